This is an optimization exercise on Yosys and OpenROAD, whose aim is small area and a short achievable clock period, not a production implementation. In this exercise RTL edits were held to simulation tests only and were not proved equivalent to the original. Runs are listed by start time; runs that overlapped did not see each other's results, and the first one shown may already differ from the original design. Not every run is shown, and edits may drop behaviour that the tests do not exercise. Power is estimated from default activity; no workload was simulated. The clock port is modelled as an ideal driver; clocking choices that lean on that would not hold on a real chip.

$ cat flow/run.sh
#!/bin/bash
# synth_recipe.tcl (not shown) runs the flow's synth.tcl, then flattens the netlist and writes it again
# the make line also repeats each setting of config.mk as NAME=value (left out here)
make -C /OpenROAD-flow-scripts/flow DESIGN_CONFIG=/design/flow/config.mk WORK_HOME=/design/flow/orfs CLKGATE_MAP_FILE= SYNTH_SCRIPT=/design/flow/synth_recipe.tcl finish
$ cat flow/config.mk
export PLATFORM = sky130hd
export DESIGN_NAME = SPIwrap
export DESIGN_NICKNAME = SPIwrap
export VERILOG_FILES = /design/flow/design.v
export SDC_FILE = /design/flow/constraint.sdc
export NUM_CORES = 4
export LEC_CHECK = 0
export CAP_MARGIN = 20
export CORE_MARGIN = 2
export CORE_UTILIZATION = 30
export SLEW_MARGIN = 20
export SYNTH_MEMORY_MAX_BITS = 4096
$ cat flow/constraint.sdc
create_clock -name core_clock -period 6.0 [get_ports {SCK}]
set_input_delay 1.2000 -clock core_clock [delete_from_list [all_inputs] [get_ports {SCK}]]
set_output_delay 1.2000 -clock core_clock [all_outputs]
set_load 0.01 [all_outputs]
$ cat flow/design.v
module SPImem(din, rx_valid, clk, rst_n, dout, tx_valid);
	input rx_valid, clk, rst_n;
	parameter MEM_DEPTH=256, ADDR_SIZE=8;
	input [ADDR_SIZE+1:0] din;
	output reg [ADDR_SIZE-1:0]dout;
	output reg tx_valid;
	reg [ADDR_SIZE-1:0] addr;
	reg sent;
	reg [ADDR_SIZE-1:0] mem [MEM_DEPTH-1:0];
	always @(posedge clk or negedge rst_n) begin
		if (~rst_n) begin
			dout<='b0;
			tx_valid<=0;
			sent<=0;
		end
		else if (rx_valid && din[9:8]!=2'b11) begin
			if (din[9:8]==2'b01) begin
				mem[addr]<=din[7:0];
				tx_valid<=0;
			end
			else begin
				addr<=din[7:0];
				tx_valid<=0;
				if (din[9:8]==2'b10) begin
					sent<=0;
				end
				else begin
					sent<=1;
				end
			end
		end
		else if (din[9:8]==2'b11 && sent==0) begin
			dout<=mem[addr];
			tx_valid<=1;
			sent<=1;
		end
		else begin
			tx_valid<=0;
		end
	end
endmodule
module SPIslav(MOSI, MISO, SS_n, clk, rst_n, rx_data, rx_valid, tx_data, tx_valid);
	parameter IDLE=3'b000, CHK_CMD=3'b001, WRITE=3'b010, READ_ADD=3'b011, READ_DATA=3'b100;
	input MOSI, SS_n, tx_valid, clk, rst_n;
	output reg MISO, rx_valid;
	input [7:0] tx_data;
	output reg [9:0] rx_data;
	reg [2:0] cs,ns;
	reg readflag;
	reg [3:0] counter;
	reg [9:0] addr_data;
	always @(posedge clk or negedge rst_n) begin
		if (~rst_n) begin
			MISO<=0;
			counter<=0;
			readflag<=0;
			addr_data<=0;
			rx_valid<=0;
			rx_data<=0;
			cs<=IDLE;
		end
		else begin
			cs<=ns;
			if (~SS_n) begin
				if (cs==IDLE) begin
					rx_valid<=0;
					MISO<=0;
				end
				else if (cs==CHK_CMD) begin
					rx_valid<=0;
					MISO<=0;				
				end
				else if (counter!=9 && cs!=READ_DATA) begin
					addr_data<={addr_data,MOSI};
					counter<=counter+1;
					rx_valid<=0;
					MISO<=0;
				end
				else if (cs==WRITE) begin
					rx_valid<=1;
					rx_data<={addr_data,MOSI};
					counter<=0;
				end
				else if (cs==READ_ADD) begin
					rx_valid<=1;
					rx_data<={addr_data,MOSI};
					counter<=0;
					readflag<=1;
				end
				else if (cs==READ_DATA) begin
					if (counter!=9 && readflag) begin
						addr_data<={addr_data,MOSI};
						counter<=counter+1;
						rx_valid<=0;
						MISO<=0;
					end
					else if (readflag) begin
						rx_valid<=1;
						rx_data<={addr_data,MOSI};
						readflag<=0;
					end
					else begin
						rx_valid<=0;
						rx_data<=0;
						if (~readflag && counter==9) begin
							counter<=0;
						end
						else if (tx_valid==1) begin
							addr_data[7:0]<=tx_data;
							MISO<=tx_data[7];
						end
						else begin
							{MISO, addr_data[6:1]}<=addr_data[6:0];
						end
					end
				end
				else begin
					rx_valid<=0;
					MISO<=0;
					counter<=0;
				end
			end
			else begin
				rx_valid<=0;
				MISO<=0;
				counter<=0;
			end
		end
	end
	always @(*) begin
		case (cs)
			IDLE:
				if (~SS_n) begin
					ns=CHK_CMD;
				end
				else begin
					ns=IDLE;
				end
			CHK_CMD:
				if (~SS_n) begin
					if (~MOSI) begin
						ns=WRITE;
					end
					else if (~readflag) begin
						ns=READ_ADD;
					end
					else begin
						ns=READ_DATA;
					end
				end
				else begin
					ns=IDLE;
				end
			WRITE:
				if (~SS_n) begin
					ns=WRITE;
				end
				else begin
					ns=IDLE;
				end
			READ_ADD:
				if (~SS_n) begin
					ns=READ_ADD;
				end
				else begin
					ns=IDLE;
				end
			READ_DATA:
				if (~SS_n) begin
					ns=READ_DATA;
				end
				else begin
					ns=IDLE;
				end
			default: ns=IDLE;
		endcase
	end
endmodule
module SPIwrap(MOSI, SCK, SS_n, rst_n, MISO);
	input MOSI, SCK, SS_n, rst_n;
	output MISO;
	wire rx_valid, tx_valid;
	wire [7:0] tx_data;
	wire [9:0] rx_data;
	SPImem SPImem1(rx_data, rx_valid, SCK, rst_n, tx_data, tx_valid);
	SPIslav SPIslav1(MOSI, MISO, SS_n, SCK, rst_n, rx_data, rx_valid, tx_data, tx_valid);
endmodule
==> key figures, run 1 <==
Route
  – Drt drc: 0
  – DR vias/cell: 7.194
  – Routed Antenna Nets: 0
  – WL/cell: 59.88 microns
  – Final WL: 552800 microns
  – 1st-pass router iterations: 9
  – Starting DRT DRC Count: 16.39k
  – Vias: 66.41k

Logic synthesis
  – Synth top cells by count: edfxtp_1, nand3_1, a22oi_1
  – Top-count cell post-synth: edfxtp_1
  – Synthesis-stage register bit count: 2095
  – Sequential share of the synthesized area: 78.24%
  – Post-synth EDFFs: 2056
  – Mapped Area: 80150 sq um
  – Top cells by area, synth: edfxtp_1, a22oi_1, nand3_1, nor2_1, nand4_1
  – Number of cells produced by synthesis: 5077
  – Fraction of registers with async set/reset: 1.862%
  – Share of the synthesized area in the top cell type: 77.03%
  – Syn nets: 5083
  – Cell taking the most area after synthesis: edfxtp_1
  – Ys Warns: 3
  – Distinct cell type count after synthesis: 64
  – Synth Area per Inst: 15.79 sq um
  – Dominant synthesized flop cell: edfxtp_1

Outcome
  – Status: finished clean

STA
  – Setup TNS: 0 ns
  – Final setup viols: 0
  – Shortest period the worst path allows: 5.761 ns
  – Final Max Tran Viols: 0
  – Unrepaired setup endpoints after global routing: no
  – Slew of the pin with the lowest slew margin: 1.398 ns
  – Final hold viol count: 0
  – Hold_ws: 0.3386 ns
  – F_max: 173.6 MHz
  – Clk_skew: 0.1034 ns
  – Slew headroom: 6.477%
  – Final worst path period share: 96.02%

CTS
  – CTS Hold Bufs: 0
  – Clk sinks: 2095
  – Resized Gates After CTS: 0
  – Post-CTS Repair Setup Buffers: 0
  – H-tree levels: 4
  – Longest Clk Path Bufs: 3
  – Worst-path clk slew: 0.06 ns
  – Inserted Clock Buffers: 223
  – CTS tree: yes
  – Clock latency (worst-skew pair): 0.98 ns
  – Clk Tree Root Cell: clkbuf_16

Final layout
  – Final design utilization: 36.49%
  – Footprint of the multi-input gates: 16990 sq um
  – Sequential cell area: 62750 sq um
  – Syn-to-layout area delta: 20.91%
  – Layout cells sized above 1: 20.07%
  – Post-route cell area: 96910 sq um
  – Filler cells: 24.76k
  – Nets@finish: 5449

Placement
  – Placed Area: 89110 sq um
  – DP Wirelength: 371400 microns
  – Number of port buffers: 4
  – Final RePlAce weighted congestion: 1.096

Floorplan
  – Initial core utilization: 30.18%
  – Cell row count: 189
  – Total core area: 265600 sq um
  – Die span in y: 520.9 microns
  – Die width: 520.9 microns
  – Die area: 271300 sq um
  – IO Pins: 5

Min path
  – HP Class: input port to asynchronous set/reset pin

Power
  – Max IR drop VDD: 259.8 uV
  – Total design power: 32.76 mW
  – Pleak: 29.98 nW
  – Pwr/cell area: 338.1 nW/um^2

Setup path
  – CP Capture Type: register
  – Crit Path Class: register to register
  – Critical Path Start Type: register
  – Req. time, crit path: 6.84 ns
  – CP Max Fanout: 38
  – Data arrival, critical path: 6.60 ns

Global route
  – Initial antenna violation count: 95
  – Largest net degree at the start of global routing: 154
  – Global-route wire length before repair: 680100 microns
  – Gr usage total: 39.70%
  – Gr ovfl total: 0
  – Vias in the first global route: 56.65k

Run
  – Max-cap viol count: 0
==> cell families (layout without fill, tap and decap cells) <==
logic type / count (synthesis) / count (layout) / synth area share [%]
and+or+nand+nor: 1536 / 1536 / 9.993
buffers and inverters: 425 / 977 / 2.390
xor gates and xnor gates: 1 / 1 / 0.01093
muxes: 15 / 15 / 0.1904
other: 0 / 70 / 0
adders and majority gates: 2 / 2 / 0.03121
DFF: 2095 / 2095 / 78.24
AOI/OAI and AO/OA: 1003 / 1003 / 9.141
==> through the flow <==
| stage | cells | setup slack, ns |
|---|---|---|
| global placement | 8729 | 0.3907 |
| global route | 9167 | 0.6543 |
| finish | 9232 | 0.2385 |
| detailed placement | 8742 | 0.7267 |
| floorplan | 5077 | 2.000 |
| CTS | 9153 | 0.7436 |
==> final cells by class <==
type                            count  share of cell area (%)
Antenna cell                       70                  0.1807
Clock buffer                      264                   5.917
Clock inverter                    147                   1.765
Inverter                            5                 0.01937
Multi-Input combinational cell   2557                   17.53
Sequential cell                  2095                   64.74
Tap cell                         3533                   4.561
Timing Repair Buffer              561                   5.287
==> state kept, by name, indices dropped and copies added (netlist names) <==
| name | cells |
|---|---|
| SPIslav1.rx_data | 10 |
| SPIslav1.counter | 4 |
| SPIslav1.cs | 3 |
| SPIslav1.rx_valid | 1 |
| SPImem1.dout | 8 |
| SPIslav1.readflag | 1 |
| SPImem1.addr | 8 |
| SPImem1.tx_valid | 1 |
| SPIslav1.addr_data | 9 |
| SPImem1.sent | 1 |
| SPImem1.mem | 2048 |
| SPIslav1.MISO | 1 |
==> final timing paths <==
| kind | startpoint | to | slack (ns) | cells after the start |
|---|---|---|---|---|
| worst max register to register | SPImem1.addr[7] | SPImem1.dout[5] | 0.24 | 10 |
| worst max-delay path | SPImem1.addr[7] | SPImem1.dout[5] | 0.24 | 10 |
| worst min register to register | SPIslav1.addr_data[8] | SPIslav1.addr_data[8] | 0.51 | 1 |
| min in group core_clock | SPIslav1.addr_data[8] | SPIslav1.addr_data[8] | 0.51 | 1 |
| max in group asynchronous | rst_n | SPIslav1.rx_data[1] | 5.15 | 2 |
| worst min-delay path | rst_n | SPIslav1.counter[2] | 0.34 | 2 |
==> power breakdown <==
part / internal, mW / switching [mW] / total (mW)
logic: 0.135 / 1.10 / 1.24
registers: 16.8 / 0.313 / 17.1
clock network: 7.99 / 6.44 / 14.4
==> per-layer routing <==
metal	GRT usage, %	part of all wire [%]	vias up
met3	22.36	18	2247
met4	32.69	11	50
met1	46.58	33	34020
met5	0.4388	0.11	-
li1	-	-	21620
met2	52.14	38	8473
==> cell usage in the layout, fill, tap and decap left out, types with 11 or more instances in the layout <==
master      netlist  layout
a22o_1           42      42
nor2_4            0      28
nor4_1           83      67
a22oi_1         450     449
mux2i_1          13      13
o211ai_1         11      11
nor3_1           76      24
diode_2           0      70
o21ai_0          36      36
clkinv_1          0      45
nand4_1         186     186
clkinv_2          0      47
buf_12            0      60
nor2_1          314     205
a222oi_1         16      16
a21oi_1         105     105
nand3_1         610     610
dfrtp_1          39      31
edfxtp_1       2056    2056
clkinvlp_4        0      11
a221oi_1         26      26
clkinv_16         0      12
a32oi_1         119     118
buf_4            11     479
nor3_4            0      44
nor2_2            0      81
clkbuf_1        143      41
or4_1            31      31
nor4_2            2      16
o22ai_1         148     147
bufinv_16         0      26
nand2_1         129     128
nand4b_1         11      11
clkbuf_16         0     223
==> worst max-delay path, stage by stage (launching register included) <==
cell and delay [ns]:
edfxtp_1 1.05, buf_4 0.30, nand4bb_4 0.21, buf_12 0.40, nor2_1 0.45, a32oi_1 0.94, nand4_1 0.44, or4_1 0.70
nor4_4 0.81, buf_4 0.23, a21oi_1 0.06
==> run 2, diff against run 1 <==
--- a/flow/design.v
+++ b/flow/design.v
@@ -1,41 +1,58 @@
 module SPImem(din, rx_valid, clk, rst_n, dout, tx_valid);
 	input rx_valid, clk, rst_n;
-	parameter MEM_DEPTH=256, ADDR_SIZE=8;
-	input [ADDR_SIZE+1:0] din;
-	output reg [ADDR_SIZE-1:0]dout;
+	input [9:0] din;
+	output [7:0] dout;
 	output reg tx_valid;
-	reg [ADDR_SIZE-1:0] addr;
+	reg [7:0] addr;
 	reg sent;
-	reg [ADDR_SIZE-1:0] mem [MEM_DEPTH-1:0];
+	reg [7:0] data;       
+	reg wpend;            
+	reg [2:0] ph;
+	reg [2047:0] ring;    
+	wire [255:0] tap = ring[2047:1792];
+	wire hit = (ph == addr[2:0]);
+	wire [7:0] tapbyte = tap[addr[7:3]*8 +: 8];
+	wire wr = rx_valid && din[9:8] == 2'b01;
+	wire ld = rx_valid && !din[8];
+	assign dout = data;
+	reg [255:0] first;
+	integer r;
+	always @(*) begin
+		for (r = 0; r < 32; r = r + 1)
+			first[r*8 +: 8] = (hit && wpend && addr[7:3] == r) ? data : tap[r*8 +: 8];
+	end
+	always @(posedge clk) begin
+		ring <= {ring[1791:0], first};
+		ph <= ph + 3'd1;
+		if (ld)
+			addr <= din[7:0];
+		if (wr) begin
+			data <= din[7:0];
+			wpend <= 1'b1;
+		end
+		else if (hit) begin
+			if (wpend)
+				wpend <= 1'b0;
+			else
+				data <= tapbyte;
+		end
+	end
 	always @(posedge clk or negedge rst_n) begin
 		if (~rst_n) begin
-			dout<='b0;
-			tx_valid<=0;
-			sent<=0;
-		end
-		else if (rx_valid && din[9:8]!=2'b11) begin
-			if (din[9:8]==2'b01) begin
-				mem[addr]<=din[7:0];
-				tx_valid<=0;
-			end
-			else begin
-				addr<=din[7:0];
-				tx_valid<=0;
-				if (din[9:8]==2'b10) begin
-					sent<=0;
-				end
-				else begin
-					sent<=1;
-				end
-			end
-		end
-		else if (din[9:8]==2'b11 && sent==0) begin
-			dout<=mem[addr];
-			tx_valid<=1;
-			sent<=1;
+			tx_valid <= 0;
+			sent <= 0;
+		end
+		else if (rx_valid && din[9:8] != 2'b11) begin
+			tx_valid <= 0;
+			if (din[9:8] != 2'b01)
+				sent <= ~din[9];
+		end
+		else if (din[9:8] == 2'b11 && sent == 0) begin
+			tx_valid <= 1;
+			sent <= 1;
 		end
 		else begin
-			tx_valid<=0;
+			tx_valid <= 0;
 		end
 	end
 endmodule
==> key figures, run 2 <==
Logic synthesis
  – Dominant synthesized flop cell: dfxtp_1
  – Sequential share of the synthesized area: 86.71% (+8.5 points)
  – Post-synth EDFFs: 16 (-99%)
  – Distinct cell type count after synthesis: 59 (-7.8%)
  – Ys Warns: 2 (-1)
  – Cell taking the most area after synthesis: dfxtp_1
  – Syn nets: 2789 (-45%)
  – Mapped Area: 48820 sq um (-39%)
  – Synth Area per Inst: 17.55 sq um (+11%)
  – Synth top cells by count: dfxtp_1, mux2_2, mux2i_1
  – Number of cells produced by synthesis: 2782 (-45%)
  – Fraction of registers with async set/reset: 1.477% (-0.38 points)
  – Top-count cell post-synth: dfxtp_1
  – Synthesis-stage register bit count: 2099 (+0.19%)
  – Share of the synthesized area in the top cell type: 84.14% (+7.1 points)
  – Top cells by area, synth: dfxtp_1, mux2_2, mux4_2, dfrtp_1, mux2i_1

Final layout
  – Syn-to-layout area delta: 18.26%
  – Most frequent cells in the layout: dfxtp_1, mux2_2, clkbuf_16
  – Top flop regs: SPImem1.ring (2048), SPIslav1.rx_data (10), SPIslav1.addr_data (9)
  – Filler cells: 15.23k (-38%)
  – Largest Register: SPImem1.ring
  – Most common cell after layout, fill and taps aside: dfxtp_1
  – Nets@finish: 2929 (-46%)
  – Final design utilization: 35.60% (-0.90 points)
  – Layout cells sized above 1: 20.46% (+0.38 points)
  – Post-route cell area: 57740 sq um (-40%)
  – Max reg flops: 2048 (unchanged)

Power
  – Net load switching power: 5.072 mW (-35%)
  – Max IR drop VDD: 277.2 uV (+6.7%)
  – Seq pwr share: 54.0% (+1.8 points)
  – Clock network power share: 45.7% (+1.7 points)
  – Sw Share: 19.48% (-4.5 points)
  – Pwr/cell area: 451.0 nW/um^2 (+33%)
  – Pleak: 22.99 nW (-23%)
  – Internal: 20.97 mW (-16%)
  – Gate power share: 0.4% (-3.4 points)

STA
  – Setup TNS: 0 ns (unchanged)
  – Final Max Tran Viols: 0 (unchanged)
  – Clk_skew: 0.02933 ns (-0.07409 ns)
  – Slew of the pin with the lowest slew margin: 1.027 ns (-0.3704 ns)
  – Final setup viols: 0 (unchanged)
  – Final hold viol count: 0 (unchanged)
  – Final worst path period share: 49.16% (-47 points)
  – Slew headroom: 31.37% (+25 points)
  – F_max: 339.0 MHz (+95%)
  – Unrepaired setup endpoints after global routing: no
  – Shortest period the worst path allows: 2.950 ns (-2.812 ns)

Setup path
  – Bufs and invs on worst path: 2 (-1)
  – CP Capture Type: register
  – Crit Path Class: register to register
  – Critical Path Start Type: register
  – Critical Path Most Common Cell: buf_4
  – Slowest CP cell: buf_4
  – Crit-path cells: buf_4 -> buf_4 -> mux2i_1 -> o22ai_1 -> nor4_1 -> o21ai_0 -> o211a_1
  – Cell class contributing the biggest share of worst-path delay: buffers and inverters
  – Data arrival, critical path: 3.47 ns (-3.13 ns)
  – Critical Path Max Stage Delay: 0.60 ns (-0.45 ns)
  – CP Max Fanout: 30 (-21%)
  – Req. time, crit path: 6.52 ns (-0.32 ns)

Run
  – Max-cap viol count: 0 (unchanged)

Floorplan
  – IO Pins: 5 (unchanged)
  – Die span in y: 407.4 microns (-22%)
  – Total core area: 162200 sq um (-39%)
  – Cell row count: 148 (-22%)
  – Initial core utilization: 30.10% (-0.084 points)
  – Die width: 407.4 microns (-22%)
  – Die area: 166000 sq um (-39%)

Global route
  – Vias in the first global route: 19.54k (-65%)
  – Gr ovfl total: 0 (unchanged)
  – Largest net degree at the start of global routing: 40 (-74%)
  – Gr usage total: 9.101% (-31 points)
  – Initial antenna violation count: 0 (-100%)
  – Global-route wire length before repair: 115800 microns (-83%)

Route
  – 1st-pass router iterations: 4 (-5)
  – Drt drc: 0 (unchanged)
  – DR vias/cell: 3.659 (-49%)
  – Starting DRT DRC Count: 833 (-95%)
  – WL/cell: 14.38 microns (-76%)
  – Final WL: 75500 microns (-86%)
  – Vias: 19.21k (-71%)
  – Routed Antenna Nets: 0 (unchanged)

Outcome
  – Status: finished clean

CTS
  – Clk Tree Root Cell: clkbuf_16
  – Resized Gates After CTS: 0 (unchanged)
  – H-tree levels: 4 (unchanged)
  – Inserted Clock Buffers: 185 (-17%)
  – Clock latency (worst-skew pair): 0.77 ns (-0.21 ns)
  – Longest Clk Path Bufs: 3 (unchanged)
  – CTS tree: yes
  – CTS Hold Bufs: 0 (unchanged)
  – Clk sinks: 2099 (+0.19%)
  – Post-CTS Repair Setup Buffers: 0 (unchanged)
  – Worst-path clk slew: 0.06 ns (about the same)

Min path
  – HP Class: register to register

Placement
  – Number of port buffers: 4 (unchanged)
  – Placed Area: 51380 sq um (-42%)
  – Final RePlAce weighted congestion: 0.7412 (-32%)
  – DP Wirelength: 45170 microns (-88%)
run 2: cell types whose count changed in the layout (fill, tap and decap cells not counted), moves of 118 or more:
cell / previous run / this run
a32oi_1: 118 / 0
nor2_1: 205 / 23
edfxtp_1: 2056 / 16
mux2_2: 2 / 234
buf_4: 479 / 15
dfxtp_1: 0 / 2052
o22ai_1: 147 / 22
a22oi_1: 449 / 0
nand4_1: 186 / 1
nand3_1: 610 / 2
run 2: power by group through the flow:
stage / sequential [mW] / combinational, mW / clock, mW
floorplan: 14.3 / 0.0837 / 0
global placement: 14.4 / 0.0953 / 0
detailed placement: 14.4 / 0.0973 / 0
CTS: 14.0 / 0.0975 / 12.2
global route: 14.0 / 0.113 / 12.8
finish: 14.1 / 0.0965 / 11.9
run 2: metal layers:
layer / track usage (%) / routed length [microns] / up-vias
li1: - / - / 9469
met1: 12.32 / 37110 / 9303
met2: 13.75 / 32720 / 293
met3: 2.021 / 2990 / 149
met4: 4.400 / 2682 / 0
met5: 0 / 0 / -
run 2: final timing paths:
| path | from | endpoint | slack, ns | cells after the start |
|---|---|---|---|---|
| worst max-delay path | SPImem1.addr[4] | SPImem1.data[6] | 3.05 | 7 |
| worst min-delay path | SPImem1.ring[1071] | SPImem1.ring[1327] | 0.31 | 0 |
| worst max register to register | SPImem1.addr[4] | SPImem1.data[6] | 3.05 | 7 |
| worst min register to register | SPImem1.ring[1071] | SPImem1.ring[1327] | 0.31 | 0 |
| max in group asynchronous | rst_n | SPIslav1.addr_data[1] | 4.86 | 2 |
| min in group asynchronous | rst_n | SPIslav1.cs[2] | 0.82 | 2 |
run 2: layout make-up:
| type | instances | area, sq um | area share [%] |
|---|---|---|---|
| multi-input combinational | 609 | 6142 | 10.64 |
| timing repair buffer | 19 | 152.6 | 0.2644 |
| tap | 2175 | 2721 | 4.713 |
| sequential | 2099 | 42340 | 73.32 |
| antenna | 1 | 2.502 | 0.004334 |
| inverter | 8 | 30.03 | 0.05201 |
| clock buffer | 264 | 5358 | 9.279 |
| clock inverter | 76 | 999.7 | 1.731 |
run 2: kinds of logic (layout without fill, tap and decap cells):
| group | after synthesis | after routing | synth area share [%] |
|---|---|---|---|
| AO/OA/AOI/OAI | 84 | 84 | 1.115 |
| adder cells (fa/ha/maj) | 3 | 3 | 0.07689 |
| AND/OR/NAND/NOR | 147 | 147 | 1.989 |
| other | 0 | 1 | 0 |
| XOR/XNOR | 5 | 5 | 0.1051 |
| flip-flops | 2099 | 2099 | 86.71 |
| buffers and inverters | 74 | 367 | 0.7099 |
| multiplexers | 370 | 370 | 9.295 |
run 2: per-stage QoR:
step,power (mW),instances,hold slack [ns],worst slack [ns]
final,26.04,5251,0.3059,3.050
after global routing,26.92,5250,0.3086,2.762
after CTS,26.33,5250,0.3004,2.926
after detailed placement,14.46,4910,0.3121,2.965
after global placement,14.46,4910,0.3096,3.007
after floorplan,14.42,2782,0.3096,3.921
run 2: worst register-to-register path, delay by kind of cell (launching register included):
| family | cells | cell delay (ns) |
|---|---|---|
| buf+inv | 2 | 1.13 |
| compound gates | 3 | 0.50 |
| simple gates | 1 | 0.46 |
| flops | 1 | 0.36 |
| mux | 1 | 0.26 |
==> run 3, diff against run 2 <==
==> flow/design.v (replaced) <==
module SPImem(din, rx_valid, clk, rst_n, dout, tx_valid);
	input rx_valid, clk, rst_n;
	input [9:0] din;
	output [7:0] dout;
	output reg tx_valid;
	reg [7:0] addr;
	reg sent;
	reg [7:0] data;       
	reg wpend;            
	reg [2:0] ph;
	reg hit;              
	reg [2047:0] ring;    
	wire [255:0] tap = ring[2047:1792];
	wire wr = rx_valid && din[9:8] == 2'b01;
	wire ld = rx_valid && !din[8];
	assign dout = data;
	reg [31:0] rsel;
	reg [255:0] first;
	reg [7:0] tapbyte;
	integer r;
	always @(*) begin
		tapbyte = 8'd0;
		for (r = 0; r < 32; r = r + 1) begin
			rsel[r] = addr[7:3] == r;
			tapbyte = tapbyte | (tap[r*8 +: 8] & {8{rsel[r]}});
			first[r*8 +: 8] = (hit && wpend && rsel[r]) ? data : tap[r*8 +: 8];
		end
	end
	always @(posedge clk) begin
		ring <= {ring[1791:0], first};
		ph <= ph + 3'd1;
		hit <= ph + 3'd1 == addr[2:0];
		if (ld)
			addr <= din[7:0];
		if (wr) begin
			data <= din[7:0];
			wpend <= 1'b1;
		end
		else if (hit) begin
			if (wpend)
				wpend <= 1'b0;
			else
				data <= tapbyte;
		end
	end
	always @(posedge clk or negedge rst_n) begin
		if (~rst_n) begin
			tx_valid <= 0;
			sent <= 0;
		end
		else if (rx_valid && din[9:8] != 2'b11) begin
			tx_valid <= 0;
			if (din[9:8] != 2'b01)
				sent <= ~din[9];
		end
		else if (rx_valid && din[9:8] == 2'b11 && sent == 0) begin
			tx_valid <= 1;
			sent <= 1;
		end
		else begin
			tx_valid <= 0;
		end
	end
endmodule
module SPIslav(MOSI, MISO, SS_n, clk, rst_n, rx_data, rx_valid, tx_data, tx_valid);
	parameter IDLE=3'b000, CHK_CMD=3'b001, WRITE=3'b010, READ_ADD=3'b011, READ_DATA=3'b100;
	input MOSI, SS_n, tx_valid, clk, rst_n;
	output reg MISO, rx_valid;
	input [7:0] tx_data;
	output [9:0] rx_data;    
	reg [2:0] cs;
	reg readflag;
	reg [3:0] counter;
	reg [9:0] sr;            
	wire last = counter == 4'd9;
	assign rx_data = sr;
	always @(posedge clk) begin
		if (~SS_n) begin
			if ((cs == WRITE || cs == READ_ADD || (cs == READ_DATA && readflag)))
				sr <= {sr[8:0], MOSI};
			else if (cs == READ_DATA && !readflag && !last) begin
				if (tx_valid)
					sr[8:1] <= tx_data;
				else
					sr[7:2] <= sr[6:1];
			end
		end
	end
	always @(posedge clk or negedge rst_n) begin
		if (~rst_n) begin
			MISO <= 0;
			counter <= 0;
			readflag <= 0;
			rx_valid <= 0;
			cs <= IDLE;
		end
		else if (SS_n) begin
			cs <= IDLE;
			rx_valid <= 0;
			MISO <= 0;
			counter <= 0;
		end
		else begin
			case (cs)
				IDLE: begin
					cs <= CHK_CMD;
					rx_valid <= 0;
					MISO <= 0;
				end
				CHK_CMD: begin
					cs <= !MOSI ? WRITE : !readflag ? READ_ADD : READ_DATA;
					rx_valid <= 0;
					MISO <= 0;
				end
				WRITE, READ_ADD: begin
					counter <= last ? 4'd0 : counter + 4'd1;
					rx_valid <= last;
					MISO <= 0;
					if (last && cs == READ_ADD)
						readflag <= 1;
				end
				READ_DATA: begin
					if (readflag) begin
						if (!last)
							counter <= counter + 4'd1;
						else
							readflag <= 0;
						rx_valid <= last;
						MISO <= 0;
					end
					else begin
						rx_valid <= 0;
						if (last)
							counter <= 0;
						else if (tx_valid)
							MISO <= tx_data[7];
						else
							MISO <= sr[7];
					end
				end
				default: begin
					cs <= IDLE;
					rx_valid <= 0;
					MISO <= 0;
					counter <= 0;
				end
			endcase
		end
	end
endmodule
module SPIwrap(MOSI, SCK, SS_n, rst_n, MISO);
	input MOSI, SCK, SS_n, rst_n;
	output MISO;
	wire rx_valid, tx_valid;
	wire [7:0] tx_data;
	wire [9:0] rx_data;
	SPImem SPImem1(rx_data, rx_valid, SCK, rst_n, tx_data, tx_valid);
	SPIslav SPIslav1(MOSI, MISO, SS_n, SCK, rst_n, rx_data, rx_valid, tx_data, tx_valid);
endmodule
--- a/flow/config.mk
+++ b/flow/config.mk
@@ -7,6 +7,10 @@
 export LEC_CHECK = 0
 export CAP_MARGIN = 20
 export CORE_MARGIN = 2
-export CORE_UTILIZATION = 30
+export CORE_UTILIZATION = 60
+export CTS_BUF_LIST = sky130_fd_sc_hd__clkbuf_16
+export CTS_CLUSTER_DIAMETER = 80
+export CTS_CLUSTER_SIZE = 24
+export SETUP_SLACK_MARGIN = 3.6
 export SLEW_MARGIN = 20
 export SYNTH_MEMORY_MAX_BITS = 4096
==> key figures, run 3 <==
STA
  – Final setup viols: 0 (unchanged)
  – Shortest period the worst path allows: 2.424 ns (-0.5261 ns)
  – Slew headroom: 17.10% (-14 points)
  – Final hold viol count: 0 (unchanged)
  – Unrepaired setup endpoints after global routing: yes
  – Final Max Tran Viols: 0 (unchanged)
  – Slew of the pin with the lowest slew margin: 1.244 ns (+0.2162 ns)
  – F_max: 412.6 MHz (+22%)
  – Final worst path period share: 40.40% (-8.8 points)
  – Clk_skew: 0.02460 ns (-0.004735 ns)
  – Hold_ws: 0.3107 ns (+0.004808 ns)
  – Setup TNS: 0 ns (unchanged)

Route
  – 1st-pass router iterations: 6 (+2)
  – Starting DRT DRC Count: 1408 (+69%)
  – WL/cell: 23.89 microns (+66%)
  – Drt drc: 0 (unchanged)
  – Vias: 20.86k (+8.6%)
  – Routed Antenna Nets: 0 (unchanged)
  – DR vias/cell: 5.127 (+40%)
  – Final WL: 97200 microns (+29%)

Placement
  – Number of port buffers: 4 (unchanged)
  – DP Wirelength: 62560 microns (+39%)
  – Final RePlAce weighted congestion: 0.8867 (+20%)

Logic synthesis
  – Sequential share of the synthesized area: 87.08% (+0.37 points)
  – Syn nets: 2916 (+4.6%)
  – Mux cell area share after synthesis: 6.396% (-2.9 points)
  – Distinct cell type count after synthesis: 62 (+5.1%)
  – Top cells by area, synth: dfxtp_1, mux2_2, nand3_1, edfxtp_1, dfrtp_1
  – Share of the synthesized area in the top cell type: 84.85% (+0.72 points)
  – Post-synth EDFFs: 26 (+10)
  – Compound-Gate Fraction of Synth Area: 1.369% (+0.25 points)
  – Ys Warns: 2 (unchanged)
  – Mapped Area: 48440 sq um (-0.79%)
  – Fraction of registers with async set/reset: 0.5739% (-0.90 points)
  – Synthesis-stage register bit count: 2091 (-0.38%)
  – Dominant synthesized flop cell: dfxtp_1
  – Largest family of logic cells by synthesized area: multiplexers
  – Top-count cell post-synth: dfxtp_1
  – Synth Area per Inst: 16.65 sq um (-5.1%)
  – Cell taking the most area after synthesis: dfxtp_1
  – Post-synthesis xor/xnor area fraction: 0.07233% (-0.033 points)
  – Number of cells produced by synthesis: 2909 (+4.6%)
  – Synth top cells by count: dfxtp_1, mux2_2, nand3_1
  – Synth Area in Adders: 0.07750% (+0.00062 points)
  – Post-Synth Simple-Gate Area: 3.893% (+1.9 points)

Final layout
  – Filler cells: 5557 (-64%)
  – Layout cells sized above 1: 17.19% (-3.3 points)
  – Sequential cell area: 42180 sq um (-0.37%)
  – Largest Register: SPImem1.ring
  – Footprint of the multi-input gates: 5979 sq um (-2.6%)
  – Max reg flops: 2048 (unchanged)
  – Top flop regs: SPImem1.ring (2048), SPIslav1.sr (10)
  – Most common cell after layout, fill and taps aside: dfxtp_1
  – Most frequent cells in the layout: dfxtp_1, mux2_2, nand3_1
  – Nets@finish: 3000 (+2.4%)
  – Syn-to-layout area delta: 9.354%

Setup path
  – Crit Path Class: register to register
  – CP Max Fanout: 11 (-63%)
  – Data arrival, critical path: 2.85 ns (-0.62 ns)
  – Flop2flop setup slack: 3.58 ns (+0.53 ns)
  – Critical Path Start Type: register
  – Req. time, crit path: 6.43 ns (-0.09 ns)
  – CP Capture Type: register

CTS
  – Worst-path clk slew: 0.10 ns (+0.04 ns)
  – Inserted Clock Buffers: 98 (-47%)
  – CTS tree: yes
  – Clock latency (worst-skew pair): 0.68 ns (-0.09 ns)
  – Clk Tree Root Cell: clkbuf_16
  – Longest Clk Path Bufs: 3 (unchanged)
  – Clk sinks: 2091 (-0.38%)
  – H-tree levels: 3 (-1)
  – CTS Hold Bufs: 0 (unchanged)

Global route
  – Gr ovfl total: 0 (unchanged)
  – Global-route wire length before repair: 139000 microns (+20%)
  – Gr usage total: 23.51% (+14 points)
  – Initial antenna violation count: 4 (+4)
  – Largest net degree at the start of global routing: 40 (unchanged)
  – Vias in the first global route: 20.43k (+4.5%)

Floorplan
  – Die area: 83020 sq um (-50%)
  – Initial core utilization: 60.33% (+30 points)
  – IO Pins: 5 (unchanged)
  – Cell row count: 104 (-30%)
  – Total core area: 80290 sq um (-51%)
  – Die width: 288.1 microns (-29%)
  – Die span in y: 288.1 microns (-29%)

Min path
  – HP Class: register to register

Outcome
  – Status: finished clean

Run
  – Max-cap viol count: 0 (unchanged)
[run 3: kinds of logic (layout without fill, tap and decap cells)]
family	count (synthesis)	count (layout)
xor gates and xnor gates	4	4
other	0	2
and+or+nand+nor	338	342
muxes	276	276
DFF	2091	2091
adders and majority gates	3	3
buffers and inverters	111	205
AOI/OAI and AO/OA	86	86
[run 3: worst paths after layout]
| check | from | to | depth (start not counted) |
|---|---|---|---|
| max in group asynchronous | rst_n | SPIslav1.counter[3] | 1 |
| worst max-delay path | SPImem1.addr[5] | SPImem1.data[2] | 7 |
| worst max register to register | SPImem1.addr[5] | SPImem1.data[2] | 7 |
| worst min register to register | SPImem1.ring[1181] | SPImem1.ring[1437] | 0 |
| min in group asynchronous | rst_n | SPIslav1.MISO | 1 |
| worst min-delay path | SPImem1.ring[1181] | SPImem1.ring[1437] | 0 |
[run 3: layout make-up]
class                      count  area share (%)
sequential                  2091           79.64
tap                         1060           2.504
inverter                       7         0.04961
timing repair buffer          84           1.512
multi-input combinational    711           11.29
clock buffer                 100           4.724
clock inverter                14          0.2764
antenna                        2        0.009449
[run 3: per-layer routing]
layer / wire (microns) / track usage [%] / share of wire, %
met2: 42320 / 35.59 / 44
met1: 45590 / 33.51 / 47
met3: 5328 / 4.659 / 5.5
met4: 3964 / 9.301 / 4.1
met5: 0 / 0 / 0
[run 3: per-stage QoR]
stage / setup WS (ns) / instance area (sq um) / std cells / util (%)
floorplan: 3.647 / 48440 / 2909 / -
global placement: 2.891 / 49510 / 3892 / 61.66
detailed placement: 2.782 / 49510 / 3892 / 61.66
CTS: 3.539 / 52770 / 4056 / 65.73
global route: 3.542 / 52960 / 4067 / 65.97
finish: 3.576 / 52970 / 4069 / 65.97
[run 3: worst max-delay path, cell delays in order (launching register included)]
cell and delay (ns):
edfxtp_1 0.49, buf_6 0.17, and3b_2 0.23, buf_12 0.16, nand3_1 0.10, nand4_1 0.12
or4_4 0.59, o32a_1 0.31
[run 3: timing repair]
action,4_1_cts,5_1_grt
resized for setup,48,26
buffers inserted,45,11
endpoints found under the setup margin,265,46
gates cloned,5,0
pin swaps,9,10
Power of run 3 is not shown: the default activity estimate is doubtful for this run.
==> run 4, diff against run 3 <==
--- a/flow/design.v
+++ b/flow/design.v
@@ -7,41 +7,44 @@
 	reg sent;
 	reg [7:0] data;       
 	reg wpend;            
-	reg [2:0] ph;
+	reg [3:0] cnt;        
 	reg hit;              
+	reg ins, keep_n;      
 	reg [2047:0] ring;    
+	wire lap = cnt[3];
 	wire [255:0] tap = ring[2047:1792];
 	wire wr = rx_valid && din[9:8] == 2'b01;
 	wire ld = rx_valid && !din[8];
+	wire hit_next = cnt[2:0] + 3'd1 == addr[2:0];
+	wire wpend_next = wr || (wpend && !ins);
+	wire [7:0] wdata = data ^ {8{lap}};
 	assign dout = data;
-	reg [31:0] rsel;
 	reg [255:0] first;
 	reg [7:0] tapbyte;
+	reg sel, keep;
 	integer r;
 	always @(*) begin
 		tapbyte = 8'd0;
 		for (r = 0; r < 32; r = r + 1) begin
-			rsel[r] = addr[7:3] == r;
-			tapbyte = tapbyte | (tap[r*8 +: 8] & {8{rsel[r]}});
-			first[r*8 +: 8] = (hit && wpend && rsel[r]) ? data : tap[r*8 +: 8];
+			sel = ins && addr[7:3] == r;
+			keep = keep_n || addr[7:3] != r;
+			tapbyte = tapbyte | (tap[r*8 +: 8] & {8{addr[7:3] == r}});
+			first[r*8 +: 8] = ~((tap[r*8 +: 8] | {8{sel}}) & (wdata | {8{keep}}));
 		end
 	end
 	always @(posedge clk) begin
 		ring <= {ring[1791:0], first};
-		ph <= ph + 3'd1;
-		hit <= ph + 3'd1 == addr[2:0];
+		cnt <= cnt + 4'd1;
+		hit <= hit_next;
+		ins <= hit_next && wpend_next;
+		keep_n <= !(hit_next && wpend_next);
+		wpend <= wpend_next;
 		if (ld)
 			addr <= din[7:0];
-		if (wr) begin
+		if (wr)
 			data <= din[7:0];
-			wpend <= 1'b1;
-		end
-		else if (hit) begin
-			if (wpend)
-				wpend <= 1'b0;
-			else
-				data <= tapbyte;
-		end
+		else if (hit && !wpend)
+			data <= tapbyte ^ {8{lap}};
 	end
 	always @(posedge clk or negedge rst_n) begin
 		if (~rst_n) begin
--- a/flow/config.mk
+++ b/flow/config.mk
@@ -9,8 +9,8 @@
 export CORE_MARGIN = 2
 export CORE_UTILIZATION = 60
 export CTS_BUF_LIST = sky130_fd_sc_hd__clkbuf_16
-export CTS_CLUSTER_DIAMETER = 80
-export CTS_CLUSTER_SIZE = 24
+export CTS_CLUSTER_DIAMETER = 100
+export CTS_CLUSTER_SIZE = 32
 export SETUP_SLACK_MARGIN = 3.6
 export SLEW_MARGIN = 20
 export SYNTH_MEMORY_MAX_BITS = 4096
==> key figures, run 4 <==
Logic synthesis
  – Distinct cell type count after synthesis: 57 (-8.1%)
  – Share of the synthesized area in the top cell type: 86.80% (+1.9 points)
  – Mapped Area: 47420 sq um (-2.1%)
  – Dominant synthesized flop cell: dfxtp_1
  – Post-synth EDFFs: 26 (unchanged)
  – Top cells by area, synth: dfxtp_1, o22ai_1, edfxtp_1, mux2i_1, and3_1
  – Fraction of registers with async set/reset: 0.5731% (-0.00082 points)
  – Number of cells produced by synthesis: 2889 (-0.69%)
  – Synth top cells by count: dfxtp_1, o22ai_1, nor2_1
  – Cell taking the most area after synthesis: dfxtp_1
  – Top-count cell post-synth: dfxtp_1
  – Synth Area per Inst: 16.41 sq um (-1.4%)
  – Ys Warns: 2 (unchanged)
  – Synthesis-stage register bit count: 2094 (+0.14%)
  – Sequential share of the synthesized area: 89.08% (+2.0 points)
  – Syn nets: 2896 (-0.69%)

Final layout
  – Nets@finish: 2940 (-2.0%)
  – Filler cells: 5585 (+0.50%)
  – Most frequent cells in the layout: dfxtp_1, o22ai_1, clkbuf_16
  – Post-Layout Cell Count: 3993 (-1.9%)
  – Top flop regs: SPImem1.ring (2048), SPIslav1.sr (10)
  – Layout cells sized above 1: 7.985% (-9.2 points)
  – Max reg flops: 2048 (unchanged)
  – Diodes inserted: 0 (-2)
  – Largest Register: SPImem1.ring
  – Most common cell after layout, fill and taps aside: dfxtp_1
  – Syn-to-layout area delta: 8.351%

Run
  – Max-cap viol count: 0 (unchanged)

Route
  – DR vias/cell: 5.121 (-0.12%)
  – Drt drc: 0 (unchanged)
  – Final WL: 84780 microns (-13%)
  – Routed Antenna Nets: 0 (unchanged)
  – Vias: 20.45k (-2.0%)
  – WL/cell: 21.23 microns (-11%)
  – 1st-pass router iterations: 7 (+1)
  – Starting DRT DRC Count: 1540 (+9.4%)

CTS
  – CTS Hold Bufs: 0 (unchanged)
  – Clk Tree Root Cell: clkbuf_16
  – CTS tree: yes
  – H-tree levels: 3 (unchanged)
  – Clk sinks: 2094 (+0.14%)
  – Clock latency (worst-skew pair): 0.65 ns (-0.03 ns)
  – Longest Clk Path Bufs: 3 (unchanged)
  – Worst-path clk slew: 0.12 ns (+0.02 ns)
  – Inserted Clock Buffers: 75 (-23%)

Setup path
  – Crit Path Class: register to register
  – CP Max Fanout: 10 (-1)
  – Critical Path Max Stage Delay: 0.41 ns (-0.18 ns)
  – Critical Path Most Common Cell: buf_6
  – Crit-path cells: buf_6 -> buf_12 -> nor3b_4 -> buf_6 -> and3_4 -> a2111oi_4 -> nand4_1 -> o311a_1 -> nor3_2
  – Critical Path Start Type: register
  – Slowest CP cell: edfxtp_1
  – CP Capture Type: register
  – Data arrival, critical path: 2.96 ns (+0.11 ns)
  – Req. time, crit path: 6.50 ns (+0.07 ns)

Global route
  – Gr usage total: 20.86% (-2.6 points)
  – Initial antenna violation count: 1 (-3)
  – Largest net degree at the start of global routing: 35 (-13%)
  – Gr ovfl total: 0 (unchanged)
  – Global-route wire length before repair: 125800 microns (-9.5%)
  – Vias in the first global route: 19.78k (-3.1%)

Placement
  – Number of port buffers: 4 (unchanged)
  – DP Worst Slack: 2.911 ns (+0.1289 ns)
  – DP Wirelength: 53240 microns (-15%)
  – Final RePlAce weighted congestion: 0.8875 (about the same)
  – Placed insts: 3880 (-0.31%)

STA
  – Final setup viols: 0 (unchanged)
  – Shortest period the worst path allows: 2.459 ns (+0.03535 ns)
  – Fin worst setup slack: 3.541 ns (-0.03535 ns)
  – F_max: 406.6 MHz (-1.4%)
  – Final Max Tran Viols: 0 (unchanged)
  – Final hold viol count: 0 (unchanged)
  – Clk_skew: 0.02130 ns (-0.003298 ns)
  – Slew of the pin with the lowest slew margin: 1.079 ns (-0.1647 ns)
  – Setup TNS: 0 ns (unchanged)
  – Unrepaired setup endpoints after global routing: yes
  – Hold_ws: 0.3226 ns (+0.01183 ns)
  – Final worst path period share: 40.99% (+0.59 points)
  – Slew headroom: 27.93% (+11 points)

Floorplan
  – IO Pins: 5 (unchanged)
  – Die area: 81290 sq um (-2.1%)
  – Total core area: 78610 sq um (-2.1%)
  – Die span in y: 285.1 microns (-1.0%)
  – Cell row count: 103 (-0.96%)
  – Initial core utilization: 60.32% (about the same)
  – Die width: 285.1 microns (-1.0%)

Outcome
  – Status: finished clean

Min path
  – HP Class: register to register
-- run 4: changes by cell type in the layout (fill, tap and decap cells not counted), moves of 35 or more --
cell,change
nand4_1,-37
mux2_2,-251
o22ai_1,+267
nand3_1,-148
buf_4,-35
-- run 4: path summary, 6_finish.rpt --
| path | from | endpoint | slack [ns] | depth (start not counted) |
|---|---|---|---|---|
| worst min register to register | SPImem1.ring[1187] | SPImem1.ring[1443] | 0.32 | 0 |
| min in group asynchronous | rst_n | SPImem1.tx_valid | 0.91 | 1 |
| worst min-delay path | SPImem1.ring[1187] | SPImem1.ring[1443] | 0.32 | 0 |
| worst max register to register | SPImem1.addr[7] | SPImem1.data[0] | 3.54 | 9 |
| max in group asynchronous | rst_n | SPIslav1.counter[1] | 4.72 | 1 |
| worst max-delay path | SPImem1.addr[7] | SPImem1.data[0] | 3.54 | 9 |
-- run 4: metrics by stage --
| stage | area, sq um | util, % |
|---|---|---|
| 6_report | 51380 | 65.36 |
| 5_1_grt | 51380 | 65.36 |
| 4_1_cts | 51000 | 64.87 |
| 3_5_place_dp | 48570 | 61.78 |
| 3_3_place_gp | 48570 | 61.78 |
| 2_1_floorplan | 47420 | - |
-- run 4: critical path, delay by kind of cell (launching register included) --
| family | cells | cell delay [ns] |
|---|---|---|
| AO/OA/AOI/OAI | 2 | 0.73 |
| flip-flops | 1 | 0.41 |
| buffers and inverters | 3 | 0.46 |
| AND/OR/NAND/NOR | 4 | 0.70 |
-- run 4: timing repair --
action                                  in CTS  in global routing
buffers inserted                            14                  7
cloned                                       3                  2
pin swaps                                    7                 24
endpoints found under the setup margin     208                120
gates resized for setup                     66                 65
-- run 4: cell families after synthesis --
| family | Yosys count | synth area share (%) |
|---|---|---|
| AO/OA/AOI/OAI | 365 | 5.027 |
| XOR/XNOR | 13 | 0.2401 |
| adder cells (fa/ha/maj) | 3 | 0.07917 |
| buffers and inverters | 85 | 0.8127 |
| flip-flops | 2094 | 89.08 |
| multiplexers | 63 | 1.612 |
| AND/OR/NAND/NOR | 266 | 3.148 |
-- run 4: per-layer routing --
| layer | vias up | GRT usage [%] | wire, microns |
|---|---|---|---|
| li1 | 9747 | - | - |
| met1 | 10080 | 32.24 | 42800 |
| met2 | 466 | 30.21 | 35520 |
| met3 | 155 | 3.112 | 3874 |
| met4 | 0 | 7.042 | 2582 |
| met5 | - | 0 | 0 |
-- run 4: cell type report --
cell class                      count  area (sq um)  area share (%)
Multi-Input combinational cell    711          5279           10.27
Inverter                            8         30.03         0.05845
Tap cell                         1050          1314           2.557
Sequential cell                  2094         42240           82.22
Clock inverter                      9         62.56          0.1218
Timing Repair Buffer               43         499.2          0.9717
Clock buffer                       78          1952           3.799
Power of run 4 is not shown: the default activity estimate is doubtful for this run.
==> run 5, diff against run 4 <==
--- a/flow/design.v
+++ b/flow/design.v
@@ -6,10 +6,14 @@
 	reg [7:0] addr;
 	reg sent;
 	reg [7:0] data;       
+	reg dpol;             
 	reg wpend;            
 	reg [3:0] cnt;        
 	reg hit;              
 	reg ins, keep_n;      
+	reg [7:0] tcap;       
+	reg tpol;             
+	reg capn;             
 	reg [2047:0] ring;    
 	wire lap = cnt[3];
 	wire [255:0] tap = ring[2047:1792];
@@ -17,8 +21,8 @@
 	wire ld = rx_valid && !din[8];
 	wire hit_next = cnt[2:0] + 3'd1 == addr[2:0];
 	wire wpend_next = wr || (wpend && !ins);
-	wire [7:0] wdata = data ^ {8{lap}};
-	assign dout = data;
+	wire [7:0] wdata = data ^ {8{lap}};    
+	assign dout = data ^ {8{dpol}};
 	reg [255:0] first;
 	reg [7:0] tapbyte;
 	reg sel, keep;
@@ -41,10 +45,17 @@
 		wpend <= wpend_next;
 		if (ld)
 			addr <= din[7:0];
-		if (wr)
+		tcap <= tapbyte;
+		tpol <= lap;
+		capn <= hit && !wpend && !wr;
+		if (wr) begin
 			data <= din[7:0];
-		else if (hit && !wpend)
-			data <= tapbyte ^ {8{lap}};
+			dpol <= 1'b0;
+		end
+		else if (capn) begin
+			data <= tcap;
+			dpol <= tpol;
+		end
 	end
 	always @(posedge clk or negedge rst_n) begin
 		if (~rst_n) begin
==> key figures, run 5 <==
Setup path
  – CP endpoint: SPImem1.tcap[3]
  – Data arrival, critical path: 3.00 ns (+0.04 ns)
  – Reg-to-reg startpoint: SPImem1.addr[6]
  – Stages on the worst setup path: 6 (-3)
  – CP Capture Type: register
  – CP Max Fanout: 24 (+14)
  – CP startpoint: SPImem1.addr[6]
  – Cell class contributing the biggest share of worst-path delay: simple AND/OR/NAND/NOR gates
  – Crit Path Class: register to register
  – Critical Path Max Stage Delay: 0.79 ns (+0.38 ns)
  – Req. time, crit path: 6.59 ns (+0.09 ns)
  – Critical Path Start Type: register
  – Flop2flop setup slack: 3.59 ns (+0.05 ns)
  – Crit-path cells: buf_6 -> buf_12 -> or4b_2 -> o21ai_1 -> a2111oi_4 -> nand4b_1
  – Reg2Reg Capture Point: SPImem1.tcap[3]
  – Reg2Reg Depth: 6 (-3)
  – Bufs and invs on worst path: 2 (-1)
  – Slowest CP cell: or4b_2

Placement
  – Final RePlAce weighted congestion: 0.9363 (+5.5%)
  – DP Wirelength: 53660 microns (+0.79%)
  – Number of port buffers: 4 (unchanged)

Logic synthesis
  – Mapped Area: 47820 sq um (+0.85%)
  – Share of the synthesized area in the top cell type: 86.53% (-0.27 points)
  – Syn nets: 2963 (+2.3%)
  – Distinct cell type count after synthesis: 58 (+1.8%)
  – Synth Area per Inst: 16.18 sq um (-1.4%)
  – Cell taking the most area after synthesis: dfxtp_1
  – Post-synth EDFFs: 26 (unchanged)
  – Synth top cells by count: dfxtp_1, o22ai_1, clkbuf_1
  – Top cells by area, synth: dfxtp_1, o22ai_1, edfxtp_1, mux2i_1, mux2_2
  – Sequential share of the synthesized area: 88.79% (-0.29 points)
  – Number of cells produced by synthesis: 2956 (+2.3%)
  – Dominant synthesized flop cell: dfxtp_1
  – Fraction of registers with async set/reset: 0.5701% (-0.0030 points)
  – Ys Warns: 2 (unchanged)
  – Top-count cell post-synth: dfxtp_1
  – Synthesis-stage register bit count: 2105 (+0.53%)

Floorplan
  – IO Pins: 5 (unchanged)
  – Die width: 286.3 microns (+0.42%)
  – Die area: 81980 sq um (+0.84%)
  – Initial core utilization: 60.53% (+0.22 points)
  – Die span in y: 286.3 microns (+0.42%)
  – Total core area: 79000 sq um (+0.49%)
  – Cell row count: 103 (unchanged)

Final layout
  – Most common cell after layout, fill and taps aside: dfxtp_1
  – Most frequent cells in the layout: dfxtp_1, o22ai_1, clkbuf_16
  – Largest Register: SPImem1.ring
  – Final design utilization: 65.00% (-0.35 points)
  – Syn-to-layout area delta: 7.381%
  – Filler cells: 5632 (+0.84%)
  – Layout cells sized above 1: 6.582% (-1.4 points)
  – Nets@finish: 2973 (+1.1%)
  – Sequential cell area: 42460 sq um (+0.52%)
  – Footprint of the multi-input gates: 5110 sq um (-3.2%)
  – Max reg flops: 2048 (unchanged)
  – Top flop regs: SPImem1.ring (2048), SPIslav1.sr (10)

STA
  – Clk_skew: 0.02470 ns (+0.003405 ns)
  – Final worst path period share: 40.16% (-0.82 points)
  – Setup TNS: 0 ns (unchanged)
  – Final Max Tran Viols: 0 (unchanged)
  – Slew headroom: 35.41% (+7.5 points)
  – Unrepaired setup endpoints after global routing: yes
  – F_max: 415.0 MHz (+2.1%)
  – Final hold viol count: 0 (unchanged)
  – Shortest period the worst path allows: 2.410 ns (-0.04943 ns)
  – Slew of the pin with the lowest slew margin: 0.9614 ns (-0.1174 ns)
  – Final setup viols: 0 (unchanged)

CTS
  – Worst-path clk slew: 0.12 ns (about the same)
  – H-tree levels: 3 (unchanged)
  – Inserted Clock Buffers: 75 (unchanged)
  – Longest Clk Path Bufs: 3 (unchanged)
  – Clk Tree Root Cell: clkbuf_16
  – CTS tree: yes
  – Clock latency (worst-skew pair): 0.65 ns (about the same)
  – Clk sinks: 2105 (+0.53%)

Route
  – Routed Antenna Nets: 0 (unchanged)
  – Drt drc: 0 (unchanged)
  – DR vias/cell: 5.112 (-0.18%)
  – Vias: 20.60k (+0.72%)
  – Final WL: 85800 microns (+1.2%)
  – 1st-pass router iterations: 7 (unchanged)
  – Starting DRT DRC Count: 1387 (-9.9%)
  – WL/cell: 21.30 microns (+0.29%)

Min path
  – HP Class: register to register

Global route
  – Largest net degree at the start of global routing: 63 (+80%)
  – Vias in the first global route: 20.05k (+1.3%)
  – Global-route wire length before repair: 125900 microns (about the same)
  – Gr usage total: 20.78% (-0.085 points)
  – Initial antenna violation count: 1 (unchanged)
  – Gr ovfl total: 0 (unchanged)

Outcome
  – Status: finished clean

Run
  – Max-cap viol count: 0 (unchanged)
==> run 5: cell types whose count changed after synthesis, sizes merged, moves of 11 or more <==
cell    before   now
nand2       41    78
o21ai        8    21
dfxtp     2056  2067
nor2        71    32
mux2        17    32
clkbuf      53    79
and4        15     0
==> run 5: per-layer routing <==
metal	global-route usage, %	wire length, microns	up-vias	part of all wire [%]
met2	31.99	37700	421	44
met3	2.703	3068	167	3.6
met4	8.194	3401	0	4.0
li1	-	-	9887	-
met5	0	0	-	0
met1	30.18	41630	10120	49
==> run 5: timing repair <==
item,CTS,global route
endpoints found under the setup margin,246,53
hold buffers,0,0
buffers inserted,3,8
pin swaps,0,1
resized for setup,35,25
cloned,1,4
==> run 5: worst min path at each step <==
stage | slack, ns | depth (start not counted) | end | start
2_1_floorplan | 0.31 | 0 | SPImem1.ring[1000] | SPImem1.ring[744]
3_3_place_gp | 0.31 | 0 | SPImem1.ring[1139] | SPImem1.ring[883]
3_5_place_dp | 0.31 | 0 | SPImem1.ring[1863] | SPImem1.ring[1607]
4_1_cts | 0.32 | 0 | SPImem1.ring[843] | SPImem1.ring[587]
5_1_grt | 0.33 | 0 | SPImem1.ring[596] | SPImem1.ring[340]
6_report | 0.32 | 0 | SPImem1.ring[843] | SPImem1.ring[587]
==> run 5: final cells by class <==
cell class | count | area share, %
Clock inverter | 10 | 0.09259
Tap cell | 1050 | 2.558
Multi-Input combinational cell | 735 | 9.951
Timing Repair Buffer | 40 | 0.7894
Clock buffer | 79 | 3.850
Inverter | 9 | 0.06579
Antenna cell | 1 | 0.004873
Sequential cell | 2105 | 82.69
==> run 5: worst reg2reg max path: cells and delay by family, from the launching register on <==
| kind | cells | cell delay, ns |
|---|---|---|
| compound gates | 2 | 0.57 |
| flops | 1 | 0.48 |
| simple gates | 2 | 0.96 |
| buf+inv | 2 | 0.35 |
==> run 5: cell families after synthesis <==
group                    count (synthesis)  share of synthesized area [%]
AO/OA/AOI/OAI                          384                          5.230
XOR/XNOR                                21                         0.3846
adder cells (fa/ha/maj)                  3                        0.07850
buffers and inverters                  117                          1.047
flip-flops                            2105                          88.79
multiplexers                            72                          1.591
AND/OR/NAND/NOR                        254                          2.881
==> run 5: stage by stage <==
stage	cells	instance area [sq um]	setup slack (ns)	hold WS, ns
2_1_floorplan	2956	47830	3.734	0.3096
3_3_place_gp	3922	48900	2.304	0.3096
3_5_place_dp	3923	48930	2.569	0.3121
4_1_cts	4016	51120	3.525	0.3178
5_1_grt	4028	51350	3.530	0.3292
6_report	4029	51350	3.590	0.3215
Power of run 5 is not shown: the default activity estimate is doubtful for this run.
==> run 6, diff against run 5 <==
==> flow/flow/run.sh (new file) <==
#!/bin/bash
# The standard layout, with clock tree synthesis told to cluster up to 32
# flip-flops within 100 um under each clkbuf_16 and to add no dummy loads.
set -euo pipefail
CTS="-sink_clustering_enable -repair_clock_nets -sink_clustering_size 32 -sink_clustering_max_diameter 100 -buf_list sky130_fd_sc_hd__clkbuf_16 -dont_use_dummy_load"
bash standard.sh "CTS_ARGS=$CTS" finish > flow_make.log 2>&1
==> flow/standard.sh (new file) <==
#!/bin/bash
# synth_recipe.tcl (not shown) runs the flow's synth.tcl, then flattens the netlist and writes it again
# the make line also repeats each setting of config.mk as NAME=value (left out here)
make -C /OpenROAD-flow-scripts/flow DESIGN_CONFIG=/design/flow/config.mk WORK_HOME=/design/flow/orfs CLKGATE_MAP_FILE= SYNTH_SCRIPT=/design/flow/synth_recipe.tcl "${@:-finish}"
--- a/flow/config.mk
+++ b/flow/config.mk
@@ -8,9 +8,6 @@
 export CAP_MARGIN = 20
 export CORE_MARGIN = 2
 export CORE_UTILIZATION = 60
-export CTS_BUF_LIST = sky130_fd_sc_hd__clkbuf_16
-export CTS_CLUSTER_DIAMETER = 100
-export CTS_CLUSTER_SIZE = 32
 export SETUP_SLACK_MARGIN = 3.6
 export SLEW_MARGIN = 20
 export SYNTH_MEMORY_MAX_BITS = 4096
removed: flow/run.sh
==> key figures, run 6 <==
Global route
  – Gr ovfl total: 0 (unchanged)
  – Met1 usage: 30.33% (+0.15 points)
  – Vias in the first global route: 20.12k (+0.35%)
  – Initial antenna violation count: 1 (unchanged)
  – Global-route wire length before repair: 126600 microns (+0.55%)
  – GRT met3 Usage: 2.647% (-0.056 points)
  – Routing usage on met2: 32.35% (+0.36 points)
  – Busiest grt layer: met2
  – Largest net degree at the start of global routing: 34 (-46%)
  – Gr usage total: 20.93% (+0.16 points)

CTS
  – Inserted Clock Buffers: 75 (unchanged)
  – Clk sinks: 2105 (unchanged)
  – Clock latency (worst-skew pair): 0.65 ns (about the same)
  – H-tree levels: 3 (unchanged)
  – Longest Clk Path Bufs: 3 (unchanged)
  – Clk Tree Root Cell: clkbuf_16
  – CTS Hold Bufs: 0 (unchanged)
  – CTS tree: yes
  – Worst-path clk slew: 0.12 ns (about the same)

STA
  – F_max: 418.4 MHz (+0.82%)
  – Final hold viol count: 0 (unchanged)
  – Final Max Tran Viols: 0 (unchanged)
  – Final setup viols: 0 (unchanged)
  – Clk_skew: 0.03165 ns (+0.006948 ns)
  – Slew of the pin with the lowest slew margin: 0.9236 ns (-0.03783 ns)
  – Final worst path period share: 39.84% (-0.33 points)
  – Unrepaired setup endpoints after global routing: yes
  – Shortest period the worst path allows: 2.390 ns (-0.01951 ns)
  – Setup TNS: 0 ns (unchanged)
  – Slew headroom: 38.43% (+3.0 points)

Logic synthesis
  – Distinct cell type count after synthesis: 58 (unchanged)
  – Syn nets: 2963 (unchanged)
  – Dominant synthesized flop cell: dfxtp_1
  – Post-synth EDFFs: 26 (unchanged)
  – Cell taking the most area after synthesis: dfxtp_1
  – Mapped Area: 47820 sq um (unchanged)
  – Top-count cell post-synth: dfxtp_1
  – Synth Area per Inst: 16.18 sq um (unchanged)
  – Number of cells produced by synthesis: 2956 (unchanged)
  – Fraction of registers with async set/reset: 0.5701% (unchanged)
  – Top cells by area, synth: dfxtp_1, o22ai_1, edfxtp_1, mux2i_1, mux2_2
  – Synthesis-stage register bit count: 2105 (unchanged)
  – Synth top cells by count: dfxtp_1, o22ai_1, clkbuf_1
  – Sequential share of the synthesized area: 88.79% (unchanged)
  – Share of the synthesized area in the top cell type: 86.53% (unchanged)
  – Ys Warns: 2 (unchanged)

Min path
  – Startpoint of the worst hold path: SPImem1.ring[1632]
  – HP Class: register to register
  – Worst Hold Path Cells: 0 (unchanged)

Route
  – Final WL: 85150 microns (-0.76%)
  – 1st-pass router iterations: 7 (unchanged)
  – Drt drc: 0 (unchanged)
  – Starting DRT DRC Count: 1298 (-6.4%)
  – WL/cell: 21.23 microns (-0.31%)
  – Routed Antenna Nets: 0 (unchanged)
  – Vias: 20.53k (-0.34%)
  – DR vias/cell: 5.118 (+0.11%)

Final layout
  – Filler cells: 5623 (-0.16%)
  – Most common cell after layout, fill and taps aside: dfxtp_1
  – Diodes inserted: 0 (-1)
  – Most frequent cells in the layout: dfxtp_1, o22ai_1, nand2_1
  – Syn-to-layout area delta: 7.130%
  – Largest Register: SPImem1.ring
  – Top flop regs: SPImem1.ring (2048), SPIslav1.sr (10)
  – Max reg flops: 2048 (unchanged)
  – Nets@finish: 2970 (-0.10%)
  – Post-route cell area: 51230 sq um (-0.23%)
  – Layout cells sized above 1: 6.518% (-0.064 points)

Placement
  – Final RePlAce weighted congestion: 0.9363 (unchanged)
  – Placed Area: 48930 sq um (unchanged)
  – Number of port buffers: 4 (unchanged)
  – DP Wirelength: 53660 microns (unchanged)

Setup path
  – CP Capture Type: register
  – Req. time, crit path: 6.58 ns (about the same)
  – Flop2flop setup slack: 3.61 ns (+0.02 ns)
  – Critical Path Start Type: register
  – CP startpoint: SPImem1.addr[6]
  – Reg-to-reg startpoint: SPImem1.addr[6]
  – Reg2Reg Depth: 6 (unchanged)
  – Reg2Reg Capture Point: SPImem1.tcap[2]
  – CP Max Fanout: 24 (unchanged)
  – CP endpoint: SPImem1.tcap[2]
  – Crit Path Class: register to register
  – Data arrival, critical path: 2.97 ns (-0.03 ns)

Outcome
  – Status: finished clean

Run
  – Max-cap viol count: 0 (unchanged)

Floorplan
  – Initial core utilization: 60.53% (unchanged)
  – Total core area: 79000 sq um (unchanged)
  – Cell row count: 103 (unchanged)
  – Die span in y: 286.3 microns (unchanged)
  – Die area: 81980 sq um (unchanged)
  – IO Pins: 5 (unchanged)
  – Die width: 286.3 microns (unchanged)
[run 6: per-layer routing]
| layer | part of all wire (%) | routed length [microns] |
|---|---|---|
| met1 | 48 | 41110 |
| met2 | 44 | 37060 |
| met3 | 3.9 | 3321 |
| met4 | 4.3 | 3646 |
| met5 | 0.015 | 13 |
[run 6: timing repair]
item	4_1_cts	5_1_grt
pin swaps	0	1
setup buffers	4	5
setup endpoints to repair	245	46
resized for setup	40	23
gates cloned	2	2
[run 6: critical path: stages, from the launching register on]
cell and delay [ns]:
edfxtp_1 0.46, buf_4 0.21, buf_12 0.17, or4b_2 0.81, o21ai_1 0.43, a2111oi_4 0.10, nand4b_1 0.15
[run 6: stage by stage]
step | hold slack (ns) | utilization (%) | worst slack, ns | std cells
after floorplan | 0.3096 | - | 3.734 | 2956
after global placement | 0.3096 | 61.90 | 2.304 | 3922
after detailed placement | 0.3121 | 61.94 | 2.569 | 3923
after CTS | 0.3093 | 64.62 | 3.475 | 4004
after global routing | 0.3178 | 64.85 | 3.576 | 4011
final | 0.3083 | 64.85 | 3.610 | 4011
[run 6: worst min path at each step]
stage	slack, ns	endpoint
2_1_floorplan	0.31	SPImem1.ring[1000]
3_3_place_gp	0.31	SPImem1.ring[1139]
3_5_place_dp	0.31	SPImem1.ring[1863]
4_1_cts	0.31	SPImem1.ring[1888]
5_1_grt	0.32	SPImem1.ring[1122]
6_report	0.31	SPImem1.ring[1888]
[run 6: cell families (layout without fill, tap and decap cells)]
logic type / count (synthesis) / in the layout / share of synthesized area [%]
flip-flops: 2105 / 2105 / 88.79
buffers and inverters: 117 / 121 / 1.047
adder cells (fa/ha/maj): 3 / 3 / 0.07850
AND/OR/NAND/NOR: 254 / 255 / 2.881
AO/OA/AOI/OAI: 384 / 384 / 5.230
multiplexers: 72 / 72 / 1.591
XOR/XNOR: 21 / 21 / 0.3846
[run 6: area by class of cell]
type                            count  area, sq um  share of cell area [%]
Clock buffer                       75         1877                   3.663
Inverter                            9        33.78                 0.06594
Multi-Input combinational cell    735         5134                   10.02
Sequential cell                  2105        42460                   82.88
Tap cell                         1050         1314                   2.564
Timing Repair Buffer               37        411.6                  0.8035
Power of run 6 is not shown: the default activity estimate is doubtful for this run.
==> run 7, diff against run 6 <==
--- a/flow/design.v
+++ b/flow/design.v
@@ -26,13 +26,19 @@
 	reg [255:0] first;
 	reg [7:0] tapbyte;
 	reg sel, keep;
-	integer r;
+	integer r, g, k;
+	reg [7:0] grp;
 	always @(*) begin
 		tapbyte = 8'd0;
+		for (g = 0; g < 8; g = g + 1) begin
+			grp = 8'd0;
+			for (k = 0; k < 4; k = k + 1)
+				grp = grp | (tap[(g*4+k)*8 +: 8] & {8{addr[4:3] == k}});
+			tapbyte = tapbyte | (grp & {8{addr[7:5] == g}});
+		end
 		for (r = 0; r < 32; r = r + 1) begin
 			sel = ins && addr[7:3] == r;
 			keep = keep_n || addr[7:3] != r;
-			tapbyte = tapbyte | (tap[r*8 +: 8] & {8{addr[7:3] == r}});
 			first[r*8 +: 8] = ~((tap[r*8 +: 8] | {8{sel}}) & (wdata | {8{keep}}));
 		end
 	end
==> key figures, run 7 <==
Outcome
  – Status: finished clean

Route
  – DR vias/cell: 5.059 (-1.2%)
  – Drt drc: 0 (unchanged)
  – Routed Antenna Nets: 0 (unchanged)
  – Starting DRT DRC Count: 1100 (-15%)
  – 1st-pass router iterations: 5 (-2)
  – WL/cell: 21.41 microns (+0.88%)
  – Vias: 19.45k (-5.3%)
  – Final WL: 82320 microns (-3.3%)

Logic synthesis
  – Distinct cell type count after synthesis: 55 (-5.2%)
  – Mapped Area: 47740 sq um (-0.18%)
  – Share of the synthesized area in the top cell type: 86.68% (+0.15 points)
  – Syn nets: 2755 (-7.0%)
  – Ys Warns: 2 (unchanged)
  – Synth top cells by count: dfxtp_1, o22ai_1, nand2_1
  – Fraction of registers with async set/reset: 0.5701% (unchanged)
  – Top cells by area, synth: dfxtp_1, o22ai_1, mux4_2, edfxtp_1, mux4_1
  – Synth Area per Inst: 17.37 sq um (+7.4%)
  – Sequential share of the synthesized area: 88.94% (+0.16 points)
  – Synthesis-stage register bit count: 2105 (unchanged)
  – Top-count cell post-synth: dfxtp_1
  – Number of cells produced by synthesis: 2748 (-7.0%)
  – Post-synth EDFFs: 26 (unchanged)
  – Dominant synthesized flop cell: dfxtp_1
  – Cell taking the most area after synthesis: dfxtp_1

CTS
  – Worst-path clk slew: 0.12 ns (about the same)
  – Inserted Clock Buffers: 75 (unchanged)
  – Clock latency (worst-skew pair): 0.66 ns (about the same)
  – H-tree levels: 3 (unchanged)
  – Clk sinks: 2105 (unchanged)
  – CTS tree: yes
  – CTS Hold Bufs: 0 (unchanged)
  – Longest Clk Path Bufs: 3 (unchanged)
  – Clk Tree Root Cell: clkbuf_16

Setup path
  – Reg2Reg Depth: 4 (-2)
  – Cell class contributing the biggest share of worst-path delay: simple AND/OR/NAND/NOR gates
  – Critical Path Start Type: register
  – Data arrival, critical path: 2.93 ns (-0.04 ns)
  – Slowest CP cell: edfxtp_1
  – Stages on the worst setup path: 4 (-2)
  – Crit-path cells: nand2_1 -> nor2_2 -> nand2_1 -> o22ai_1
  – Critical Path Max Stage Delay: 0.76 ns (-0.05 ns)
  – CP endpoint: SPImem1.ring[168]
  – Critical Path Most Common Cell: nand2_1
  – Flop2flop setup slack: 3.63 ns (+0.02 ns)
  – Reg-to-reg startpoint: SPImem1.addr[5]
  – Bufs and invs on worst path: 0 (-2)
  – Reg2Reg Capture Point: SPImem1.ring[168]
  – CP startpoint: SPImem1.addr[5]
  – Req. time, crit path: 6.55 ns (-0.03 ns)
  – Crit Path Class: register to register
  – CP Capture Type: register
  – CP Max Fanout: 14 (-42%)

Placement
  – Final RePlAce weighted congestion: 0.8320 (-11%)
  – DP Wirelength: 52080 microns (-2.9%)
  – Number of port buffers: 4 (unchanged)
  – Placed Area: 49070 sq um (+0.29%)

STA
  – Final setup viols: 0 (unchanged)
  – Final Max Tran Viols: 0 (unchanged)
  – Clk_skew: 0.03750 ns (+0.005851 ns)
  – Shortest period the worst path allows: 2.374 ns (-0.01586 ns)
  – Hold_ws: 0.3160 ns (+0.007688 ns)
  – Slew of the pin with the lowest slew margin: 0.9432 ns (+0.01961 ns)
  – Slew headroom: 36.99% (-1.4 points)
  – F_max: 421.2 MHz (+0.67%)
  – Final worst path period share: 39.57% (-0.26 points)
  – Unrepaired setup endpoints after global routing: yes
  – Setup TNS: 0 ns (unchanged)
  – Final hold viol count: 0 (unchanged)

Final layout
  – Diodes inserted: 0 (unchanged)
  – Largest Register: SPImem1.ring
  – Filler cells: 5646 (+0.41%)
  – Most common cell after layout, fill and taps aside: dfxtp_1
  – Layout cells sized above 1: 8.053% (+1.5 points)
  – Post-route cell area: 51080 sq um (-0.29%)
  – Syn-to-layout area delta: 7.003%
  – Nets@finish: 2803 (-5.6%)
  – Most frequent cells in the layout: dfxtp_1, o22ai_1, clkbuf_16
  – Max reg flops: 2048 (unchanged)
  – Top flop regs: SPImem1.ring (2048), SPIslav1.sr (10)

Global route
  – Largest net degree at the start of global routing: 33 (-2.9%)
  – Gr usage total: 20.36% (-0.57 points)
  – Global-route wire length before repair: 122100 microns (-3.6%)
  – Gr ovfl total: 0 (unchanged)
  – Vias in the first global route: 19.62k (-2.5%)
  – Initial antenna violation count: 3 (+2)

Floorplan
  – Initial core utilization: 60.53% (about the same)
  – Die width: 286.1 microns (about the same)
  – Cell row count: 103 (unchanged)
  – Total core area: 78870 sq um (-0.16%)
  – Die area: 81840 sq um (-0.17%)
  – Die span in y: 286.1 microns (about the same)
  – IO Pins: 5 (unchanged)

Min path
  – HP Class: register to register

Run
  – Max-cap viol count: 0 (unchanged)
[run 7: kinds of logic (layout without fill, tap and decap cells)]
family,count (synthesis),count (layout),share of synthesized area [%]
AO/OA/AOI/OAI,307,307,4.128
XOR/XNOR,20,20,0.3669
adder cells (fa/ha/maj),3,3,0.07864
buffers and inverters,69,115,0.7444
flip-flops,2105,2105,88.94
multiplexers,77,77,3.423
AND/OR/NAND/NOR,167,167,2.314
[run 7: metrics by stage]
step                util, %  cells  worst slack (ns)
floorplan                 -   2748             3.733
global placement      62.22   3760             2.922
detailed placement    62.22   3760             2.914
CTS                   64.72   3842             3.409
global route          64.77   3844             3.555
finish                64.77   3844             3.626
[run 7: layer usage]
layer	part of all wire (%)	GRT usage, %
met5	0.016	0
met4	3.9	7.932
met3	4.2	3.620
met2	43	30.33
met1	49	29.91
[run 7: cell type report]
| class | instances | area (sq um) | share of cell area (%) |
|---|---|---|---|
| multi-input cells | 574 | 5122 | 10.03 |
| clock buffers | 75 | 1877 | 3.674 |
| repair buffers | 33 | 281.5 | 0.5511 |
| inverters | 7 | 26.28 | 0.05144 |
| well taps | 1050 | 1314 | 2.572 |
| flip-flops and latches | 2105 | 42460 | 83.12 |
[run 7: worst min path at each step]
stage	start	end	slack (ns)	cells past startpoint
floorplan	SPImem1.ring[744]	SPImem1.ring[1000]	0.31	0
global placement	SPImem1.ring[929]	SPImem1.ring[1185]	0.31	0
detailed placement	SPImem1.ring[1733]	SPImem1.ring[1989]	0.31	0
CTS	SPImem1.ring[920]	SPImem1.ring[1176]	0.32	0
global route	SPImem1.ring[494]	SPImem1.ring[750]	0.33	0
finish	SPImem1.ring[1440]	SPImem1.ring[1696]	0.32	0
[run 7: repair_timing]
action | 4_1_cts | 5_1_grt
gates resized for setup | 9 | 10
setup endpoints to repair | 238 | 30
buffers inserted | 7 | 2
pin swaps | 1 | 1
gates cloned | 0 | 0
Power of run 7 is not shown: the default activity estimate is doubtful for this run.
==> run 8, diff against run 7 <==
--- a/flow/design.v
+++ b/flow/design.v
@@ -11,6 +11,8 @@
 	reg [3:0] cnt;        
 	reg hit;              
 	reg ins, keep_n;      
+	reg [7:0] dec_hi;     
+	reg [3:0] dec_lo;     
 	reg [7:0] tcap;       
 	reg tpol;             
 	reg capn;             
@@ -33,12 +35,12 @@
 		for (g = 0; g < 8; g = g + 1) begin
 			grp = 8'd0;
 			for (k = 0; k < 4; k = k + 1)
-				grp = grp | (tap[(g*4+k)*8 +: 8] & {8{addr[4:3] == k}});
-			tapbyte = tapbyte | (grp & {8{addr[7:5] == g}});
+				grp = grp | (tap[(g*4+k)*8 +: 8] & {8{dec_lo[k]}});
+			tapbyte = tapbyte | (grp & {8{dec_hi[g]}});
 		end
 		for (r = 0; r < 32; r = r + 1) begin
-			sel = ins && addr[7:3] == r;
-			keep = keep_n || addr[7:3] != r;
+			sel = ins && dec_hi[r/4] && dec_lo[r%4];
+			keep = keep_n || !(dec_hi[r/4] && dec_lo[r%4]);
 			first[r*8 +: 8] = ~((tap[r*8 +: 8] | {8{sel}}) & (wdata | {8{keep}}));
 		end
 	end
@@ -46,6 +48,8 @@
 		ring <= {ring[1791:0], first};
 		cnt <= cnt + 4'd1;
 		hit <= hit_next;
+		dec_hi <= 8'd1 << addr[7:5];
+		dec_lo <= 4'd1 << addr[4:3];
 		ins <= hit_next && wpend_next;
 		keep_n <= !(hit_next && wpend_next);
 		wpend <= wpend_next;
==> key figures, run 8 <==
Power
  – Pwr/cell area: 400.3 nW/um^2
  – Max IR drop VDD: 295.7 uV
  – Pleak: 19.95 nW

STA
  – Unrepaired setup endpoints after global routing: no
  – Final hold viol count: 0 (unchanged)
  – Clk_skew: 0.06140 ns (+0.02390 ns)
  – Slew headroom: 19.05% (-18 points)
  – Final worst path period share: 39.04% (-0.54 points)
  – Setup TNS: 0 ns (unchanged)
  – Shortest period the worst path allows: 2.342 ns (-0.03216 ns)
  – Hold_ws: 0.2569 ns (-0.05915 ns)
  – Final setup viols: 0 (unchanged)
  – F_max: 427.0 MHz (+1.4%)
  – Final Max Tran Viols: 0 (unchanged)
  – Slew of the pin with the lowest slew margin: 1.214 ns (+0.2711 ns)

Logic synthesis
  – Top cells by area, synth: dfxtp_1, o22ai_1, a22oi_1, edfxtp_1, nand2_1
  – Sequential share of the synthesized area: 89.64% (+0.69 points)
  – Distinct cell type count after synthesis: 49 (-11%)
  – Synth Area per Inst: 16.28 sq um (-6.3%)
  – Top-count cell post-synth: dfxtp_1
  – Dominant synthesized flop cell: dfxtp_1
  – Cell taking the most area after synthesis: dfxtp_1
  – Post-synth EDFFs: 26 (unchanged)
  – Mapped Area: 47640 sq um (-0.21%)
  – Share of the synthesized area in the top cell type: 87.37% (+0.69 points)
  – Fraction of registers with async set/reset: 0.5668% (-0.0032 points)
  – Syn nets: 2933 (+6.5%)
  – Synthesis-stage register bit count: 2117 (+0.57%)
  – Ys Warns: 2 (unchanged)
  – Number of cells produced by synthesis: 2926 (+6.5%)
  – Synth top cells by count: dfxtp_1, o22ai_1, a22oi_1

Global route
  – Gr ovfl total: 0 (unchanged)
  – Initial antenna violation count: 1 (-2)
  – Global-route wire length before repair: 122300 microns (+0.15%)
  – Largest net degree at the start of global routing: 39 (+18%)
  – Vias in the first global route: 19.78k (+0.84%)
  – Gr usage total: 19.98% (-0.39 points)

Final layout
  – Sequential cell area: 42710 sq um (+0.58%)
  – Max reg flops: 2048 (unchanged)
  – Top flop regs: SPImem1.ring (2048), SPIslav1.sr (10)
  – Filler cells: 5617 (-0.51%)
  – Most frequent cells in the layout: dfxtp_1, o22ai_1, a22oi_1
  – Layout cells sized above 1: 4.357% (-3.7 points)
  – Largest Register: SPImem1.ring
  – Nets@finish: 2924 (+4.3%)
  – Footprint of the multi-input gates: 4583 sq um (-11%)
  – Syn-to-layout area delta: 6.438%
  – Most common cell after layout, fill and taps aside: dfxtp_1
  – Post-route cell area: 50700 sq um (-0.74%)

Route
  – Vias: 20.12k (+3.4%)
  – Drt drc: 0 (unchanged)
  – Starting DRT DRC Count: 1515 (+38%)
  – DR vias/cell: 5.072 (+0.26%)
  – 1st-pass router iterations: 5 (unchanged)
  – Final WL: 80740 microns (-1.9%)
  – WL/cell: 20.36 microns (-4.9%)
  – Routed Antenna Nets: 0 (unchanged)

Placement
  – Number of port buffers: 4 (unchanged)
  – DP Wirelength: 48290 microns (-7.3%)
  – Final RePlAce weighted congestion: 0.8137 (-2.2%)
  – Placed Area: 48760 sq um (-0.63%)

Setup path
  – Cell class contributing the biggest share of worst-path delay: flip-flops
  – Critical Path Max Stage Delay: 0.40 ns (-0.36 ns)
  – Reg2Reg Capture Point: SPImem1.tcap[1]
  – CP Capture Type: primary output
  – Req. time, crit path: 4.80 ns (-1.75 ns)
  – Data arrival, critical path: 1.14 ns (-1.79 ns)
  – Crit-path cells: clkbuf_2
  – Critical Path Start Type: register
  – CP Max Fanout: 2 (-12)
  – Crit Path Class: register to primary output
  – Bufs and invs on worst path: 1 (+1)
  – Flop2flop setup slack: 3.66 ns (+0.03 ns)
  – Slowest CP cell: dfrtp_1
  – Reg2Reg Depth: 5 (+1)
  – Reg-to-reg startpoint: SPImem1.dec_lo[0]

CTS
  – CTS tree: yes
  – Clock latency (worst-skew pair): 0.66 ns (about the same)
  – Longest Clk Path Bufs: 3 (unchanged)
  – Clk sinks: 2117 (+0.57%)
  – Inserted Clock Buffers: 76 (+1.3%)
  – H-tree levels: 3 (unchanged)
  – Clk Tree Root Cell: clkbuf_16
  – Worst-path clk slew: 0.11 ns (about the same)

Min path
  – HP Class: register to register
  – Startpoint of the worst hold path: SPImem1.ring[983]
  – Worst Hold Path Cells: 0 (unchanged)
  – Hold path endpoint: SPImem1.ring[1239]

Run
  – Max-cap viol count: 0 (unchanged)

Floorplan
  – Die area: 81670 sq um (-0.21%)
  – Die span in y: 285.8 microns (-0.10%)
  – Initial core utilization: 60.50% (about the same)
  – Die width: 285.8 microns (-0.10%)
  – IO Pins: 5 (unchanged)
  – Total core area: 78740 sq um (-0.16%)
  – Cell row count: 103 (unchanged)

Outcome
  – Status: finished clean
-- run 8: cell count changes in the layout (fill, tap and decap cells not counted), moves of 9 or more --
cell	change
nor2_4	-9
mux4_1	-14
and3_1	+33
a22oi_1	+130
nand2_1	+64
nor2_2	-16
mux4_2	-50
-- run 8: per-stage QoR --
step / instances / worst slack [ns] / utilization, % / power (mW)
6_report: 3966 / 3.658 / 64.39 / 20.30
5_1_grt: 3965 / 3.612 / 64.39 / 20.96
2_1_floorplan: 2926 / 3.650 / - / 14.53
4_1_cts: 3964 / 3.462 / 64.38 / 20.44
3_5_place_dp: 3888 / 2.808 / 61.93 / 14.55
3_3_place_gp: 3888 / 3.003 / 61.93 / 14.55
-- run 8: repair_timing --
item,in CTS,in global routing
endpoints found under the hold margin,0,0
endpoints found under the setup margin,204,2
gates resized for setup,7,3
hold buffers,0,0
buffers inserted,0,1
-- run 8: layout make-up --
cell class                 instances  area share, %
sequential                      2117          84.23
multi-input combinational        693          9.039
clock buffer                      76          3.751
tap                             1050          2.591
timing repair buffer              22         0.3356
inverter                           7        0.05182
antenna                            1       0.004935
-- run 8: worst max path at each step --
stage / cells past startpoint / start / slack, ns / endpoint
2_1_floorplan: 3 / SS_n / 3.65 / SPIslav1.sr[1]
3_3_place_gp: 3 / SS_n / 3.00 / SPIslav1.sr[1]
3_5_place_dp: 3 / SS_n / 2.81 / SPIslav1.sr[8]
4_1_cts: 1 / SPIslav1.MISO / 3.46 / MISO
5_1_grt: 1 / SPIslav1.MISO / 3.61 / MISO
6_report: 1 / SPIslav1.MISO / 3.66 / MISO
-- run 8: cells by family (layout without fill, tap and decap cells) --
| kind of cell | count (synthesis) | count (layout) | synth area share, % |
|---|---|---|---|
| AND/OR/NAND/NOR | 223 | 223 | 2.322 |
| flip-flops | 2117 | 2117 | 89.64 |
| adder cells (fa/ha/maj) | 3 | 3 | 0.07880 |
| XOR/XNOR | 20 | 20 | 0.3992 |
| multiplexers | 10 | 10 | 0.2758 |
| AO/OA/AOI/OAI | 437 | 437 | 6.170 |
| other | 0 | 1 | 0 |
| buffers and inverters | 116 | 105 | 1.119 |
-- run 8: routing by layer --
metal | track usage, % | part of all wire [%] | vias up
met3 | 2.895 | 4.5 | 140
met2 | 28.60 | 42 | 398
li1 | - | - | 9709
met4 | 6.584 | 2.8 | 2
met1 | 31.31 | 51 | 9867
met5 | 0 | 0.016 | -
-- run 8: where the power goes --
part,switching (mW),total (mW),internal [mW]
combinational,0.0476,0.0859,0.0383
clock,3.76,6.06,2.30
sequential,0.0338,14.1,14.1
total,3.84,20.3,16.5

re-timing with driven ports:
No port has a modelled driver above. Below, the same layouts with a new extraction and two added sets of constraints.
Step 1 (the two cells are an assumption about what drives the block):
set clk [get_ports {SCK}]
set_driving_cell -lib_cell sky130_fd_sc_hd__clkbuf_16 $clk
set_driving_cell -lib_cell sky130_fd_sc_hd__buf_2 [delete_from_list [all_inputs] $clk]
Step 2 adds t to the input delays and takes it off the output delays; t is the mean of the earliest and latest rising clock arrival at the registers after step 1. Input paths then give back, and output paths get back, about the clock's delay inside the block.
Slacks: no drivers / after step 1 / after step 2; pairs: no drivers / after step 1.
| run | t, ns | slack for setup (ns) | worst data-port slew with drivers (ns) |
|---|---|---|---|
| run 1 | 1.030 | 0.239 / 0.239 / 0.239 | 0.04 |
| run 2 | 0.826 | 3.050 / 3.050 / 2.972 | 0.03 |
| run 3 | 0.739 | 3.576 / 3.525 / 3.089 | 0.03 |
| run 4 | 0.706 | 3.541 / 3.541 / 3.136 | 0.03 |
| run 5 | 0.710 | 3.590 / 3.550 / 3.032 | 0.04 |
| run 6 | 0.705 | 3.610 / 3.560 / 3.019 | 0.04 |
| run 7 | 0.710 | 3.626 / 3.566 / 3.198 | 0.09 |
| run 8 | 0.697 | 3.658 / 3.591 / 3.041 | 0.05 |
After both steps every run listed still meets setup and hold. The setup slack of run 8, which loses most, moves by -0.067 ns with the drivers and by -0.617 ns with both steps.
